Background: an optimization exercise with open tools, aiming at small area, a short achievable clock period and few clock cycles. Do not read the settings as production practice. At most, simulation tests tie the RTL to the original design; equivalence was not proved. Runs are listed by start time; runs that overlapped did not see each other's results, and the first one shown may already differ from the original design. Some runs may be left out. An edit can pass the tests and still lose a function that they never use. Only the layout flow was run in run 1; the RTL was not checked for function there. Power and IR drop assume default switching activity.

**design/flow/constraint.sdc**
```tcl
create_clock -name core_clock -period 16.0 [get_ports {clk}]
set_input_delay 3.2000 -clock core_clock [delete_from_list [all_inputs] [get_ports {clk}]]
set_output_delay 3.2000 -clock core_clock [all_outputs]
set_load 0.01 [all_outputs]
```
**design/flow/config.mk**
```make
export PLATFORM = sky130hd
export DESIGN_NAME = riscv
export DESIGN_NICKNAME = riscv
export VERILOG_FILES = /design/flow/design.v
export SDC_FILE = /design/flow/constraint.sdc
export NUM_CORES = 4
export LEC_CHECK = 0
export CAP_MARGIN = 20
export CORE_MARGIN = 2
export CORE_UTILIZATION = 30
export SETUP_SLACK_MARGIN = 0.5
export SLEW_MARGIN = 20
```
**design/flow/design.v**
```verilog
module alu (
  input             [31:0]  ALU_A,
  input             [31:0]  ALU_B,
  input             [ 3:0]  ALUCtrl,
  output    reg     [31:0]  ALUResult
);
    always @(*) begin
        case(ALUCtrl)
            4'b0000:      ALUResult <= ALU_A + ALU_B;
            4'b1000:      ALUResult <= ALU_A - ALU_B;
            4'b0001:      ALUResult <= ALU_A << ALU_B[4:0];
            4'b0010:      ALUResult <= $signed(ALU_A) < $signed(ALU_B);
            4'b0011:     ALUResult <= ALU_A < ALU_B;
            4'b0100:      ALUResult <= ALU_A ^ ALU_B;
            4'b0101:      ALUResult <= ALU_A >> ALU_B[4:0];
            4'b1101:      ALUResult <= $signed(ALU_A) >>> ALU_B[4:0];
            4'b0110:       ALUResult <= ALU_A | ALU_B;
            4'b0111:      ALUResult <= ALU_A & ALU_B;
            4'b1001:       ALUResult <= ALU_A == ALU_B;
            4'b1010:      ALUResult <= ALU_A != ALU_B;
            4'b1100:       ALUResult <= $signed(ALU_A) >= $signed(ALU_B);
            4'b1011:      ALUResult <= ALU_A >= ALU_B;
            default: begin 
                                ALUResult <= 32'b0; 
            end
        endcase
    end
endmodule
module extend (
    input       [31:7] instr,
    input       [2:0 ] immSrc,
    output reg  [31:0] immExt
);
    always @(*)
    begin
        case(immSrc)
            3'b000: 
                immExt = {{20{instr[31]}}, instr[31:20]};                                        
            3'b001: 
                immExt = {{20{instr[31]}}, instr[31:25], instr[11:7]};                           
            3'b010: 
                immExt = {{20{instr[31]}}, instr[7], instr[30:25], instr[11:8], 1'b0};           
            3'b100:
                immExt = {instr[31], instr[30:12], {12{1'b0}}};                                  
            3'b011: 
                immExt = {{12{instr[31]}}, instr[19:12], instr[20], instr[30:21], 1'b0};         
            default:
                immExt = 32'b0;                                                                  
        endcase
    end
endmodule
module regfile (
    input           clk,
    input           rst_n,
    input   [4 :0]  addr3,
    input           wirte_enable3,
    input   [31:0]  write_data3,
    input   [4 :0]  addr1, addr2,
    output  [31:0]  read_data1, read_data2
);
    reg [31:0] reg_files[31:0];    
    integer i;
    always @(posedge clk or negedge rst_n)
    begin
        if(!rst_n) begin
                for ( i = 0; i < 32; i = i + 1)
                    reg_files[i] <= 32'd0;
        end
        else if (wirte_enable3)
                reg_files[addr3] <= write_data3;
    end
    assign read_data1 = (addr1 != 0) ? reg_files[addr1] : 0;
    assign read_data2 = (addr2 != 0) ? reg_files[addr2] : 0;
endmodule
module decode (
    input               [31:0]  Instr,               
    output      reg     [ 2:0]  ImmSrc,              
    output      reg             ALUSrcB,             
    output      reg             ALUSrcA,             
    output      reg     [ 3:0]  ALUControl,          
    output      reg             RegWriteEn,          
    output      reg     [ 1:0]  RegResultSrc,        
    output      reg     [ 2:0]  TransferCtrl,        
    output      reg             MemWriteEn           
);
    wire [6:0] op = Instr[6:0];
    wire [2:0] funct3 = Instr[14:12];
    wire       funct7_bit_5 = Instr[30];
    reg  [1:0] ALUOp;
    always @(*) begin
        case(op)
            7'b011_0111:
                begin
                    RegWriteEn = 1'b1; ImmSrc = 3'b100; ALUSrcB = 1'b0; ALUSrcA = 1'b0; MemWriteEn = 1'b0; RegResultSrc = 2'b11; ALUOp = 2'b00; TransferCtrl = 3'b000;
                end
            7'b001_0111:
                begin
                    RegWriteEn = 1'b1; ImmSrc = 3'b100; ALUSrcB = 1'b1; ALUSrcA = 1'b1; MemWriteEn = 1'b0; RegResultSrc = 2'b00; ALUOp = 2'b00; TransferCtrl = 3'b000;
                end
            7'b000_0011:
                begin
                    RegWriteEn = 1'b1; ImmSrc = 3'b000; ALUSrcB = 1'b1; ALUSrcA = 1'b0; MemWriteEn = 1'b0; RegResultSrc = 2'b01; ALUOp = 2'b00; TransferCtrl = 3'b000;
                end
            7'b110_0111:
                begin
                    RegWriteEn = 1'b1; ImmSrc = 3'b000; ALUSrcB = 1'b1; ALUSrcA = 1'b0; MemWriteEn = 1'b0; RegResultSrc = 2'b10; ALUOp = 2'b00; TransferCtrl = 3'b011;
                end
            7'b010_0011:
                begin
                    RegWriteEn = 1'b0; ImmSrc = 3'b001; ALUSrcB = 1'b1; ALUSrcA = 1'b0; MemWriteEn = 1'b1; RegResultSrc = 2'b00; ALUOp = 2'b00; TransferCtrl = 3'b000;
                end
            7'b011_0011:
                begin
                    RegWriteEn = 1'b1; ImmSrc = 3'b000; ALUSrcB = 1'b0; ALUSrcA = 1'b0; MemWriteEn = 1'b0; RegResultSrc = 2'b00; ALUOp = 2'b10; TransferCtrl = 3'b000;
                end
            7'b110_0011:
                begin
                    RegWriteEn = 1'b0; ImmSrc = 3'b010; ALUSrcB = 1'b0; ALUSrcA = 1'b0; MemWriteEn = 1'b0; RegResultSrc = 2'b00; ALUOp = 2'b01; TransferCtrl = 3'b001;
                end
            7'b001_0011:
                begin
                    RegWriteEn = 1'b1; ImmSrc = 3'b000; ALUSrcB = 1'b1; ALUSrcA = 1'b0; MemWriteEn = 1'b0; RegResultSrc = 2'b00; ALUOp = 2'b10; TransferCtrl = 3'b000;
                end
            7'b110_1111:
                begin
                    RegWriteEn = 1'b1; ImmSrc = 3'b011; ALUSrcB = 1'b0; ALUSrcA = 1'b0; MemWriteEn = 1'b0; RegResultSrc = 2'b10; ALUOp = 2'b00; TransferCtrl = 3'b010;
                end
            default:
                begin
                    RegWriteEn = 1'b0; ImmSrc = 3'b000; ALUSrcB = 1'b0; ALUSrcA = 1'b0; MemWriteEn = 1'b0; RegResultSrc = 2'b00; ALUOp = 2'b00; TransferCtrl = 3'b000;
                end
        endcase
    end
    always @(*) begin
        case (ALUOp)
            2'b00:   
                ALUControl = 4'b0000;
            2'b01:   
                case (funct3)
                    3'b000: 
                        ALUControl = 4'b1001;
                    3'b001:
                        ALUControl = 4'b1010;
                    3'b100:
                        ALUControl = 4'b0010;
                    3'b101:
                        ALUControl = 4'b1100;
                    3'b110:
                        ALUControl = 4'b0011;
                    3'b111:
                        ALUControl = 4'b1011;
                    default: 
                        ALUControl = 4'b1111;
                endcase 
            2'b10:   
                case (funct3)
                    3'b000: 
                        if(funct7_bit_5 & op[5])
                            ALUControl = 4'b1000;
                        else
                            ALUControl = 4'b0000;
                    3'b001:
                        ALUControl = 4'b0001;
                    3'b010:
                        ALUControl = 4'b0010;
                    3'b011:
                        ALUControl = 4'b0011;
                    3'b100:
                        ALUControl = 4'b0100;
                    3'b101:
                        if(funct7_bit_5)
                            ALUControl = 4'b1101;
                        else
                            ALUControl = 4'b0101;
                    3'b110:
                        ALUControl = 4'b0110;
                    3'b111:
                        ALUControl = 4'b0111;
                    default: 
                        ALUControl = 4'b1111;
                endcase 
            default: 
                ALUControl = 4'b1111;
        endcase
    end
endmodule
module datapath (
    input                    clk,                   
    input                    rst_n,                 
    input        [31:0]      Instr,                 
    input        [ 2:0]      ImmSrc,                 
    input                    ALUSrcB,                
    input                    ALUSrcA,                
    input        [ 3:0]      ALUControl,             
    input                    RegWriteEn,             
    input        [ 1:0]      RegResultSrc,           
    input        [ 2:0]      TransferCtrl,           
    input        [31:0]      MemReadData,            
    output       [31:0]      MemWriteData,           
    output       [31:0]      MemDataAdr,             
    output  reg  [31:0]      PC                      
);
    reg     [31:0]  write_data3;    
    wire    [31:0]  read_data1;     
    wire    [31:0]  read_data2;     
    wire    [31:0]  immExt;          
    wire    [31:0]  ALU_A;           
    wire    [31:0]  ALU_B;           
    wire    [31:0]  ALUResult;
    reg     [31:0]  PCNext;          
    extend U_extend (
        .instr          (Instr[31:7]),
        .immSrc         (ImmSrc     ),
        .immExt         (immExt     )
    );
    assign ALU_A = ALUSrcA ? PC : read_data1;
    assign ALU_B = ALUSrcB ? immExt : MemWriteData;
    alu U_alu (
        .ALU_A               (ALU_A       ),
		.ALU_B               (ALU_B       ),
		.ALUCtrl            (ALUControl   ),
		.ALUResult          (ALUResult    )
    );
    always @(posedge clk or negedge rst_n) begin
        if(!rst_n)
            PC <= 32'h0;
        else
            PC <= PCNext;
    end
    always @(*) begin
        case (TransferCtrl)
            3'b000: PCNext = PC + 32'd4;        
            3'b001: PCNext = ALUResult[0] ? PC + immExt : PC + 32'd4;  
            3'b010: PCNext = PC + immExt;        
            3'b011: PCNext = ALUResult & (~1);   
            default: PCNext = PC;
        endcase
    end
    regfile U_regfile (
        .clk            (clk                ),    
        .rst_n          (rst_n              ),    
        .addr3          (Instr[11: 7]       ),     
        .wirte_enable3  (RegWriteEn         ),    
        .write_data3    (write_data3        ),    
        .addr1          (Instr[19:15]       ),    
        .addr2          (Instr[24:20]       ),    
        .read_data1     (read_data1         ),    
        .read_data2     (read_data2         )     
    );
    always @(*) begin
        case (RegResultSrc)
            2'b00:
                write_data3 = ALUResult;         
            2'b01:
                write_data3 = MemReadData;       
            2'b10:
                write_data3 = PC + 32'd4;        
            2'b11:
                write_data3 = immExt;            
            default: 
                write_data3 = 32'b0;
        endcase
    end
    assign MemDataAdr = ALUResult;
    assign MemWriteData = read_data2;
endmodule
module riscv(
    input            clk,
    input            rst_n,
    input    [31:0]  Instr,
    input    [31:0]  ReadData,
    output   [31:0]  PC,
    output           MemWriteEn,
    output   [31:0]  MemDataAdr,
    output   [31:0]  WriteData
);
    wire ALUSrcB, ALUSrcA, RegWriteEn;
    wire [1:0] ResultSrc;
    wire [2:0] ImmSrc;
    wire [3:0] ALUControl;
    wire [2:0] TransferCtrl;
    decode U_decode (
        .Instr          (Instr          ),
        .ImmSrc         (ImmSrc         ),
        .ALUSrcB        (ALUSrcB        ),
        .ALUSrcA        (ALUSrcA        ),
        .ALUControl     (ALUControl     ),
        .RegWriteEn     (RegWriteEn     ),
        .RegResultSrc   (ResultSrc      ),
        .TransferCtrl   (TransferCtrl   ),
        .MemWriteEn     (MemWriteEn     )
    );
    datapath U_datapath (
        .clk                (clk            ),
        .rst_n              (rst_n          ),
        .Instr              (Instr          ),
        .ImmSrc             (ImmSrc         ),
        .ALUSrcB            (ALUSrcB        ),
        .ALUSrcA            (ALUSrcA        ),
        .ALUControl         (ALUControl     ),
        .RegWriteEn         (RegWriteEn     ),
        .RegResultSrc       (ResultSrc      ),
        .TransferCtrl       (TransferCtrl   ),
        .MemDataAdr         (MemDataAdr     ),
        .MemWriteData       (WriteData      ),
        .MemReadData        (ReadData       ),
        .PC                 (PC             )
    );
endmodule
```
**design/flow/run.sh**
```bash
#!/bin/bash
# synth_recipe.tcl (not shown) runs the flow's synth.tcl, then flattens the netlist and writes it again
# the make line also repeats each setting of config.mk as NAME=value (left out here)
make -C /OpenROAD-flow-scripts/flow DESIGN_CONFIG=/design/flow/config.mk WORK_HOME=/design/flow/orfs CLKGATE_MAP_FILE= SYNTH_SCRIPT=/design/flow/synth_recipe.tcl finish
```
==> results.yml, run 1 <==
global_route:
  grt.total_usage: 0.408
  grt-ovfl-total: 0
  antenna_found_initial: 62
  grt_max_degree: 166
  grt_pass1_wl_um: 643000
  grt_pass1_vias: 70747
setup_path:
  worst_setup_path_start_kind: "primary input"
  critical_path.max_stage_delay_ps: 1000
  critPathRequiredTime_ps: 12800
  worstPathMaxFanout: 14
  arrival_ps: 12240
  critPathKind: "in -> out"
  path_cells: "clkdlybuf4s50_1 -> or3b_1 -> nor2_4 -> buf_4 -> a22oi_1 -> nand2_1 -> or4_1 -> nor2_1 -> a21oi_1 -> inv_1 -> ha_1 -> nor2b_1 -> o21ai_0 -> a31oi_1 -> nor3_1 -> o21ai_0 -> a31oi_1 -> nor3_1 -> a2111oi_0 -> o21ai_0 -> a221oi_1 -> nand3_1 -> clkdlybuf4s50_1"
  cp-end-kind: "output port"
  cpMaxStageDelayCell: "a2111oi_0"
  reg2reg_depth: 21
  crit_top_cell: "o21ai_0"
timing:
  max_freq_mhz: 64.8
  fin_skew_ps: 65.9
  slew_violations: 0
  worst_hold_slack_ps: 503
  rsz0062_at_grt: "false"
  tns_ps: 0
  setup_slack_ps: 556
  finalCriticalPeriod_ps: 15440
  slew_headroom: 0.0707
  worst_pin_slew_ps: 1390
  setup_viol: 0
  finalHoldViolCount: 0
  period_share: 0.965
logic_synthesis:
  async_reset_ff_frac: 1.00
  synth.avg_cell_area_um2: 8.47
  synthCells: 7914
  synthFlopType: "dfrtp_1"
  ys_seq_elements: 1024
  synth_edf_count: 0
  yosysWarnings: 6
  synth_cell_types: 103
  syn_area_mm2: 0.0670
  yosysSeqAreaShare: 0.382
place:
  dp_slack_ps: 1150
  io_buffers: 162
  hpwl_um: 338000
  gp_congestion: 1.10
run_status:
  status: "complete, no violations"
die:
  initial_core_util: 0.302
  rows: 173
  fp.dieW_um: 477
  core-area_mm2: 0.222
  dieArea_mm2: 0.227
  die_h_um: 477
  ioPinCount: 163
cts:
  worstSkewPairLatency_ps: 820
  hold_buffers: 0
  cts_setup_buffers: 0
  cts_buffers: 116
  root_buffer: "clkbuf_16"
  cts_tree: "built"
  clk_pin_slew_ps: 60
  clock-sinks: 1024
  cts_buffer_depth: 3
  ctsHtreeMaxLevel: 3
  cts_resized: 0
routing:
  via_per_inst: 7.09
  via_count: 77411
  wl_per_cell_um: 44.2
  route.detailed.drc: 0
  wirelength_um: 483000
  drtPass1Iterations: 10
  ant_nets: 0
  drt_iter0_drc: 15640
layout:
  drive_gt1_frac: 0.127
  syn_to_final_growth_pct: 15.5
  nets: 7997
  num-fill-cells: 23142
power:
  ir_worst_vdd_mv: 0.0867
  total_power_uw: 7560
  p_per_area_mw_per_mm2: 97.7
  power_leakage_uw: 0.0330
hold_path:
  holdCritPathClass: "reg -> reg"
  whs_path_depth: 2
flow_run:
  cap_violations: 0
-- metal layers --
metal | global-route usage | up-vias | routed length [um]
li1 | - | 29631 | -
met1 | 0.482 | 37645 | 169000
met2 | 0.560 | 7524 | 188000
met3 | 0.181 | 2573 | 71900
met4 | 0.348 | 38 | 53600
met5 | 0.00546 | - | 329
-- cell families (layout without fill, tap and decap cells) --
logic type / after synthesis / count (layout) / synth area share
AO/OA/AOI/OAI: 2842 / 2842 / 0.291
XOR/XNOR: 73 / 73 / 0.00954
adder cells (fa/ha/maj): 133 / 133 / 0.0252
buffers and inverters: 927 / 910 / 0.0580
flip-flops: 1024 / 1024 / 0.382
multiplexers: 265 / 265 / 0.0434
other: 0 / 51 / 0
AND/OR/NAND/NOR: 2650 / 2650 / 0.190
-- report_power, final --
group	internal (uW)	switching, uW	total, uW
combinational	496	1240	1740
sequential	2690	202	2890
clock	1680	1250	2930
-- sequential cells by signal, summed over array words and instances (netlist names) --
signal,count
U_datapath.U_regfile.reg_files,992
U_datapath.PC,32
-- synthesized netlist by cell type (all sizes together) (38+ instances only) --
library cell / n / area (um^2)
dfrtp: 1024 / 25600
nand2: 843 / 3160
a22oi: 750 / 5660
nor2: 681 / 2590
o21ai: 609 / 3190
clkbuf: 591 / 2230
a21oi: 440 / 2210
and3: 391 / 2450
o31ai: 235 / 1790
buf: 200 / 1140
mux2i: 168 / 1680
nand3: 163 / 826
nand4: 146 / 913
inv: 133 / 499
ha: 130 / 1630
a2111oi: 114 / 1020
nor3: 100 / 500
a31oi: 96 / 613
mux2: 85 / 957
o211ai: 63 / 473
a221oi: 56 / 503
a22o: 53 / 464
a21o: 51 / 384
or3: 45 / 282
o22ai: 44 / 275
xnor2: 41 / 359
nand2b: 39 / 244
a211oi: 38 / 290
-- final cells by class --
cell class | count | area, um^2 | share of cell area
Sequential cell | 1024 | 25600 | 0.331
Timing Repair Buffer | 557 | 4830 | 0.0623
Clock buffer | 166 | 3390 | 0.0438
Clock inverter | 51 | 679 | 0.00877
Multi-Input combinational cell | 5963 | 38600 | 0.498
Antenna cell | 51 | 128 | 0.00165
Tap cell | 2975 | 3720 | 0.0481
Inverter | 136 | 510 | 0.00659
-- through the flow --
| stage | util | cell area [um^2] | instances |
|---|---|---|---|
| floorplan | - | 67000 | 7914 |
| finish | 0.349 | 77400 | 10923 |
| global route | 0.348 | 77400 | 10891 |
| global placement | 0.329 | 73100 | 10647 |
| CTS | 0.347 | 77200 | 10864 |
| detailed placement | 0.329 | 73100 | 10647 |
-- final timing paths --
kind	startpoint	end	slack [ps]
min in group asynchronous	rst_n	U_datapath.U_regfile.reg_files[15][11]$_DFFE_PN0P_	2440
max reg2reg	U_datapath.U_regfile.reg_files[3][8]$_DFFE_PN0P_	U_datapath.U_regfile.reg_files[20][31]$_DFFE_PN0P_	7320
max	Instr[22]	MemDataAdr[31]	560
min reg2reg	U_datapath.U_regfile.reg_files[12][4]$_DFFE_PN0P_	U_datapath.U_regfile.reg_files[12][4]$_DFFE_PN0P_	500
min	U_datapath.U_regfile.reg_files[12][4]$_DFFE_PN0P_	U_datapath.U_regfile.reg_files[12][4]$_DFFE_PN0P_	500
max in group asynchronous	rst_n	U_datapath.U_regfile.reg_files[25][15]$_DFFE_PN0P_	10360
-- worst max-delay path, delay by kind of cell --
kind                     cells  cell delay, ps
adder cells (fa/ha/maj)      1             240
AND/OR/NAND/NOR              9            3230
AO/OA/AOI/OAI                9            3380
buffers and inverters        4            2120
-- cell usage in the layout (no fill, tap or decap), types with 32 or more instances in the layout --
| cell | instances |
|---|---|
| a2111oi_0 | 108 |
| a211oi_1 | 37 |
| a21o_1 | 50 |
| a21oi_1 | 435 |
| a221oi_1 | 54 |
| a222oi_1 | 33 |
| a22o_1 | 53 |
| a22oi_1 | 742 |
| a31oi_1 | 92 |
| and3_1 | 389 |
| and4_1 | 32 |
| buf_4 | 374 |
| clkbuf_16 | 117 |
| clkdlybuf4s50_1 | 156 |
| dfrtp_1 | 1024 |
| diode_2 | 51 |
| ha_1 | 130 |
| inv_1 | 128 |
| mux2_2 | 85 |
| mux2i_1 | 167 |
| nand2_1 | 807 |
| nand2b_1 | 38 |
| nand3_1 | 161 |
| nand4_1 | 146 |
| nor2_1 | 574 |
| nor2_2 | 47 |
| nor2_4 | 60 |
| nor3_1 | 96 |
| o211ai_1 | 63 |
| o21ai_0 | 528 |
| o21ai_1 | 41 |
| o21ai_2 | 34 |
| o22ai_1 | 41 |
| o31ai_1 | 231 |
| o41ai_1 | 32 |
| or3_1 | 45 |
| xnor2_1 | 39 |
==> run 2, diff against run 1 <==
==> design/flow/design.v (replaced) <==
module regfile (
    input             clk,
    input             rst_n,
    input             we,
    input      [4:0]  wa,
    input      [31:0] wd,
    input      [4:0]  ra1,
    input      [4:0]  ra2,
    output reg [31:0] rd1,
    output reg [31:0] rd2
);
    reg [31:0] r [1:31];
    reg [31:1] v;
    integer i;
    always @(posedge clk)
        if (we && wa != 5'd0) r[wa] <= wd;
    always @(posedge clk or negedge rst_n)
        if (!rst_n) v <= 31'd0;
        else if (we && wa != 5'd0) v[wa] <= 1'b1;
    always @(*) begin
        rd1 = 32'd0;
        rd2 = 32'd0;
        for (i = 1; i < 32; i = i + 1) begin
            rd1 = rd1 | ({32{ra1 == i && v[i]}} & r[i]);
            rd2 = rd2 | ({32{ra2 == i && v[i]}} & r[i]);
        end
    end
endmodule
module riscv(
    input            clk,
    input            rst_n,
    input    [31:0]  Instr,
    input    [31:0]  ReadData,
    output   [31:0]  PC,
    output           MemWriteEn,
    output   [31:0]  MemDataAdr,
    output   [31:0]  WriteData
);
    reg  [31:2] pc_f;
    reg         d_valid;
    reg  [31:0] d_instr;
    reg  [31:2] d_pc, d_tgt;     
    reg         e_valid, e_kill, e_wen, e_br, e_jalr, e_load, e_store;
    reg         e_alu, e_xsel, e_sub, e_sra, e_pred, e_fa, e_fb, e_fsd;
    reg  [2:0]  e_f3;
    reg  [4:0]  e_rd;
    reg  [31:0] e_a, e_b, e_sd;    
    reg  [31:2] e_x;         
    reg         m_wen, m_load, m_store;
    reg  [4:0]  m_rd;
    reg  [31:0] m_res, m_adr, m_sd;
    wire [31:0] wb_data = m_load ? ReadData : m_res;
    assign MemDataAdr = m_adr;
    assign WriteData  = m_sd;
    assign MemWriteEn = m_store;
    assign PC         = {pc_f, 2'b00};
    wire ev    = e_valid & ~e_kill;
    wire e_wr  = e_wen   & ~e_kill;
    wire [31:0] i   = d_instr;
    wire [4:0]  op  = i[6:2];
    wire [2:0]  f3  = i[14:12];
    wire [4:0]  rd  = i[11:7];
    wire [4:0]  rs1 = i[19:15];
    wire [4:0]  rs2 = i[24:20];
    wire is_lui   = op == 5'b01101;
    wire is_auipc = op == 5'b00101;
    wire is_jal   = op == 5'b11011;
    wire is_jalr  = op == 5'b11001;
    wire is_br    = op == 5'b11000;
    wire is_load  = op == 5'b00000;
    wire is_store = op == 5'b01000;
    wire is_alui  = op == 5'b00100;
    wire is_alur  = op == 5'b01100;
    wire use_rs1  = is_jalr | is_br | is_load | is_store | is_alui | is_alur;
    wire use_rs2  = is_br | is_store | is_alur;
    wire wr_rd    = (is_lui | is_auipc | is_jal | is_jalr | is_load | is_alui | is_alur) && rd != 5'd0;
    wire [31:0] imm_i = {{20{i[31]}}, i[31:20]};
    wire [31:0] imm_s = {{20{i[31]}}, i[31:25], i[11:7]};
    wire [31:2] imm_b = {{20{i[31]}}, i[7], i[30:25], i[11:9]};
    wire [31:2] imm_j = {{12{i[31]}}, i[19:12], i[20], i[30:22]};
    wire jalr_fast = is_jalr & e_wr & e_xsel & (rs1 == e_rd);
    wire [31:2] jalr_tgt = e_x + imm_i[31:2];
    wire [31:2] d_pc4    = d_pc + 30'd1;
    wire [31:12] auipc_hi = d_pc[31:12] + i[31:12];
    wire        d_pred = is_br & i[31];
    wire        d_sub  = is_br | ((is_alui | is_alur) & f3[2:1] == 2'b01) | (is_alur & f3 == 3'b000 & i[30]);
    wire [31:0] rf1, rf2;
    regfile u_rf (
        .clk (clk), .rst_n (rst_n),
        .we  (m_wen), .wa (m_rd), .wd (wb_data),
        .ra1 (rs1), .ra2 (rs2),
        .rd1 (rf1), .rd2 (rf2)
    );
    wire [31:0] rs1v = (m_wen && m_rd == rs1) ? wb_data : rf1;
    wire [31:0] rs2v = (m_wen && m_rd == rs2) ? wb_data : rf2;
    wire stall = d_valid & e_load & e_wr &
                 ((use_rs1 && rs1 == e_rd) || (use_rs2 && rs2 == e_rd));
    wire [31:0] A  = e_fa  ? m_res : e_a;
    wire [31:0] B  = e_fb  ? m_res ^ {32{e_sub}} : e_b;    
    wire [31:0] SD = e_fsd ? m_res : e_sd;
    wire [33:0] sum2 = {1'b0, A, e_sub} + {1'b0, B, e_sub};    
    wire [32:0] sum  = sum2[33:1];
    wire [31:0] x   = A ^ B;
    wire        eq  = &x;                                    
    wire        ltu = ~sum[32];
    wire        lt  = (A[31] ^ ~B[31]) ? A[31] : sum[31];
    wire        shl = ~e_f3[2];
    reg  [31:0] sh_in_r, sh_out_r;
    integer k;
    always @(*) for (k = 0; k < 32; k = k + 1) sh_in_r[k] = A[31-k];
    wire [31:0] sh_in  = shl ? sh_in_r : A;
    wire [31:0] sh_out = $signed({e_sra & A[31], sh_in}) >>> B[4:0];
    always @(*) for (k = 0; k < 32; k = k + 1) sh_out_r[k] = sh_out[31-k];
    wire [31:0] shres = shl ? sh_out_r : sh_out;
    reg  [31:0] alu;
    always @(*) begin
        case (e_f3)
            3'b000:  alu = sum[31:0];
            3'b010:  alu = {31'd0, lt};
            3'b011:  alu = {31'd0, ltu};
            3'b100:  alu = x;
            3'b110:  alu = A | B;
            3'b111:  alu = A & B;
            default: alu = shres;
        endcase
    end
    wire [31:0] e_res = e_xsel ? {e_x, 2'b00} : e_alu ? alu : sum[31:0];
    wire taken = e_f3[2] ? ((e_f3[1] ? ltu : lt) ^ e_f3[0]) : (eq ^ e_f3[0]);
    wire e_redirect = ev & (e_jalr | (e_br & (taken != e_pred)));
    wire [31:2] e_tgt = e_jalr ? sum[31:2] : e_x;
    wire d_redirect = d_valid & ~stall & jalr_fast;
    wire        f_jal = Instr[6:2] == 5'b11011;
    wire        f_bbr = Instr[6:2] == 5'b11000 && Instr[31];
    wire [31:2] f_imm = Instr[3] ? {{12{Instr[31]}}, Instr[19:12], Instr[20], Instr[30:22]} :
                                   {{20{Instr[31]}}, Instr[7], Instr[30:25], Instr[11:9]};
    wire [31:2] f_tgt = pc_f + f_imm;
    wire [31:2] f_pc4 = pc_f + 30'd1;
    always @(posedge clk or negedge rst_n) begin
        if (!rst_n) begin
            pc_f    <= 30'd0;
            d_valid <= 1'b0;
        end else if (e_redirect) begin
            pc_f    <= e_tgt;
            d_valid <= 1'b0;
        end else if (stall) begin
            pc_f    <= d_pc;
            d_valid <= 1'b0;
        end else if (d_redirect) begin
            pc_f    <= jalr_tgt;
            d_valid <= 1'b0;
        end else begin
            pc_f    <= (f_jal | f_bbr) ? f_tgt : f_pc4;
            d_valid <= 1'b1;
        end
    end
    always @(posedge clk) begin
        d_instr <= Instr;
        d_pc    <= pc_f;
        d_tgt   <= f_tgt;
    end
    wire d_go = d_valid & ~stall;
    always @(posedge clk or negedge rst_n) begin
        if (!rst_n) begin
            e_valid <= 1'b0; e_kill <= 1'b0; e_wen <= 1'b0; e_br <= 1'b0; e_jalr <= 1'b0;
            e_load  <= 1'b0; e_store <= 1'b0;
        end else begin
            e_valid <= d_go;
            e_kill  <= e_redirect;
            e_wen   <= d_go & wr_rd;
            e_br    <= d_go & is_br;
            e_jalr  <= d_go & is_jalr & ~jalr_fast;
            e_load  <= d_go & is_load;
            e_store <= d_go & is_store;
        end
    end
    always @(posedge clk) begin
        e_alu  <= is_alui | is_alur;
        e_xsel <= is_lui | is_auipc | is_jal | is_jalr;
        e_sub  <= d_sub;
        e_sra  <= i[30];
        e_pred <= d_pred;
        e_f3   <= f3;
        e_rd   <= rd;
        e_a    <= rs1v;
        e_b    <= ((is_alur | is_br) ? rs2v : is_store ? imm_s : imm_i) ^ {32{d_sub}};
        e_sd   <= rs2v;
        e_x    <= is_lui ? {i[31:12], 10'd0} : is_auipc ? {auipc_hi, d_pc[11:2]} :
                  (is_br & ~d_pred) ? d_tgt : d_pc4;
        e_fa   <= e_wr && use_rs1 && rs1 == e_rd;
        e_fb   <= e_wr && (is_alur | is_br) && rs2 == e_rd;
        e_fsd  <= e_wr && is_store && rs2 == e_rd;
    end
    always @(posedge clk or negedge rst_n) begin
        if (!rst_n) begin
            m_wen   <= 1'b0;
            m_store <= 1'b0;
        end else begin
            m_wen   <= e_wr;
            m_store <= e_store & ~e_kill;
        end
    end
    always @(posedge clk) begin
        m_load <= e_load;
        m_rd   <= e_rd;
        m_res  <= e_res;
        m_adr  <= sum[31:0];
        m_sd   <= SD;
    end
endmodule
==> design/flow/flow/run.sh (new file) <==
#!/bin/bash
set -euo pipefail
MARGIN=$(cat flow/margin.txt)
TNS=$(cat flow/tns.txt)
bash standard.sh SETUP_SLACK_MARGIN=$MARGIN TNS_END_PERCENT=$TNS finish > make_finish.log 2>&1
==> design/flow/flow/margin.txt (new file) <==
11
==> design/flow/flow/tns.txt (new file) <==
100
==> design/flow/standard.sh (new file) <==
#!/bin/bash
# synth_recipe.tcl (not shown) runs the flow's synth.tcl, then flattens the netlist and writes it again
# the make line also repeats each setting of config.mk as NAME=value (left out here)
make -C /OpenROAD-flow-scripts/flow DESIGN_CONFIG=/design/flow/config.mk WORK_HOME=/design/flow/orfs CLKGATE_MAP_FILE= SYNTH_SCRIPT=/design/flow/synth_recipe.tcl "${@:-finish}"
--- a/design/flow/config.mk
+++ b/design/flow/config.mk
@@ -7,6 +7,5 @@
 export LEC_CHECK = 0
 export CAP_MARGIN = 20
 export CORE_MARGIN = 2
-export CORE_UTILIZATION = 30
-export SETUP_SLACK_MARGIN = 0.5
+export CORE_UTILIZATION = 40
 export SLEW_MARGIN = 20
removed: design/flow/run.sh
==> results.yml, run 2 <==
power:
  seqPwrFrac: 0.423
  p_per_area_mw_per_mm2: 144
  switching_share: 0.331
  p_int_uw: 7600
  clkPwrFrac: 0.319
  ir_worst_vdd_mv: 0.0858
  share_comb_of_total_power: 0.258
  power_leakage_uw: 0.0275
  p_switching_uw: 3750
global_route:
  grt-ovfl-total: 0
  grt.total_usage: 0.356
  grt_max_degree: 75
  grt_pass1_vias: 54060
  grt_pass1_wl_um: 430000
  antenna_found_initial: 15
layout:
  instances_no_fill: 8010
  drive_gt1_frac: 0.157
  mostFrequentLayoutCells: "992 x edfxtp_1, 459 x a221oi_1, 452 x a22o_1, 323 x dfxtp_1, 276 x a21oi_1"
  multiInputGateArea_mm2: 0.0283
  largest_reg_flops: 992
  num-fill-cells: 14750
  syn_to_final_growth_pct: 16.8
  seqCellArea_mm2: 0.0383
  nets: 5901
  largest-register: "u_rf.r"
  mostFrequentLayoutCell: "edfxtp_1"
routing:
  dr_wl_met3_um: 48100
  drt_iter0_drc: 12338
  wirelength_um: 319000
  via_per_inst: 7.24
  drtPass1Iterations: 11
  met2WireLength_um: 134000
  routedLengthMet1_um: 108000
  via_count: 57984
  route.top_layer_used: "met5"
  ant_nets: 0
  route.detailed.drc: 0
  wl_per_cell_um: 39.9
setup_path:
  reg2reg_from: "e_sub$_DFF_P_"
  critPathKind: "in -> reg"
  worstPathMaxFanout: 5
  path_cells: "buf_12 -> mux2_4 -> ha_4 -> inv_4 -> fa_2 -> nor2b_4 -> o31ai_4 -> a21oi_4 -> or4_4 -> a41oi_4 -> o21ai_2 -> xor2_2 -> o311ai_4 -> o2111a_1 -> o2bb2ai_1"
  arrival_ps: 6150
  critical_path.max_stage_delay_ps: 540
  cp-end-kind: "register"
  critPathRequiredTime_ps: 16710
  worst_setup_path_start_kind: "primary input"
  cpMaxStageDelayCell: "or4_4"
  crit_path_start: "Instr[3]"
  reg2reg_depth: 23
place:
  hpwl_um: 183000
  io_buffers: 158
  gp_congestion: 0.980
  place_inst: 7638
timing:
  fin_skew_ps: 44.5
  rsz0062_at_grt: "true"
  finalCriticalPeriod_ps: 5440
  tns_ps: 0
  worst_pin_slew_ps: 1270
  period_share: 0.340
  setup_viol: 0
  finalHoldViolCount: 0
  slew_violations: 0
  slew_headroom: 0.145
  max_freq_mhz: 184
logic_synthesis:
  synth_xor_area_frac: 0.0298
  synth.avg_cell_area_um2: 12.1
  synth.most_common_cell: "edfxtp_1"
  synth_area_leaders: "edfxtp_1 44%, dfxtp_1 9.9%, a221oi_1 6.0%"
  synth_edf_count: 992
  syn_area_mm2: 0.0673
  synth.mux.area_fraction: 0.0455
  synth_compound_area_frac: 0.212
  yosysSeqAreaShare: 0.568
  async_reset_ff_frac: 0.0508
  yosysTopAreaCell: "edfxtp_1"
  synthCells: 5576
  synth_cell_types: 98
  yosysWarnings: 2
  ys_seq_elements: 1397
  synth_adder_area_share: 0.0303
  yosys.area_share.simple: 0.0798
  synth_top_family_by_area: "compound AO/OA/AOI/OAI gates"
  synthFlopType: "edfxtp_1"
  synthTopCellsByCount: "992 x edfxtp_1, 460 x a221oi_1, 452 x a22o_1, 365 x clkbuf_1, 334 x dfxtp_1"
  synth_top_area_frac: 0.442
cts:
  clk_pin_slew_ps: 60
  clock-sinks: 1397
  root_buffer: "clkbuf_16"
  ctsHtreeMaxLevel: 4
  worstSkewPairLatency_ps: 840
  cts_buffers: 148
  cts_tree: "built"
  cts_buffer_depth: 3
die:
  fp.dieW_um: 414
  dieArea_mm2: 0.172
  initial_core_util: 0.403
  ioPinCount: 163
  core-area_mm2: 0.167
  rows: 150
  die_h_um: 414
flow_run:
  cap_violations: 0
hold_path:
  whs_path_depth: 0
  hp-start: "d_instr[10]$_DFF_P_"
  holdCritPathClass: "reg -> reg"
run_status:
  status: "complete, no violations"
run 2: cell types whose count changed in the layout (fill, tap and decap cells not counted), moves of 121 or more:
cell	change
a22oi_1	-727
a221oi_1	+405
dfrtp_1	-982
and3_1	-358
a22o_1	+399
nor2_1	-352
xnor2_1	+121
o21ai_0	-362
a21oi_1	-159
dfxtp_1	+323
o31ai_1	-221
nand2_1	-584
edfxtp_1	+992
buf_4	-184
run 2: per-stage QoR:
step	setup slack, ps	hold slack [ps]	area, um^2	util	power (uW)
finish	10560	403	78600	0.470	11400
CTS	10440	401	77700	0.465	11100
global route	10510	406	78600	0.470	11700
global placement	8590	387	71500	0.428	7320
detailed placement	8560	385	71500	0.428	7350
floorplan	10230	342	67500	-	6250
run 2: area by class of cell:
cell class | instances | share of cell area
flip-flops and latches | 1397 | 0.487
repair buffers | 379 | 0.0451
multi-input cells | 3594 | 0.360
inverters | 155 | 0.00745
clock inverters | 91 | 0.0144
well taps | 2204 | 0.0351
diodes | 7 | 0.000223
clock buffers | 183 | 0.0507
run 2: cells by family (layout without fill, tap and decap cells):
group,after synthesis,count (layout)
adders and majority gates,160,160
xor gates and xnor gates,228,228
buffers and inverters,586,808
DFF,1397,1397
AOI/OAI and AO/OA,1882,1882
other,1,9
muxes,246,246
and+or+nand+nor,1076,1076
run 2: timing repair:
action,in CTS,in global routing
pin swaps,51,93
buffers inserted,54,29
cloned,5,3
hold buffers,0,0
setup endpoints to repair,107,100
resized for setup,202,135
run 2: final timing paths:
path                                 endpoint  slack, ps
setup / recovery           pc_f[30]$_DFF_PN0_      10560
hold / removal                e_rd[3]$_DFF_P_        400
setup reg to reg           pc_f[27]$_DFF_PN0_      11050
hold reg to reg               e_rd[3]$_DFF_P_        400
max in group asynchronous   pc_f[7]$_DFF_PN0_      12600
min in group asynchronous  pc_f[30]$_DFF_PN0_       2190
run 2: power groups by stage:
stage | clock, uW | sequential [uW] | combinational [uW]
after global routing | 3760 | 4810 | 3090
after detailed placement | 0 | 4890 | 2460
after global placement | 0 | 4890 | 2430
after CTS | 3620 | 4790 | 2690
final | 3620 | 4800 | 2930
after floorplan | 0 | 4700 | 1550
run 2: routing by layer:
| layer | vias up | track usage |
|---|---|---|
| met4 | 22 | 0.258 |
| li1 | 22563 | - |
| met5 | - | 0.00194 |
| met1 | 28229 | 0.423 |
| met2 | 5574 | 0.523 |
| met3 | 1596 | 0.141 |
run 2: worst max-delay path: cells and delay by family:
kind	cells	cell delay, ps
XOR/XNOR	1	170
multiplexers	1	300
buffers and inverters	2	160
AO/OA/AOI/OAI	7	1290
adder cells (fa/ha/maj)	2	400
AND/OR/NAND/NOR	2	600
Testbench counts for the RTL of run 2, summed over its fixed seeds: cycles 86,983.
==> run 3, diff against run 2 <==
--- a/design/flow/design.v
+++ b/design/flow/design.v
@@ -1,30 +1,24 @@
-module regfile (
-    input             clk,
-    input             rst_n,
-    input             we,
-    input      [4:0]  wa,
-    input      [31:0] wd,
-    input      [4:0]  ra1,
-    input      [4:0]  ra2,
-    output reg [31:0] rd1,
-    output reg [31:0] rd2
+module pcnext (
+    input      [12:2]  pc_lo,      
+    input      [31:13] hi,         
+    input      [31:13] hi_inc,     
+    input      [31:13] hi_dec,     
+    input      [31:0]  instr,      
+    input              kill,       
+    input      [31:2]  pc_other,   
+    output     [31:2]  tgt,        
+    output     [31:2]  pc_next
 );
-    reg [31:0] r [1:31];
-    reg [31:1] v;
-    integer i;
-    always @(posedge clk)
-        if (we && wa != 5'd0) r[wa] <= wd;
-    always @(posedge clk or negedge rst_n)
-        if (!rst_n) v <= 31'd0;
-        else if (we && wa != 5'd0) v[wa] <= 1'b1;
-    always @(*) begin
-        rd1 = 32'd0;
-        rd2 = 32'd0;
-        for (i = 1; i < 32; i = i + 1) begin
-            rd1 = rd1 | ({32{ra1 == i && v[i]}} & r[i]);
-            rd2 = rd2 | ({32{ra2 == i && v[i]}} & r[i]);
-        end
-    end
+    wire s   = instr[31];
+    wire jal = instr[6:2] == 5'b11011 && instr[19:12] == {8{s}};
+    wire bbr = instr[6:2] == 5'b11000 && s;
+    wire [12:2] off = instr[3] ? {instr[12], instr[20], instr[30:22]}
+                               : {s, instr[7], instr[30:25], instr[11:9]};
+    wire [11:0] lo  = {1'b0, pc_lo} + {1'b0, off};
+    wire        c   = lo[11];
+    wire [31:13] up = s ? (c ? hi : hi_dec) : (c ? hi_inc : hi);
+    assign tgt     = {up, lo[10:0]};
+    assign pc_next = ((jal | bbr) & ~kill) ? tgt : pc_other;
 endmodule
 module riscv(
     input            clk,
@@ -44,7 +38,7 @@
     reg         e_alu, e_xsel, e_sub, e_sra, e_pred, e_fa, e_fb, e_fsd;
     reg  [2:0]  e_f3;
     reg  [4:0]  e_rd;
-    reg  [31:0] e_a, e_b, e_sd;    
+    reg  [31:0] e_a, e_b, e_sd;
     reg  [31:2] e_x;         
     reg         m_wen, m_load, m_store;
     reg  [4:0]  m_rd;
@@ -79,31 +73,42 @@
     wire [31:2] imm_b = {{20{i[31]}}, i[7], i[30:25], i[11:9]};
     wire [31:2] imm_j = {{12{i[31]}}, i[19:12], i[20], i[30:22]};
     wire jalr_fast = is_jalr & e_wr & e_xsel & (rs1 == e_rd);
-    wire [31:2] jalr_tgt = e_x + imm_i[31:2];
+    wire        jal_long = is_jal && i[19:12] != {8{i[31]}};
+    wire [31:2] jalr_tgt = (is_jal ? d_pc : e_x) + (is_jal ? imm_j : imm_i[31:2]);
     wire [31:2] d_pc4    = d_pc + 30'd1;
     wire [31:12] auipc_hi = d_pc[31:12] + i[31:12];
     wire        d_pred = is_br & i[31];
-    wire        d_sub  = is_br | ((is_alui | is_alur) & f3[2:1] == 2'b01) | (is_alur & f3 == 3'b000 & i[30]);
-    wire [31:0] rf1, rf2;
-    regfile u_rf (
-        .clk (clk), .rst_n (rst_n),
-        .we  (m_wen), .wa (m_rd), .wd (wb_data),
-        .ra1 (rs1), .ra2 (rs2),
-        .rd1 (rf1), .rd2 (rf2)
-    );
+    wire        d_sub  = is_alur & f3 == 3'b000 & i[30];
+    reg  [31:0] rf [1:31];
+    reg  [31:1] rf_v;
+    reg  [31:0] rf1, rf2;
+    integer n;
+    always @(posedge clk)
+        if (m_wen) rf[m_rd] <= wb_data;
+    always @(posedge clk or negedge rst_n)
+        if (!rst_n) rf_v <= 31'd0;
+        else if (m_wen) rf_v[m_rd] <= 1'b1;
+    always @(*) begin
+        rf1 = 32'd0;
+        rf2 = 32'd0;
+        for (n = 1; n < 32; n = n + 1) begin
+            rf1 = rf1 | ({32{rs1 == n && rf_v[n]}} & rf[n]);
+            rf2 = rf2 | ({32{rs2 == n && rf_v[n]}} & rf[n]);
+        end
+    end
     wire [31:0] rs1v = (m_wen && m_rd == rs1) ? wb_data : rf1;
     wire [31:0] rs2v = (m_wen && m_rd == rs2) ? wb_data : rf2;
     wire stall = d_valid & e_load & e_wr &
                  ((use_rs1 && rs1 == e_rd) || (use_rs2 && rs2 == e_rd));
     wire [31:0] A  = e_fa  ? m_res : e_a;
-    wire [31:0] B  = e_fb  ? m_res ^ {32{e_sub}} : e_b;    
+    wire [31:0] B  = e_fb  ? m_res : e_b;
     wire [31:0] SD = e_fsd ? m_res : e_sd;
-    wire [33:0] sum2 = {1'b0, A, e_sub} + {1'b0, B, e_sub};    
-    wire [32:0] sum  = sum2[33:1];
+    wire [33:0] sum2 = {1'b0, A, e_sub} + {1'b0, B ^ {32{e_sub}}, e_sub};    
+    wire [31:0] sum  = sum2[32:1];
     wire [31:0] x   = A ^ B;
-    wire        eq  = &x;                                    
-    wire        ltu = ~sum[32];
-    wire        lt  = (A[31] ^ ~B[31]) ? A[31] : sum[31];
+    wire        eq  = A == B;
+    wire        ltu = A < B;
+    wire        lt  = $signed(A) < $signed(B);
     wire        shl = ~e_f3[2];
     reg  [31:0] sh_in_r, sh_out_r;
     integer k;
@@ -115,7 +120,7 @@
     reg  [31:0] alu;
     always @(*) begin
         case (e_f3)
-            3'b000:  alu = sum[31:0];
+            3'b000:  alu = sum;
             3'b010:  alu = {31'd0, lt};
             3'b011:  alu = {31'd0, ltu};
             3'b100:  alu = x;
@@ -124,33 +129,29 @@
             default: alu = shres;
         endcase
     end
-    wire [31:0] e_res = e_xsel ? {e_x, 2'b00} : e_alu ? alu : sum[31:0];
+    wire [31:0] e_res = e_xsel ? {e_x, 2'b00} : e_alu ? alu : sum;
     wire taken = e_f3[2] ? ((e_f3[1] ? ltu : lt) ^ e_f3[0]) : (eq ^ e_f3[0]);
     wire e_redirect = ev & (e_jalr | (e_br & (taken != e_pred)));
     wire [31:2] e_tgt = e_jalr ? sum[31:2] : e_x;
-    wire d_redirect = d_valid & ~stall & jalr_fast;
-    wire        f_jal = Instr[6:2] == 5'b11011;
-    wire        f_bbr = Instr[6:2] == 5'b11000 && Instr[31];
-    wire [31:2] f_imm = Instr[3] ? {{12{Instr[31]}}, Instr[19:12], Instr[20], Instr[30:22]} :
-                                   {{20{Instr[31]}}, Instr[7], Instr[30:25], Instr[11:9]};
-    wire [31:2] f_tgt = pc_f + f_imm;
+    wire d_redirect = d_valid & ~stall & (jalr_fast | jal_long);
     wire [31:2] f_pc4 = pc_f + 30'd1;
+    wire [31:2] pc_other = stall ? d_pc : d_redirect ? jalr_tgt : f_pc4;
+    wire [31:2] f_tgt, pc_fd;
+    wire [31:13] hi_inc = pc_f[31:13] + 19'd1;
+    wire [31:13] hi_dec = pc_f[31:13] - 19'd1;
+    pcnext u_pcn (
+        .pc_lo (pc_f[12:2]), .hi (pc_f[31:13]), .hi_inc (hi_inc), .hi_dec (hi_dec),
+        .instr (Instr), .kill (stall | d_redirect),
+        .pc_other (pc_other), .tgt (f_tgt), .pc_next (pc_fd)
+    );
+    wire [31:2] pc_next = e_redirect ? e_tgt : pc_fd;
     always @(posedge clk or negedge rst_n) begin
         if (!rst_n) begin
             pc_f    <= 30'd0;
             d_valid <= 1'b0;
-        end else if (e_redirect) begin
-            pc_f    <= e_tgt;
-            d_valid <= 1'b0;
-        end else if (stall) begin
-            pc_f    <= d_pc;
-            d_valid <= 1'b0;
-        end else if (d_redirect) begin
-            pc_f    <= jalr_tgt;
-            d_valid <= 1'b0;
         end else begin
-            pc_f    <= (f_jal | f_bbr) ? f_tgt : f_pc4;
-            d_valid <= 1'b1;
+            pc_f    <= pc_next;
+            d_valid <= ~(e_redirect | stall | d_redirect);
         end
     end
     always @(posedge clk) begin
@@ -182,7 +183,7 @@
         e_f3   <= f3;
         e_rd   <= rd;
         e_a    <= rs1v;
-        e_b    <= ((is_alur | is_br) ? rs2v : is_store ? imm_s : imm_i) ^ {32{d_sub}};
+        e_b    <= (is_alur | is_br) ? rs2v : is_store ? imm_s : imm_i;
         e_sd   <= rs2v;
         e_x    <= is_lui ? {i[31:12], 10'd0} : is_auipc ? {auipc_hi, d_pc[11:2]} :
                   (is_br & ~d_pred) ? d_tgt : d_pc4;
@@ -203,7 +204,7 @@
         m_load <= e_load;
         m_rd   <= e_rd;
         m_res  <= e_res;
-        m_adr  <= sum[31:0];
+        m_adr  <= sum;
         m_sd   <= SD;
     end
 endmodule
==> design/flow/flow/run.sh (replaced) <==
#!/bin/bash
set -euo pipefail
MARGIN=$(cat flow/margin.txt)
TNS=$(cat flow/tns.txt)
bash standard.sh SETUP_SLACK_MARGIN=$MARGIN TNS_END_PERCENT=$TNS \
  "BUFFER_PORTS_ARGS=-buffer_cell sky130_fd_sc_hd__buf_4" finish > make_finish.log 2>&1
--- a/design/flow/config.mk
+++ b/design/flow/config.mk
@@ -9,3 +9,4 @@
 export CORE_MARGIN = 2
 export CORE_UTILIZATION = 40
 export SLEW_MARGIN = 20
+export SYNTH_HIERARCHICAL = 1
==> results.yml, run 3 <==
die:
  core-area_mm2: 0.173
  fp.dieW_um: 421
  rows: 153
  ioPinCount: 163
  initial_core_util: 0.402
  die_h_um: 421
  dieArea_mm2: 0.178
logic_synthesis:
  synth_edf_count: 992
  synthTopCellsByCount: "992 x edfxtp_1, 469 x a221oi_1, 449 x a22o_1, 445 x nand2_1, 380 x clkbuf_1"
  yosysWarnings: 7
  synth_area_leaders: "edfxtp_1 43%, dfxtp_1 9.6%, a221oi_1 5.9%"
  synth_cell_types: 100
  synthCells: 5921
  synth.most_common_cell: "edfxtp_1"
  async_reset_ff_frac: 0.0508
  yosysTopAreaCell: "edfxtp_1"
  ys_seq_elements: 1397
  synth.avg_cell_area_um2: 11.8
  syn_area_mm2: 0.0697
  synth_top_area_frac: 0.427
  yosysSeqAreaShare: 0.549
  synthFlopType: "edfxtp_1"
setup_path:
  worst_setup_path_start_kind: "register"
  r2r_setup_slack_ps: 11040
  critPathKind: "reg -> reg"
  critical_path.max_stage_delay_ps: 710
  path_cells: "buf_8 -> mux2i_1 -> ha_1 -> inv_1 -> a221oi_1 -> nor3_1 -> o21ai_0 -> a31oi_2 -> a2111oi_1 -> o31a_1 -> nor3_4 -> buf_6 -> a221o_1"
  worstPathMaxFanout: 37
  critical_path.top_delay_family: "compound AO/OA/AOI/OAI gates"
  cpMaxStageDelayCell: "mux2i_1"
  critPathRequiredTime_ps: 16710
  path_buf_inv: 3
  arrival_ps: 5660
  cp-end-kind: "register"
timing:
  setup_viol: 0
  rsz0062_at_grt: "false"
  worst_pin_slew_ps: 1410
  slew_headroom: 0.0522
  finalCriticalPeriod_ps: 4960
  finalHoldViolCount: 0
  tns_ps: 0
  slew_violations: 0
  max_freq_mhz: 202
  setup_slack_ps: 11040
  fin_skew_ps: 39.5
  period_share: 0.310
power:
  ir_worst_vdd_mv: 0.110
  power_leakage_uw: 0.0290
  p_per_area_mw_per_mm2: 141
routing:
  wirelength_um: 325000
  wl_per_cell_um: 38.7
  via_per_inst: 7.16
  route.detailed.drc: 0
  drt_iter0_drc: 12684
  via_count: 60155
  drtPass1Iterations: 10
  ant_nets: 0
global_route:
  grt-ovfl-total: 0
  grt_max_degree: 61
  antenna_found_initial: 11
  grt_pass1_vias: 56029
  grt.total_usage: 0.350
  grt_pass1_wl_um: 442000
cts:
  clk_pin_slew_ps: 60
  root_buffer: "clkbuf_16"
  ctsHtreeMaxLevel: 4
  cts_buffers: 150
  clock-sinks: 1397
  worstSkewPairLatency_ps: 830
  cts_buffer_depth: 3
  hold_buffers: 0
  cts_tree: "built"
place:
  gp_congestion: 0.984
  dp_slack_ps: 9440
  io_buffers: 158
  hpwl_um: 188000
run_status:
  status: "complete, no violations"
layout:
  largest_reg_flops: 992
  largest-register: "rf"
  drive_gt1_frac: 0.145
  mostFrequentLayoutCell: "edfxtp_1"
  mostFrequentLayoutCells: "992 x edfxtp_1, 469 x a221oi_1, 449 x a22o_1, 444 x nand2_1, 326 x dfxtp_1"
  syn_to_final_growth_pct: 14.1
  nets: 6211
hold_path:
  holdCritPathClass: "reg -> reg"
flow_run:
  cap_violations: 0
run 3: Yosys stat by module, one instance, submodules excluded:
module  flops+latches  cells
riscv            1397   5628
pcnext              0    293
run 3: final cells by class:
| type | instances | area, um^2 |
|---|---|---|
| clock inverter | 99 | 1210 |
| clock buffer | 178 | 3990 |
| antenna | 11 | 27.5 |
| sequential | 1397 | 38300 |
| timing repair buffer | 328 | 2720 |
| tap | 2325 | 2910 |
| multi-input combinational | 3897 | 29800 |
| inverter | 166 | 628 |
| fill | 15732 | 93900 |
run 3: report_power, final:
group	switching [uW]	internal, uW	total (uW)
registers	478	4370	4850
logic	1600	1000	2600
clock network	1580	2160	3730
total	3660	7530	11200
run 3: repair_timing:
item	4_1_cts	5_1_grt
endpoints found under the setup margin	59	45
pin swaps	6	11
cloned	3	3
buffers inserted	9	21
gates resized for setup	36	36
run 3: logic make-up (layout without fill, tap and decap cells):
kind of cell	Yosys count	count (layout)	synth area share
other cells	1	13	0.0000538
xor+xnor	211	211	0.0268
compound gates	1781	1781	0.197
mux	363	363	0.0609
buf+inv	629	771	0.0364
fa+ha+maj	205	205	0.0371
flops	1397	1397	0.549
simple gates	1334	1335	0.0928
run 3: metal layers:
metal  global-route usage  routed length (um)
met5                    0                  88
met3                0.134               47100
met1                0.416              110000
met4                0.250               30000
met2                0.520              138000
run 3: final timing paths:
path / from / to / depth (start not counted)
max in group asynchronous: rst_n / pc_f[24]$_DFF_PN0_ / 2
min in group asynchronous: rst_n / rf_v[1]$_DFFE_PN0P_ / 1
worst min-delay path: e_rd[2]$_DFF_P_ / m_rd[2]$_DFF_P_ / 0
worst max-delay path: e_fb$_DFF_P_ / pc_f[30]$_DFF_PN0_ / 13
worst max register to register: e_fb$_DFF_P_ / pc_f[30]$_DFF_PN0_ / 13
worst min register to register: e_rd[2]$_DFF_P_ / m_rd[2]$_DFF_P_ / 0
run 3: metrics by stage:
stage               power (uW)  area [um^2]  utilization  hold WS [ps]  cells
detailed placement        7280        73600        0.424           385   8076
CTS                      11000        79100        0.456           396   8365
floorplan                 6300        69900            -           347   5922
global route             11500        79500        0.459           402   8390
global placement          7240        73600        0.424           379   8076
finish                   11200        79600        0.459           395   8401
Testbench counts for the RTL of run 3, summed over its fixed seeds: cycles 86,983.
==> run 4, diff against run 3 <==
--- a/design/flow/design.v
+++ b/design/flow/design.v
@@ -11,7 +11,7 @@
 );
     wire s   = instr[31];
     wire jal = instr[6:2] == 5'b11011 && instr[19:12] == {8{s}};
-    wire bbr = instr[6:2] == 5'b11000 && s;
+    wire bbr = instr[6:2] == 5'b11000 && (instr[19:15] == instr[24:20] ? ~(instr[12] ^ instr[14]) : (s | instr[12]));
     wire [12:2] off = instr[3] ? {instr[12], instr[20], instr[30:22]}
                                : {s, instr[7], instr[30:25], instr[11:9]};
     wire [11:0] lo  = {1'b0, pc_lo} + {1'b0, off};
@@ -33,7 +33,7 @@
     reg  [31:2] pc_f;
     reg         d_valid;
     reg  [31:0] d_instr;
-    reg  [31:2] d_pc, d_tgt;     
+    reg  [31:2] d_pc;
     reg         e_valid, e_kill, e_wen, e_br, e_jalr, e_load, e_store;
     reg         e_alu, e_xsel, e_sub, e_sra, e_pred, e_fa, e_fb, e_fsd;
     reg  [2:0]  e_f3;
@@ -74,10 +74,10 @@
     wire [31:2] imm_j = {{12{i[31]}}, i[19:12], i[20], i[30:22]};
     wire jalr_fast = is_jalr & e_wr & e_xsel & (rs1 == e_rd);
     wire        jal_long = is_jal && i[19:12] != {8{i[31]}};
-    wire [31:2] jalr_tgt = (is_jal ? d_pc : e_x) + (is_jal ? imm_j : imm_i[31:2]);
+    wire [31:2] jalr_tgt = (is_jal | is_br ? d_pc : e_x) + (is_jal ? imm_j : is_br ? imm_b : imm_i[31:2]);
     wire [31:2] d_pc4    = d_pc + 30'd1;
     wire [31:12] auipc_hi = d_pc[31:12] + i[31:12];
-    wire        d_pred = is_br & i[31];
+    wire        d_pred = is_br & (rs1 == rs2 ? ~(i[12] ^ i[14]) : (i[31] | i[12]));
     wire        d_sub  = is_alur & f3 == 3'b000 & i[30];
     reg  [31:0] rf [1:31];
     reg  [31:1] rf_v;
@@ -157,7 +157,6 @@
     always @(posedge clk) begin
         d_instr <= Instr;
         d_pc    <= pc_f;
-        d_tgt   <= f_tgt;
     end
     wire d_go = d_valid & ~stall;
     always @(posedge clk or negedge rst_n) begin
@@ -186,7 +185,7 @@
         e_b    <= (is_alur | is_br) ? rs2v : is_store ? imm_s : imm_i;
         e_sd   <= rs2v;
         e_x    <= is_lui ? {i[31:12], 10'd0} : is_auipc ? {auipc_hi, d_pc[11:2]} :
-                  (is_br & ~d_pred) ? d_tgt : d_pc4;
+                  (is_br & ~d_pred) ? jalr_tgt : d_pc4;
         e_fa   <= e_wr && use_rs1 && rs1 == e_rd;
         e_fb   <= e_wr && (is_alur | is_br) && rs2 == e_rd;
         e_fsd  <= e_wr && is_store && rs2 == e_rd;
==> results.yml, run 4 <==
run_status:
  status: "complete, no violations"
power:
  total_power_uw: 10700
  power_leakage_uw: 0.0281
  p_per_area_mw_per_mm2: 137
  ir_worst_vdd_mv: 0.116
routing:
  via_per_inst: 7.15
  via_count: 58997
  wirelength_um: 323000
  wl_per_cell_um: 39.2
  drt_iter0_drc: 11876
  ant_nets: 0
  drtPass1Iterations: 11
  route.detailed.drc: 0
timing:
  setup_slack_ps: 10900
  setup_viol: 0
  finalHoldViolCount: 0
  slew_headroom: 0.0704
  rsz0062_at_grt: "true"
  finalCriticalPeriod_ps: 5100
  slew_violations: 0
  tns_ps: 0
  period_share: 0.319
  max_freq_mhz: 196
  fin_skew_ps: 50.5
  worst_pin_slew_ps: 1380
logic_synthesis:
  synth_edf_count: 992
  synth_top_area_frac: 0.432
  synth_area_leaders: "edfxtp_1 43%, dfxtp_1 8.8%, a221oi_1 5.9%"
  synth.avg_cell_area_um2: 11.9
  synth_cell_types: 101
  ys_seq_elements: 1367
  synthFlopType: "edfxtp_1"
  synth.most_common_cell: "edfxtp_1"
  synthCells: 5797
  synthTopCellsByCount: "992 x edfxtp_1, 463 x a221oi_1, 449 x a22o_1, 369 x clkbuf_1, 332 x nand2_1"
  async_reset_ff_frac: 0.0519
  syn_area_mm2: 0.0690
  yosysWarnings: 7
  yosysSeqAreaShare: 0.546
  yosysTopAreaCell: "edfxtp_1"
cts:
  clock-sinks: 1367
  hold_buffers: 0
  clk_pin_slew_ps: 70
  ctsHtreeMaxLevel: 4
  worstSkewPairLatency_ps: 830
  cts_tree: "built"
  root_buffer: "clkbuf_16"
  cts_buffer_depth: 3
  cts_buffers: 145
setup_path:
  critPathRequiredTime_ps: 16690
  reg2reg_depth: 15
  worstReg2RegEnd: "pc_f[27]$_DFF_PN0_"
  critical_path.max_stage_delay_ps: 520
  worst_setup_path_start_kind: "register"
  path_buf_inv: 4
  critPathKind: "reg -> reg"
  cpMaxStageDelayCell: "mux2i_2"
  arrival_ps: 5790
  critical_path_cell_count: 15
  crit_path_start: "e_fb$_DFF_P_"
  reg2reg_from: "e_fb$_DFF_P_"
  crit_end: "pc_f[27]$_DFF_PN0_"
  path_cells: "buf_12 -> mux2i_2 -> ha_1 -> nor3_1 -> nand4_1 -> buf_4 -> nor3_4 -> o311ai_0 -> nand4_1 -> mux2i_4 -> mux2_2 -> a221oi_4 -> buf_12 -> clkinv_2 -> a2bb2oi_1"
  worstPathMaxFanout: 56
  cp-end-kind: "register"
  critical_path.top_delay_family: "multiplexers"
  r2r_setup_slack_ps: 10900
die:
  dieArea_mm2: 0.176
  rows: 152
  die_h_um: 419
  initial_core_util: 0.402
  ioPinCount: 163
  core-area_mm2: 0.172
  fp.dieW_um: 419
place:
  gp_congestion: 0.988
  hpwl_um: 190000
  io_buffers: 158
  dp_slack_ps: 9080
layout:
  multiInputGateArea_mm2: 0.0295
  largest_reg_flops: 992
  nets: 6080
  seqCellArea_mm2: 0.0377
  mostFrequentLayoutCell: "edfxtp_1"
  syn_to_final_growth_pct: 13.5
  drive_gt1_frac: 0.154
  mostFrequentLayoutCells: "992 x edfxtp_1, 460 x a221oi_1, 449 x a22o_1, 330 x nand2_1, 304 x buf_4"
  num-fill-cells: 15545
  largest-register: "rf"
global_route:
  grt-ovfl-total: 0
  grt_max_degree: 61
  grt.total_usage: 0.356
  grt_pass1_vias: 55257
  grt_pass1_wl_um: 438000
  antenna_found_initial: 13
hold_path:
  holdCritPathClass: "reg -> reg"
flow_run:
  cap_violations: 0
## run 4: worst reg2reg max path, delay by kind of cell, from the launching register on
| family | cells | cell delay (ps) |
|---|---|---|
| mux | 3 | 1370 |
| simple gates | 4 | 1130 |
| buf+inv | 4 | 1050 |
| compound gates | 3 | 730 |
| fa+ha+maj | 1 | 350 |
| flops | 1 | 340 |
## run 4: stage by stage
| step | utilization | hold slack (ps) | area, um^2 | std cells |
|---|---|---|---|---|
| 4_1_cts | 0.454 | 389 | 77800 | 8217 |
| 5_1_grt | 0.456 | 397 | 78300 | 8234 |
| 2_1_floorplan | - | 348 | 69200 | 5798 |
| 3_3_place_gp | 0.423 | 388 | 72600 | 7938 |
| 3_5_place_dp | 0.423 | 388 | 72600 | 7939 |
| 6_report | 0.456 | 382 | 78300 | 8247 |
## run 4: modules after synthesis (local to each module, per instance)
module | times used | area (um^2) | cells | flops+latches
pcnext | 1 | 2010 | 268 | 0
riscv | 1 | 67000 | 5529 | 1367
## run 4: what timing repair did
item / in CTS / in global routing
pin swaps: 7 / 16
buffers inserted: 10 / 12
gates cloned: 4 / 4
resized for setup: 56 / 33
setup endpoints to repair: 54 / 35
## run 4: cell type report
cell class / instances / share of cell area
tap: 2310 / 0.0369
timing repair buffer: 326 / 0.0346
clock buffer: 180 / 0.0492
antenna: 13 / 0.000415
timing repair inverter: 1 / 0.000144
inverter: 163 / 0.00817
multi-input combinational: 3803 / 0.377
sequential: 1367 / 0.481
clock inverter: 84 / 0.0123
## run 4: layer usage
| layer | GRT usage | part of all wire | vias up |
|---|---|---|---|
| met5 | 0.00639 | 0.00082 | - |
| met4 | 0.254 | 0.093 | 22 |
| met3 | 0.148 | 0.15 | 1698 |
| met2 | 0.521 | 0.42 | 5632 |
| met1 | 0.419 | 0.34 | 28559 |
| li1 | - | - | 23086 |
## run 4: kinds of logic (layout without fill, tap and decap cells)
| logic type | Yosys count | in the layout | share of synthesized area |
|---|---|---|---|
| AOI/OAI and AO/OA | 1848 | 1849 | 0.206 |
| xor gates and xnor gates | 226 | 226 | 0.0287 |
| adders and majority gates | 207 | 207 | 0.0379 |
| buffers and inverters | 629 | 754 | 0.0393 |
| DFF | 1367 | 1367 | 0.546 |
| muxes | 333 | 333 | 0.0585 |
| other | 1 | 15 | 0.0000544 |
| and+or+nand+nor | 1186 | 1186 | 0.0837 |
## run 4: report_power, final
part	internal, uW	switching, uW
sequential	4260	456
combinational	963	1560
clock	1940	1520
total	7160	3540
## run 4: how the worst min path moves through the flow
stage,startpoint,endpoint,cells past startpoint
after floorplan,e_load$_DFF_PN0_,m_load$_DFF_P_,0
after global placement,e_rd[3]$_DFF_P_,m_rd[3]$_DFF_P_,0
after detailed placement,e_rd[4]$_DFF_P_,m_rd[4]$_DFF_P_,0
after CTS,e_load$_DFF_PN0_,m_load$_DFF_P_,0
after global routing,e_load$_DFF_PN0_,m_load$_DFF_P_,0
final,e_load$_DFF_PN0_,m_load$_DFF_P_,0
Testbench counts for the RTL of run 4, summed over its fixed seeds: cycles 83,013.
==> run 5, diff against run 4 <==
==> design/flow/flow/margin.txt (replaced) <==
11.3
--- a/design/flow/config.mk
+++ b/design/flow/config.mk
@@ -7,6 +7,7 @@
 export LEC_CHECK = 0
 export CAP_MARGIN = 20
 export CORE_MARGIN = 2
-export CORE_UTILIZATION = 40
+export CORE_UTILIZATION = 50
+export CTS_BUF_LIST = sky130_fd_sc_hd__clkbuf_8
 export SLEW_MARGIN = 20
 export SYNTH_HIERARCHICAL = 1
==> results.yml, run 5 <==
run_status:
  status: "complete, no violations"
hold_path:
  holdCritPathClass: "reg -> reg"
die:
  fp.dieW_um: 375
  initial_core_util: 0.503
  die_h_um: 375
  ioPinCount: 163
  core-area_mm2: 0.137
  dieArea_mm2: 0.141
  rows: 136
routing:
  drt_iter0_drc: 12444
  route.top_layer_used: "met5"
  via_count: 59899
  dr_wl_met3_um: 48600
  wirelength_um: 326000
  ant_nets: 0
  routedLengthMet1_um: 112000
  route.detailed.drc: 0
  met2WireLength_um: 135000
  drtPass1Iterations: 10
  wl_per_cell_um: 40.9
  via_per_inst: 7.53
layout:
  syn_to_final_growth_pct: 14.4
  mostFrequentLayoutCell: "edfxtp_1"
  largest-register: "rf"
  nets: 6239
  drive_gt1_frac: 0.193
  largest_reg_flops: 992
  mostFrequentLayoutCells: "992 x edfxtp_1, 460 x a221oi_1, 449 x a22o_1, 331 x buf_4, 327 x nand2_1"
timing:
  setup_slack_ps: 11210
  tns_ps: 0
  finalHoldViolCount: 0
  finalCriticalPeriod_ps: 4790
  slew_headroom: 0.145
  setup_viol: 0
  period_share: 0.299
  worst_pin_slew_ps: 1270
  rsz0062_at_grt: "true"
  fin_skew_ps: 54.5
  slew_violations: 0
  max_freq_mhz: 209
setup_path:
  critical_path.max_stage_delay_ps: 350
  crit_top_cell: "buf_12"
  cp-end-kind: "register"
  critPathRequiredTime_ps: 16840
  path_cells: "buf_12 -> mux2i_4 -> inv_2 -> ha_4 -> a21oi_2 -> nand4b_4 -> a211oi_4 -> buf_6 -> buf_12 -> a211oi_2 -> a311o_1 -> mux2_4 -> nand2_2 -> o21ai_2"
  reg2reg_depth: 10
  path_buf_inv: 4
  worst_setup_path_start_kind: "primary input"
  worstPathMaxFanout: 5
  r2r_setup_slack_ps: 11360
  arrival_ps: 5630
  critical_path_cell_count: 14
  reg2reg_from: "d_instr[22]$_DFF_P_"
  critical_path.top_delay_family: "compound AO/OA/AOI/OAI gates"
  cpMaxStageDelayCell: "a311o_1"
  crit_path_start: "Instr[3]"
  critPathKind: "in -> reg"
  worstReg2RegEnd: "e_b[15]$_DFF_P_"
  crit_end: "pc_f[20]$_DFF_PN0_"
power:
  ir_worst_vdd_mv: 0.113
  power_leakage_uw: 0.0290
  p_per_area_mw_per_mm2: 136
place:
  io_buffers: 158
  gp_congestion: 0.994
  dp_slack_ps: 9220
  hpwl_um: 190000
logic_synthesis:
  synth.avg_cell_area_um2: 11.9
  synthCells: 5797
  synth_top_area_frac: 0.432
  synth_area_leaders: "edfxtp_1 43%, dfxtp_1 8.8%, a221oi_1 5.9%"
  ys_seq_elements: 1367
  yosysSeqAreaShare: 0.546
  synth.most_common_cell: "edfxtp_1"
  async_reset_ff_frac: 0.0519
  yosysWarnings: 7
  synthFlopType: "edfxtp_1"
  syn_area_mm2: 0.0690
  yosysTopAreaCell: "edfxtp_1"
  synthTopCellsByCount: "992 x edfxtp_1, 463 x a221oi_1, 449 x a22o_1, 369 x clkbuf_1, 332 x nand2_1"
  synth_edf_count: 992
  synth_cell_types: 101
global_route:
  grt-ovfl-total: 0
  grt.total_usage: 0.446
  grt_max_degree: 64
  grt_pass1_wl_um: 439000
  antenna_found_initial: 8
  grt_pass1_vias: 55362
cts:
  clock-sinks: 1367
  ctsHtreeMaxLevel: 4
  cts_buffer_depth: 3
  cts_tree: "built"
  root_buffer: "clkbuf_8"
  worstSkewPairLatency_ps: 1020
  hold_buffers: 0
  cts_buffers: 220
  clk_pin_slew_ps: 60
flow_run:
  cap_violations: 0
## run 5: cell counts after synthesis
No cell type changed its count.
## run 5: logic make-up (layout without fill, tap and decap cells)
logic type	Yosys count	in the layout	synth area share
AO/OA/AOI/OAI	1848	1849	0.206
flip-flops	1367	1367	0.546
AND/OR/NAND/NOR	1186	1186	0.0837
buffers and inverters	629	983	0.0393
multiplexers	333	333	0.0585
XOR/XNOR	226	226	0.0287
adder cells (fa/ha/maj)	207	207	0.0379
other	1	13	0.0000544
## run 5: layer usage
metal | vias to the layer above | global-route usage
li1 | 23449 | -
met1 | 28844 | 0.552
met2 | 5893 | 0.643
met3 | 1699 | 0.161
met4 | 14 | 0.317
met5 | - | 0.0154
## run 5: how the worst min path moves through the flow
stage          slack, ps        startpoint               to  cells past startpoint
3_3_place_gp         350  e_load$_DFF_PN0_   m_load$_DFF_P_                      0
3_5_place_dp         360  e_load$_DFF_PN0_   m_load$_DFF_P_                      0
4_1_cts              380  e_load$_DFF_PN0_   m_load$_DFF_P_                      0
2_1_floorplan        350  e_load$_DFF_PN0_   m_load$_DFF_P_                      0
6_report             380  e_load$_DFF_PN0_   m_load$_DFF_P_                      0
5_1_grt              410   e_rd[0]$_DFF_P_  m_rd[0]$_DFF_P_                      0
## run 5: modules after synthesis (local to each module, per instance)
module  times used  cells inside  cell area (um^2)  flip-flops and latches
riscv            1          5529             67000                    1367
pcnext           1           268              2010                       0
## run 5: cell type report
class                      count  area [um^2]
clock inverter               175         1470
sequential                  1367        37700
fill                       11465        58300
timing repair buffer         409         3630
tap                         1794         2240
clock buffer                 234         3220
timing repair inverter         2         22.5
antenna                       11         27.5
multi-input combinational   3803        29900
inverter                     163          641
## run 5: repair_timing
action                                 in CTS  in global routing
gates resized for setup                   182                 98
setup endpoints to repair                 117                 72
setup buffers                              55                 32
cloned                                      6                  8
endpoints found under the hold margin       0                  0
pin swaps                                  15                 39
## run 5: per-stage QoR
step / cells / hold slack [ps] / total power, uW / area, um^2 / utilization
finish: 7958 / 379 / 10700 / 78900 / 0.575
global route: 7949 / 406 / 11100 / 78900 / 0.575
global placement: 7436 / 353 / 7110 / 72000 / 0.525
detailed placement: 7436 / 364 / 7130 / 72000 / 0.525
floorplan: 5798 / 348 / 6140 / 69200 / -
CTS: 7906 / 377 / 10500 / 78000 / 0.569
## run 5: worst register-to-register path: cells and delay by family (launching register included)
kind	cells	cell delay (ps)
simple gates	5	2100
compound gates	4	1140
flops	1	840
buf+inv	1	490
## run 5: report_power, final
group          internal [uW]  switching [uW]
clock                   1740            1530
sequential              4270             378
combinational           1080            1740
==> run 6, diff against run 5 <==
--- a/design/flow/design.v
+++ b/design/flow/design.v
@@ -74,9 +74,9 @@
     wire [31:2] imm_j = {{12{i[31]}}, i[19:12], i[20], i[30:22]};
     wire jalr_fast = is_jalr & e_wr & e_xsel & (rs1 == e_rd);
     wire        jal_long = is_jal && i[19:12] != {8{i[31]}};
-    wire [31:2] jalr_tgt = (is_jal | is_br ? d_pc : e_x) + (is_jal ? imm_j : is_br ? imm_b : imm_i[31:2]);
+    wire [31:2] jalr_tgt = (jalr_fast ? e_x : d_pc) +
+                           (is_jal ? imm_j : is_br ? imm_b : is_auipc ? {i[31:12], 10'd0} : imm_i[31:2]);
     wire [31:2] d_pc4    = d_pc + 30'd1;
-    wire [31:12] auipc_hi = d_pc[31:12] + i[31:12];
     wire        d_pred = is_br & (rs1 == rs2 ? ~(i[12] ^ i[14]) : (i[31] | i[12]));
     wire        d_sub  = is_alur & f3 == 3'b000 & i[30];
     reg  [31:0] rf [1:31];
@@ -184,8 +184,7 @@
         e_a    <= rs1v;
         e_b    <= (is_alur | is_br) ? rs2v : is_store ? imm_s : imm_i;
         e_sd   <= rs2v;
-        e_x    <= is_lui ? {i[31:12], 10'd0} : is_auipc ? {auipc_hi, d_pc[11:2]} :
-                  (is_br & ~d_pred) ? jalr_tgt : d_pc4;
+        e_x    <= is_lui ? {i[31:12], 10'd0} : (is_auipc | (is_br & ~d_pred)) ? jalr_tgt : d_pc4;
         e_fa   <= e_wr && use_rs1 && rs1 == e_rd;
         e_fb   <= e_wr && (is_alur | is_br) && rs2 == e_rd;
         e_fsd  <= e_wr && is_store && rs2 == e_rd;
==> results.yml, run 6 <==
power:
  clkPwrFrac: 0.289
  p_int_uw: 7110
  ir_worst_vdd_mv: 0.0927
  share_comb_of_total_power: 0.276
  switching_share: 0.346
  p_switching_uw: 3760
  p_per_area_mw_per_mm2: 139
  power_leakage_uw: 0.0288
  seqPwrFrac: 0.435
global_route:
  grt-ovfl-total: 0
  grt.total_usage: 0.448
  grt_pass1_wl_um: 438000
  grt_max_degree: 70
  grt_pass1_vias: 55524
  antenna_found_initial: 22
setup_path:
  critPathRequiredTime_ps: 16850
  worstReg2RegEnd: "pc_f[28]$_DFF_PN0_"
  arrival_ps: 5780
  worstPathMaxFanout: 6
  worst_setup_path_start_kind: "primary input"
  r2r_setup_slack_ps: 11110
  crit_path_start: "Instr[3]"
  critPathKind: "in -> reg"
  reg2reg_from: "d_instr[18]$_DFF_P_"
  reg2reg_depth: 20
  cp-end-kind: "register"
logic_synthesis:
  syn_area_mm2: 0.0680
  async_reset_ff_frac: 0.0519
  yosysWarnings: 7
  synth_area_leaders: "edfxtp_1 44%, dfxtp_1 8.9%, a221oi_1 5.9%"
  synthTopCellsByCount: "992 x edfxtp_1, 456 x a221oi_1, 449 x a22o_1, 357 x clkbuf_1, 314 x nand2_1"
  ys_seq_elements: 1367
  synthCells: 5641
  synth.most_common_cell: "edfxtp_1"
  synth.avg_cell_area_um2: 12.1
  yosysTopAreaCell: "edfxtp_1"
  synth_top_area_frac: 0.438
  synth_cell_types: 106
  synth_edf_count: 992
  yosysSeqAreaShare: 0.553
  synthFlopType: "edfxtp_1"
die:
  ioPinCount: 163
  rows: 135
  dieArea_mm2: 0.139
  core-area_mm2: 0.135
  initial_core_util: 0.503
  die_h_um: 373
  fp.dieW_um: 373
cts:
  cts_tree: "built"
  root_buffer: "clkbuf_8"
  worstSkewPairLatency_ps: 1010
  clock-sinks: 1367
  ctsHtreeMaxLevel: 4
  cts_buffers: 221
  cts_buffer_depth: 3
  hold_buffers: 0
  clk_pin_slew_ps: 60
timing:
  fin_skew_ps: 76.4
  setup_slack_ps: 11070
  worst_pin_slew_ps: 1300
  slew_violations: 0
  worst_hold_slack_ps: 397
  setup_viol: 0
  max_freq_mhz: 203
  slew_headroom: 0.128
  period_share: 0.308
  finalHoldViolCount: 0
  rsz0062_at_grt: "true"
  tns_ps: 0
  finalCriticalPeriod_ps: 4930
hold_path:
  whs_path_depth: 0
  hp-start: "e_load$_DFF_PN0_"
  hold_path_end: "m_load$_DFF_P_"
  holdCritPathClass: "reg -> reg"
layout:
  drive_gt1_frac: 0.209
  largest-register: "rf"
  instances_no_fill: 7849
  mostFrequentLayoutCell: "edfxtp_1"
  mostFrequentLayoutCells: "992 x edfxtp_1, 454 x a221oi_1, 449 x a22o_1, 372 x buf_4, 312 x nand2_1"
  largest_reg_flops: 992
  fin_util: 0.580
  syn_to_final_growth_pct: 15.3
  nets: 6124
run_status:
  status: "complete, no violations"
routing:
  via_per_inst: 7.54
  ant_nets: 0
  drtPass1Iterations: 11
  drt_iter0_drc: 12410
  wl_per_cell_um: 41.0
  via_count: 59187
  route.detailed.drc: 0
  wirelength_um: 322000
place:
  io_buffers: 158
  hpwl_um: 187000
  gp_congestion: 0.993
  place_inst: 7276
  dp_slack_ps: 9320
flow_run:
  cap_violations: 0
==> run 6: cell count changes after synthesis, moves of 12 or more <==
cell	before	now
a21o_1	66	84
a21oi_1	256	277
clkbuf_1	369	357
ha_1	204	186
inv_1	156	170
nand2_1	332	314
nor2_1	263	239
nor3_1	130	112
o21ai_0	211	148
o21bai_1	39	21
==> run 6: cell type report <==
class,instances,area (um^2)
flip-flops and latches,1367,37800
fillers,11116,56800
inverters,172,671
multi-input cells,3645,29200
repair buffers,462,4050
diodes,11,27.5
repair inverters,1,8.76
clock inverters,170,1180
well taps,1781,2230
clock buffers,240,3300
==> run 6: metal layers <==
layer  global-route usage  routed length, um  vias up
li1                     -                  -    22976
met1                0.545             111000    28653
met2                0.649             135000     5865
met3                0.180              48900     1663
met4                0.306              27100       30
met5              0.00105                278        -
==> run 6: worst max-delay path by stage <==
stage | endpoint | cells after the start | slack [ps]
finish | pc_f[28]$_DFF_PN0_ | 13 | 11070
global route | pc_f[30]$_DFF_PN0_ | 22 | 10960
CTS | pc_f[30]$_DFF_PN0_ | 23 | 11030
floorplan | pc_f[28]$_DFF_PN0_ | 13 | 10320
detailed placement | pc_f[31]$_DFF_PN0_ | 12 | 9320
global placement | pc_f[28]$_DFF_PN0_ | 13 | 9330
==> run 6: per-module statistics from Yosys (local to each module, per instance) <==
module  flip-flops and latches  area (um^2)  times used
riscv                     1367        66000           1
pcnext                       0         2010           1
==> run 6: repair_timing <==
action,in CTS,in global routing
gates resized for setup,244,96
setup endpoints to repair,136,80
pin swaps,56,40
cloned,9,2
buffers inserted,108,32
==> run 6: cell families after synthesis <==
| kind of cell | after synthesis | share of synthesized area |
|---|---|---|
| xor+xnor | 224 | 0.0288 |
| flops | 1367 | 0.553 |
| fa+ha+maj | 188 | 0.0348 |
| mux | 340 | 0.0609 |
| other cells | 1 | 0.0000551 |
| buf+inv | 632 | 0.0392 |
| simple gates | 1114 | 0.0803 |
| compound gates | 1775 | 0.203 |
==> run 6: power groups by stage <==
stage	clock, uW	combinational, uW	sequential [uW]
5_1_grt	3280	3170	4730
3_5_place_dp	0	2380	4850
4_1_cts	3120	2780	4710
2_1_floorplan	0	1570	4600
3_3_place_gp	0	2360	4850
6_report	3140	3010	4730
==> run 6: per-stage QoR <==
stage / total power, uW / instance area [um^2]
2_1_floorplan: 6170 / 68200
3_3_place_gp: 7210 / 71200
3_5_place_dp: 7230 / 71200
4_1_cts: 10600 / 77700
5_1_grt: 11200 / 78500
6_report: 10900 / 78500
==> run 6: critical path: stages <==
cell and delay [ps]:
buf_12 120, mux2_4 340, ha_4 310, nand4_1 150, buf_6 160, a211oi_4 210, buf_4 170, buf_8 130
a211oi_2 50, a311o_1 360, mux2_4 280, o22a_1 200, o21a_1 100
Testbench counts for the RTL of run 6, summed over its fixed seeds: cycles 83,013.
==> run 7, diff against run 6 <==
--- a/design/flow/config.mk
+++ b/design/flow/config.mk
@@ -8,6 +8,8 @@
 export CAP_MARGIN = 20
 export CORE_MARGIN = 2
 export CORE_UTILIZATION = 50
-export CTS_BUF_LIST = sky130_fd_sc_hd__clkbuf_8
+export CTS_BUF_LIST = sky130_fd_sc_hd__clkbuf_16
+export CTS_CLUSTER_DIAMETER = 80
+export CTS_CLUSTER_SIZE = 25
 export SLEW_MARGIN = 20
 export SYNTH_HIERARCHICAL = 1
==> results.yml, run 7 <==
routing:
  wirelength_um: 318000
  via_count: 57842
  via_per_inst: 7.67
  drtPass1Iterations: 12
  wl_per_cell_um: 42.2
  route.detailed.drc: 0
  drt_iter0_drc: 12357
  ant_nets: 0
logic_synthesis:
  syn_area_mm2: 0.0680
  synth.most_common_cell: "edfxtp_1"
  synthFlopType: "edfxtp_1"
  yosysSeqAreaShare: 0.553
  ys_seq_elements: 1367
  synth_cell_types: 106
  synth_edf_count: 992
  yosysWarnings: 7
  async_reset_ff_frac: 0.0519
  yosysTopAreaCell: "edfxtp_1"
  synthCells: 5641
  synthTopCellsByCount: "992 x edfxtp_1, 456 x a221oi_1, 449 x a22o_1, 357 x clkbuf_1, 314 x nand2_1"
  synth.avg_cell_area_um2: 12.1
  synth_top_area_frac: 0.438
  synth_area_leaders: "edfxtp_1 44%, dfxtp_1 8.9%, a221oi_1 5.9%"
global_route:
  grt_max_degree: 70
  grt_pass1_wl_um: 430000
  met3_usage: 0.167
  busiest_layer: "met2"
  antenna_found_initial: 17
  grt_pass1_vias: 53605
  use_met2: 0.641
  grt.total_usage: 0.440
  grt-ovfl-total: 0
  gr-usage-met1: 0.543
timing:
  setup_viol: 0
  worst_pin_slew_ps: 1340
  finalHoldViolCount: 0
  period_share: 0.316
  slew_violations: 0
  finalCriticalPeriod_ps: 5050
  fin_skew_ps: 60.5
  rsz0062_at_grt: "true"
  max_freq_mhz: 198
  slew_headroom: 0.0843
  tns_ps: 0
layout:
  drive_gt1_frac: 0.180
  instances_no_fill: 7541
  largest-register: "rf"
  largest_reg_flops: 992
  mostFrequentLayoutCells: "992 x edfxtp_1, 454 x a221oi_1, 449 x a22o_1, 396 x buf_4, 311 x nand2_1"
  num-fill-cells: 11277
  mostFrequentLayoutCell: "edfxtp_1"
  syn_to_final_growth_pct: 11.6
  nets: 5958
hold_path:
  hp-start: "e_rd[4]$_DFF_P_"
  holdCritPathClass: "reg -> reg"
  whs_path_depth: 0
setup_path:
  reg2reg_from: "d_instr[4]$_DFF_P_"
  critical_path.max_stage_delay_ps: 360
  arrival_ps: 5730
  critPathKind: "reg -> reg"
  worst_setup_path_start_kind: "register"
  critPathRequiredTime_ps: 16680
  worstPathMaxFanout: 2
  cp-end-kind: "register"
  cpMaxStageDelayCell: "dfxtp_4"
  reg2reg_depth: 38
  crit_top_cell: "buf_4"
  crit_path_start: "d_instr[4]$_DFF_P_"
die:
  ioPinCount: 163
  die_h_um: 373
  fp.dieW_um: 373
  dieArea_mm2: 0.139
  core-area_mm2: 0.135
  rows: 135
  initial_core_util: 0.503
cts:
  ctsHtreeMaxLevel: 3
  root_buffer: "clkbuf_16"
  cts_buffer_depth: 3
  cts_buffers: 78
  cts_tree: "built"
  worstSkewPairLatency_ps: 770
  clock-sinks: 1367
  clk_pin_slew_ps: 110
flow_run:
  cap_violations: 0
power:
  total_power_uw: 9840
  p_per_area_mw_per_mm2: 130
  power_leakage_uw: 0.0273
  ir_worst_vdd_mv: 0.131
place:
  place_inst: 7276
  io_buffers: 158
  gp_congestion: 0.993
  hpwl_um: 187000
run_status:
  status: "complete, no violations"
-- run 7: cell count changes in the layout (fill, tap and decap cells not counted), sizes merged --
cell and change:
buf -24, clkinv -66, bufinv -13, clkbuf -162
clkinvlp +2, diode -2, a211o +1, inv -44
-- run 7: final timing paths --
check | slack [ps] | endpoint
worst max register to register | 10950 | e_wen$_DFF_PN0_
max in group asynchronous | 12770 | pc_f[25]$_DFF_PN0_
min in group asynchronous | 2220 | rf_v[1]$_DFFE_PN0P_
worst min register to register | 410 | m_rd[4]$_DFF_P_
worst max-delay path | 10950 | e_wen$_DFF_PN0_
worst min-delay path | 410 | m_rd[4]$_DFF_P_
-- run 7: critical path, delay by kind of cell (launching register included) --
family                 cells  cell delay, ps
flip-flops                 1             360
AO/OA/AOI/OAI              1             200
buffers and inverters     34            4050
AND/OR/NAND/NOR            3             340
-- run 7: what timing repair did --
| action | 4_1_cts | 5_1_grt |
|---|---|---|
| hold buffers | 0 | 0 |
| pin swaps | 43 | 43 |
| resized for setup | 147 | 96 |
| setup endpoints to repair | 113 | 55 |
| setup buffers | 76 | 39 |
| cloned | 10 | 4 |
-- run 7: final cells by class --
cell class                      instances  area [um^2]  share of cell area
Timing Repair Buffer                  438         3680              0.0484
Timing Repair inverter                  1         8.76            0.000115
Tap cell                             1781         2230              0.0293
Inverter                              172          668             0.00880
Sequential cell                      1367        37700               0.497
Antenna cell                            9         22.5            0.000297
Clock buffer                           78         1950              0.0257
Multi-Input combinational cell       3646        29100               0.384
Clock inverter                         49          534             0.00703
-- run 7: power breakdown --
part	switching, uW	internal (uW)	leakage (uW)
clock network	1330	945	0.00123
logic	1710	1070	0.0137
registers	475	4320	0.0124
-- run 7: per-module statistics from Yosys (local to each module, per instance) --
module,flops+latches,cells
riscv,1367,5373
pcnext,0,268
-- run 7: through the flow --
| stage | worst slack, ps | hold WS (ps) | area, um^2 | util |
|---|---|---|---|---|
| 2_1_floorplan | 10320 | 348 | 68200 | - |
| 3_3_place_gp | 9330 | 385 | 71200 | 0.526 |
| 3_5_place_dp | 9320 | 387 | 71200 | 0.526 |
| 4_1_cts | 11020 | 408 | 75100 | 0.555 |
| 5_1_grt | 10860 | 411 | 75900 | 0.561 |
| 6_report | 10950 | 408 | 76000 | 0.561 |
-- run 7: logic make-up after synthesis --
| logic type | synth area share |
|---|---|
| compound gates | 0.203 |
| flops | 0.553 |
| simple gates | 0.0803 |
| buf+inv | 0.0392 |
| mux | 0.0609 |
| xor+xnor | 0.0288 |
| fa+ha+maj | 0.0348 |
| other cells | 0.0000551 |
-- run 7: layer usage --
metal	vias to the layer above	routed length, um	share of wire
met5	-	340	0.0011
met4	22	27400	0.086
met3	1565	47800	0.15
met2	5560	133000	0.42
met1	28190	110000	0.34
li1	22505	-	-
==> run 8, diff against run 7 <==
==> design/flow/flow/margin.txt (replaced) <==
11.5
==> results.yml, run 8 <==
logic_synthesis:
  ys_seq_elements: 1367
  yosysTopAreaCell: "edfxtp_1"
  synthTopCellsByCount: "992 x edfxtp_1, 456 x a221oi_1, 449 x a22o_1, 357 x clkbuf_1, 314 x nand2_1"
  yosysWarnings: 7
  yosysSeqAreaShare: 0.553
  synth_area_leaders: "edfxtp_1 44%, dfxtp_1 8.9%, a221oi_1 5.9%"
  synth.most_common_cell: "edfxtp_1"
  syn_area_mm2: 0.0680
  async_reset_ff_frac: 0.0519
  synth_edf_count: 992
  synth.avg_cell_area_um2: 12.1
  synthCells: 5641
  synthFlopType: "edfxtp_1"
  synth_top_area_frac: 0.438
  synth_cell_types: 106
cts:
  cts_buffer_depth: 3
  ctsHtreeMaxLevel: 3
  clk_pin_slew_ps: 90
  worstSkewPairLatency_ps: 780
  hold_buffers: 0
  clock-sinks: 1367
  cts_tree: "built"
  root_buffer: "clkbuf_16"
  cts_buffers: 77
layout:
  finish.instance_area_mm2: 0.0758
  num-fill-cells: 11280
  mostFrequentLayoutCell: "edfxtp_1"
  drive_gt1_frac: 0.176
  syn_to_final_growth_pct: 11.5
  largest_reg_flops: 992
  nets: 5926
  largest-register: "rf"
  mostFrequentLayoutCells: "992 x edfxtp_1, 455 x a221oi_1, 449 x a22o_1, 347 x buf_4, 312 x nand2_1"
place:
  io_buffers: 158
  gp_congestion: 0.979
  placed_area_mm2: 0.0711
  hpwl_um: 185000
timing:
  period_share: 0.314
  finalHoldViolCount: 0
  finalCriticalPeriod_ps: 5020
  slew_headroom: 0.0856
  max_freq_mhz: 199
  slew_violations: 0
  fin_skew_ps: 81.1
  worst_pin_slew_ps: 1360
  tns_ps: 0
  setup_viol: 0
  rsz0062_at_grt: "true"
die:
  ioPinCount: 163
  fp.dieW_um: 373
  rows: 135
  dieArea_mm2: 0.139
  initial_core_util: 0.503
  die_h_um: 373
  core-area_mm2: 0.135
routing:
  ant_nets: 0
  via_per_inst: 7.69
  drtPass1Iterations: 10
  wl_per_cell_um: 42.3
  route.detailed.drc: 0
  via_count: 57769
  wirelength_um: 318000
  drt_iter0_drc: 11950
setup_path:
  cp-end-kind: "register"
  critPathRequiredTime_ps: 16650
  worstPathMaxFanout: 10
  worst_setup_path_start_kind: "primary input"
  critPathKind: "in -> reg"
  arrival_ps: 5670
global_route:
  grt-ovfl-total: 0
  grt_max_degree: 59
  grt_pass1_vias: 53445
  grt.total_usage: 0.440
  grt_pass1_wl_um: 430000
  antenna_found_initial: 21
hold_path:
  holdCritPathClass: "reg -> reg"
run_status:
  status: "complete, no violations"
power:
  total_power_uw: 9960
  p_per_area_mw_per_mm2: 131
  power_leakage_uw: 0.0272
  ir_worst_vdd_mv: 0.0952
flow_run:
  cap_violations: 0
-- run 8: cell counts after synthesis --
No cell type changed its count.
-- run 8: cell type report --
| cell class | instances | area [um^2] | area share |
|---|---|---|---|
| timing repair buffer | 406 | 3490 | 0.0460 |
| tap | 1781 | 2230 | 0.0294 |
| timing repair inverter | 4 | 35.0 | 0.000462 |
| multi-input combinational | 3644 | 29000 | 0.383 |
| clock inverter | 51 | 656 | 0.00865 |
| inverter | 172 | 686 | 0.00904 |
| antenna | 11 | 27.5 | 0.000363 |
| clock buffer | 78 | 1950 | 0.0257 |
| sequential | 1367 | 37700 | 0.498 |
-- run 8: path summary, 6_finish.rpt --
path / from / to / slack, ps / cells after the start
setup / recovery: Instr[31] / pc_f[31]$_DFF_PN0_ / 10980 / 14
hold / removal: e_rd[3]$_DFF_P_ / m_rd[3]$_DFF_P_ / 400 / 0
setup reg to reg: d_instr[19]$_DFF_P_ / pc_f[30]$_DFF_PN0_ / 11100 / 21
hold reg to reg: e_rd[3]$_DFF_P_ / m_rd[3]$_DFF_P_ / 400 / 0
max in group asynchronous: rst_n / pc_f[18]$_DFF_PN0_ / 12470 / 2
min in group asynchronous: rst_n / rf_v[19]$_DFFE_PN0P_ / 2300 / 1
-- run 8: layer usage --
| metal | routed length, um | vias up | track usage |
|---|---|---|---|
| met3 | 47700 | 1648 | 0.161 |
| li1 | - | 22460 | - |
| met1 | 110000 | 27927 | 0.548 |
| met5 | 290 | - | 0.00384 |
| met2 | 133000 | 5709 | 0.647 |
| met4 | 27000 | 25 | 0.281 |
-- run 8: worst max-delay path: stages --
cell and delay, ps:
buf_16 120, clkinv_16 90, o21ai_4 260, ha_4 270, nand4_1 150, buf_4 140, buf_4 130, a211o_4 160
buf_12 140, a21oi_2 50, a311o_1 370, mux2_4 280, o22a_1 190, o21a_1 90
-- run 8: cell families after synthesis --
logic type | after synthesis | share of synthesized area
AOI/OAI and AO/OA | 1775 | 0.203
muxes | 340 | 0.0609
xor gates and xnor gates | 224 | 0.0288
and+or+nand+nor | 1114 | 0.0803
adders and majority gates | 188 | 0.0348
other | 1 | 0.0000551
DFF | 1367 | 0.553
buffers and inverters | 632 | 0.0392
-- run 8: per-module statistics from Yosys (local to each module, per instance) --
module / flops+latches / copies in the design / cells inside
riscv: 1367 / 1 / 5373
pcnext: 0 / 1 / 268
-- run 8: timing repair --
item / 4_1_cts / 5_1_grt
gates resized for setup: 195 / 78
gates cloned: 7 / 4
pin swaps: 37 / 27
buffers inserted: 80 / 17
endpoints found under the setup margin: 171 / 244
-- run 8: stage by stage --
stage,worst slack [ps],utilization,std cells,hold slack [ps]
detailed placement,9310,0.525,7266,391
global route,10930,0.560,7503,409
CTS,11030,0.556,7482,402
floorplan,10320,-,5642,348
global placement,9330,0.525,7266,388
finish,10980,0.561,7514,397
-- run 8: power breakdown --
part,internal (uW),switching (uW),total (uW),leakage [uW]
registers,4320,399,4720,0.0124
clock network,1020,1320,2340,0.00130
logic,1110,1790,2900,0.0136
total,6450,3500,9960,0.0272
==> run 9, diff against run 8 <==
--- a/design/flow/design.v
+++ b/design/flow/design.v
@@ -12,12 +12,11 @@
     wire s   = instr[31];
     wire jal = instr[6:2] == 5'b11011 && instr[19:12] == {8{s}};
     wire bbr = instr[6:2] == 5'b11000 && (instr[19:15] == instr[24:20] ? ~(instr[12] ^ instr[14]) : (s | instr[12]));
-    wire [12:2] off = instr[3] ? {instr[12], instr[20], instr[30:22]}
-                               : {s, instr[7], instr[30:25], instr[11:9]};
-    wire [11:0] lo  = {1'b0, pc_lo} + {1'b0, off};
-    wire        c   = lo[11];
-    wire [31:13] up = s ? (c ? hi : hi_dec) : (c ? hi_inc : hi);
-    assign tgt     = {up, lo[10:0]};
+    wire [11:0] lo_j = {1'b0, pc_lo} + {1'b0, instr[12], instr[20], instr[30:22]};
+    wire [11:0] lo_b = {1'b0, pc_lo} + {1'b0, s, instr[7], instr[30:25], instr[11:9]};
+    wire [31:13] up_j = s ? (lo_j[11] ? hi : hi_dec) : (lo_j[11] ? hi_inc : hi);
+    wire [31:13] up_b = s ? (lo_b[11] ? hi : hi_dec) : (lo_b[11] ? hi_inc : hi);
+    assign tgt     = instr[3] ? {up_j, lo_j[10:0]} : {up_b, lo_b[10:0]};
     assign pc_next = ((jal | bbr) & ~kill) ? tgt : pc_other;
 endmodule
 module riscv(
==> design/flow/flow/margin.txt (replaced) <==
11.3
==> results.yml, run 9 <==
setup_path:
  cp-end-kind: "register"
  worstPathMaxFanout: 2
  critPathKind: "in -> reg"
  critical_path.max_stage_delay_ps: 390
  crit_top_cell: "mux2_4"
  arrival_ps: 5480
  worst_setup_path_start_kind: "primary input"
  critical_path.top_delay_family: "multiplexers"
  path_buf_inv: 1
  cpMaxStageDelayCell: "fa_2"
  path_cells: "buf_8 -> ha_4 -> fa_2 -> a21oi_4 -> o211ai_1 -> a221o_1 -> xor2_1 -> mux2_4 -> mux2_4 -> mux2_4"
  critPathRequiredTime_ps: 16640
cts:
  clk_pin_slew_ps: 90
  worstSkewPairLatency_ps: 770
  cts_tree: "built"
  ctsHtreeMaxLevel: 3
  cts_buffer_depth: 3
  cts_buffers: 83
  clock-sinks: 1367
  root_buffer: "clkbuf_16"
  hold_buffers: 0
timing:
  fin_skew_ps: 55.3
  setup_viol: 0
  slew_headroom: 0.0716
  finalHoldViolCount: 0
  worst_pin_slew_ps: 1380
  slew_violations: 0
  max_freq_mhz: 206
  tns_ps: 0
  period_share: 0.303
  rsz0062_at_grt: "true"
  finalCriticalPeriod_ps: 4850
global_route:
  grt.total_usage: 0.451
  grt_pass1_vias: 55218
  antenna_found_initial: 15
  grt_max_degree: 53
  grt-ovfl-total: 0
  grt_pass1_wl_um: 444000
die:
  core-area_mm2: 0.137
  rows: 136
  fp.dieW_um: 375
  initial_core_util: 0.502
  ioPinCount: 163
  die_h_um: 375
  dieArea_mm2: 0.141
logic_synthesis:
  synthCells: 5719
  yosysWarnings: 7
  syn_area_mm2: 0.0688
  synth.avg_cell_area_um2: 12.0
layout:
  nets: 5975
  syn_to_final_growth_pct: 11.6
  num-fill-cells: 11435
  largest_reg_flops: 992
  mostFrequentLayoutCells: "992 x edfxtp_1, 473 x a221oi_1, 455 x a22o_1, 336 x buf_4, 287 x dfxtp_1"
  drive_gt1_frac: 0.175
  mostFrequentLayoutCell: "edfxtp_1"
  largest-register: "rf"
routing:
  via_per_inst: 7.80
  via_count: 59090
  ant_nets: 0
  wirelength_um: 329000
  route.detailed.drc: 0
  wl_per_cell_um: 43.5
  drt_iter0_drc: 12594
  drtPass1Iterations: 11
power:
  power_leakage_uw: 0.0275
  p_switching_uw: 3620
  clkPwrFrac: 0.239
  p_per_area_mw_per_mm2: 132
  switching_share: 0.358
  p_int_uw: 6480
  ir_worst_vdd_mv: 0.101
  seqPwrFrac: 0.471
  share_comb_of_total_power: 0.290
  total_power_uw: 10100
flow_run:
  cap_violations: 0
place:
  io_buffers: 158
  hpwl_um: 192000
  gp_congestion: 1.02
hold_path:
  holdCritPathClass: "reg -> reg"
run_status:
  status: "complete, no violations"
==> run 9: through the flow <==
stage | cells | hold WS [ps] | util | worst slack, ps | cell area, um^2
after detailed placement | 7345 | 390 | 0.527 | 9900 | 72200
after global routing | 7567 | 429 | 0.561 | 11120 | 76800
after global placement | 7344 | 382 | 0.527 | 9890 | 72200
final | 7571 | 418 | 0.561 | 11150 | 76800
after CTS | 7516 | 417 | 0.553 | 11140 | 75800
after floorplan | 5720 | 351 | - | 10690 | 69300
==> run 9: worst paths after layout <==
check	from	to	slack (ps)	cells past startpoint
worst max-delay path	Instr[9]	pc_f[12]$_DFF_PN0_	11150	10
worst min-delay path	e_rd[2]$_DFF_P_	m_rd[2]$_DFF_P_	420	0
worst max register to register	e_fb$_DFF_P_	pc_f[19]$_DFF_PN0_	11240	13
worst min register to register	e_rd[2]$_DFF_P_	m_rd[2]$_DFF_P_	420	0
max in group asynchronous	rst_n	pc_f[11]$_DFF_PN0_	12540	2
min in group asynchronous	rst_n	pc_f[26]$_DFF_PN0_	2380	1
==> run 9: timing repair <==
| action | in CTS | in global routing |
|---|---|---|
| pin swaps | 12 | 33 |
| gates cloned | 7 | 7 |
| endpoints found under the setup margin | 96 | 47 |
| setup buffers | 22 | 41 |
| gates resized for setup | 120 | 105 |
==> run 9: power groups by stage <==
| stage | registers, uW | clock network, uW | logic, uW |
|---|---|---|---|
| finish | 4760 | 2420 | 2930 |
| global route | 4770 | 2510 | 3080 |
| CTS | 4740 | 2390 | 2680 |
| detailed placement | 4810 | 0 | 2560 |
| global placement | 4810 | 0 | 2540 |
| floorplan | 4580 | 0 | 1710 |
==> run 9: final cells by class <==
cell class,count,area [um^2],share of cell area
timing repair inverter,1,11.3,0.000147
tap,1794,2240,0.0292
clock inverter,57,583,0.00759
sequential,1367,37700,0.491
inverter,165,652,0.00849
timing repair buffer,370,3180,0.0414
antenna,5,12.5,0.000163
clock buffer,85,2130,0.0277
multi-input combinational,3727,30200,0.394
==> run 9: routing by layer <==
metal	vias to the layer above	global-route usage	share of wire	routed length [um]
met2	5776	0.661	0.42	138000
li1	22812	-	-	-
met5	-	0.0199	0.0016	510
met3	1801	0.160	0.15	47800
met1	28674	0.545	0.34	111000
met4	27	0.336	0.097	32100
==> run 9: worst register-to-register path: stages (launching register included) <==
cell,delay (ps)
dfxtp_2,470
buf_16,300
mux2i_4,300
buf_4,390
xnor2_1,140
ha_1,390
nand2_1,160
a2111o_1,480
nand4_1,170
o2111ai_2,230
and2_1,260
xnor2_1,700
mux2i_1,470
o21ai_1,220
Testbench counts for the RTL of run 9, summed over its fixed seeds: cycles 83,013.
==> run 10, diff against run 9 <==
--- a/design/flow/config.mk
+++ b/design/flow/config.mk
@@ -8,8 +8,6 @@
 export CAP_MARGIN = 20
 export CORE_MARGIN = 2
 export CORE_UTILIZATION = 50
-export CTS_BUF_LIST = sky130_fd_sc_hd__clkbuf_16
-export CTS_CLUSTER_DIAMETER = 80
-export CTS_CLUSTER_SIZE = 25
+export CTS_BUF_LIST = sky130_fd_sc_hd__clkbuf_8
 export SLEW_MARGIN = 20
 export SYNTH_HIERARCHICAL = 1
==> results.yml, run 10 <==
run_status:
  status: "complete, no violations"
cts:
  worstSkewPairLatency_ps: 1020
  clk_pin_slew_ps: 70
  clock-sinks: 1367
  cts_buffer_depth: 3
  cts_tree: "built"
  hold_buffers: 0
  ctsHtreeMaxLevel: 4
  root_buffer: "clkbuf_8"
  cts_buffers: 222
layout:
  fin_util: 0.574
  largest-register: "rf"
  finish.instance_area_mm2: 0.0787
  mostFrequentLayoutCells: "992 x edfxtp_1, 480 x a221oi_1, 455 x a22o_1, 301 x buf_4, 264 x dfxtp_1"
  syn_to_final_growth_pct: 14.3
  mostFrequentLayoutCell: "edfxtp_1"
  nets: 6119
  largest_reg_flops: 992
  drive_gt1_frac: 0.199
global_route:
  grt_max_degree: 63
  antenna_found_initial: 19
  grt_pass1_wl_um: 448000
  grt-ovfl-total: 0
  grt_pass1_vias: 56602
  gr-usage-met1: 0.540
  grt.total_usage: 0.455
  use_met2: 0.663
  met3_usage: 0.176
  busiest_layer: "met2"
place:
  placed_area_mm2: 0.0722
  hpwl_um: 192000
  gp_congestion: 1.02
  io_buffers: 158
timing:
  period_share: 0.302
  max_freq_mhz: 207
  slew_headroom: 0.0936
  worst_hold_slack_ps: 410
  rsz0062_at_grt: "true"
  fin_skew_ps: 64.2
  worst_pin_slew_ps: 1350
  tns_ps: 0
  setup_viol: 0
  slew_violations: 0
  finalHoldViolCount: 0
  finalCriticalPeriod_ps: 4830
setup_path:
  critical_path.top_delay_family: "flip-flops"
  worstPathMaxFanout: 2
  path_cells: "buf_6"
  critical_path.max_stage_delay_ps: 480
  cp-end-kind: "output port"
  worst_setup_path_start_kind: "register"
  critPathRequiredTime_ps: 12800
  cpMaxStageDelayCell: "dfrtp_2"
  arrival_ps: 1630
  critPathKind: "reg -> out"
  path_buf_inv: 1
routing:
  wl_per_cell_um: 42.1
  wirelength_um: 331000
  drt_iter0_drc: 12225
  route.detailed.drc: 0
  drtPass1Iterations: 12
  via_count: 60327
  via_per_inst: 7.67
  ant_nets: 0
power:
  power_leakage_uw: 0.0288
  p_per_area_mw_per_mm2: 139
  ir_worst_vdd_mv: 0.0842
logic_synthesis:
  syn_area_mm2: 0.0688
  yosysWarnings: 7
  synthCells: 5719
  synth.avg_cell_area_um2: 12.0
die:
  ioPinCount: 163
  die_h_um: 375
  fp.dieW_um: 375
  rows: 136
  initial_core_util: 0.502
  dieArea_mm2: 0.141
  core-area_mm2: 0.137
flow_run:
  cap_violations: 0
hold_path:
  holdCritPathClass: "reg -> reg"
run 10: cell count changes in the layout (fill, tap and decap cells not counted), moves of 9 or more:
| cell | before | now |
|---|---|---|
| buf_4 | 336 | 301 |
| clkbuf_16 | 89 | 2 |
| buf_12 | 13 | 4 |
| inv_6 | 11 | 1 |
| inv_8 | 15 | 1 |
| clkinv_2 | 9 | 43 |
| inv_1 | 159 | 229 |
| buf_6 | 8 | 64 |
| clkbuf_8 | 0 | 238 |
| diode_2 | 5 | 16 |
| dfxtp_1 | 287 | 264 |
| dfxtp_2 | 8 | 31 |
| clkinv_1 | 6 | 38 |
| bufinv_16 | 1 | 16 |
run 10: path summary, 6_finish.rpt:
check                      depth (start not counted)  slack [ps]                 end              start
setup / recovery                                   1       11170               PC[5]  pc_f[5]$_DFF_PN0_
hold / removal                                     0         410     m_rd[2]$_DFF_P_    e_rd[2]$_DFF_P_
setup reg to reg                                  13       11200  pc_f[19]$_DFF_PN0_       e_fb$_DFF_P_
hold reg to reg                                    0         410     m_rd[2]$_DFF_P_    e_rd[2]$_DFF_P_
max in group asynchronous                          2       12760  pc_f[12]$_DFF_PN0_              rst_n
min in group asynchronous                          1        2150  pc_f[26]$_DFF_PN0_              rst_n
run 10: per-stage QoR:
stage / cells / setup WS, ps / total power, uW
finish: 7864 / 11170 / 10900
CTS: 7815 / 11140 / 10700
detailed placement: 7345 / 9900 / 7370
global placement: 7344 / 9890 / 7350
global route: 7849 / 11140 / 11200
floorplan: 5720 / 10690 / 6290
run 10: report_power, final:
| part | switching, uW | internal, uW | total, uW |
|---|---|---|---|
| registers | 374 | 4320 | 4700 |
| logic | 1890 | 1130 | 3030 |
| clock network | 1540 | 1640 | 3190 |
| total | 3810 | 7100 | 10900 |
run 10: timing repair:
| action | in CTS | in global routing |
|---|---|---|
| pin swaps | 18 | 31 |
| cloned | 4 | 3 |
| endpoints found under the setup margin | 129 | 73 |
| setup buffers | 47 | 29 |
| resized for setup | 210 | 72 |
run 10: cell type report:
| cell class | count | area (um^2) |
|---|---|---|
| repair buffers | 379 | 3290 |
| multi-input cells | 3724 | 30100 |
| well taps | 1794 | 2240 |
| clock buffers | 236 | 3250 |
| flip-flops and latches | 1367 | 37800 |
| inverters | 165 | 638 |
| clock inverters | 183 | 1340 |
| fillers | 11363 | 58300 |
| diodes | 16 | 40.0 |
run 10: layer usage:
layer | share of wire | wire, um
met1 | 0.33 | 111000
met4 | 0.099 | 32900
met5 | 0.00094 | 311
met2 | 0.42 | 138000
met3 | 0.15 | 49300
==> run 11, diff against run 10 <==
==> design/flow/flow/run.sh (replaced) <==
#!/bin/bash
set -euo pipefail
MARGIN=$(cat flow/margin.txt)
TNS=$(cat flow/tns.txt)
bash standard.sh SETUP_SLACK_MARGIN=$MARGIN TNS_END_PERCENT=$TNS \
  "BUFFER_PORTS_ARGS=-buffer_cell sky130_fd_sc_hd__buf_2" finish > make_finish.log 2>&1
--- a/design/flow/config.mk
+++ b/design/flow/config.mk
@@ -8,6 +8,8 @@
 export CAP_MARGIN = 20
 export CORE_MARGIN = 2
 export CORE_UTILIZATION = 50
-export CTS_BUF_LIST = sky130_fd_sc_hd__clkbuf_8
+export CTS_BUF_LIST = sky130_fd_sc_hd__clkbuf_16
+export CTS_CLUSTER_DIAMETER = 80
+export CTS_CLUSTER_SIZE = 25
 export SLEW_MARGIN = 20
 export SYNTH_HIERARCHICAL = 1
==> results.yml, run 11 <==
cts:
  cts_buffers: 80
  cts_buffer_depth: 3
  hold_buffers: 0
  cts_tree: "built"
  ctsHtreeMaxLevel: 3
  worstSkewPairLatency_ps: 760
  clock-sinks: 1367
  clk_pin_slew_ps: 100
  root_buffer: "clkbuf_16"
setup_path:
  cpMaxStageDelayCell: "mux2i_1"
  cp-end-kind: "register"
  critPathKind: "in -> reg"
  critPathRequiredTime_ps: 16280
  path_cells: "buf_2 -> mux2i_1 -> inv_1"
  worstReg2RegEnd: "pc_f[6]$_DFF_PN0_"
  crit_end: "rf[2][3]$_DFFE_PP_"
  r2r_setup_slack_ps: 11290
  worst_setup_path_start_kind: "primary input"
  critical_path_cell_count: 3
  critical_path.max_stage_delay_ps: 1010
  reg2reg_depth: 16
  arrival_ps: 5180
  crit_path_start: "ReadData[3]"
  path_buf_inv: 2
  critical_path.top_delay_family: "multiplexers"
  reg2reg_from: "d_instr[4]$_DFF_P_"
  worstPathMaxFanout: 31
layout:
  mostFrequentLayoutCells: "992 x edfxtp_1, 474 x a221oi_1, 454 x a22o_1, 287 x dfxtp_1, 260 x nand2_1"
  largest_reg_flops: 992
  fin_util: 0.561
  multiInputGateArea_mm2: 0.0305
  seqCellArea_mm2: 0.0377
  syn_to_final_growth_pct: 11.6
  instances_no_fill: 7608
  num-fill-cells: 11413
  drive_gt1_frac: 0.182
  largest-register: "rf"
  nets: 6012
  mostFrequentLayoutCell: "edfxtp_1"
global_route:
  grt_pass1_wl_um: 443000
  antenna_found_initial: 13
  grt.total_usage: 0.451
  grt_max_degree: 56
  grt-ovfl-total: 0
  grt_pass1_vias: 54966
timing:
  rsz0062_at_grt: "true"
  slew_violations: 0
  tns_ps: 0
  fin_skew_ps: 43.0
  finalCriticalPeriod_ps: 4910
  finalHoldViolCount: 0
  slew_headroom: 0.108
  setup_viol: 0
  worst_pin_slew_ps: 1300
  period_share: 0.307
  max_freq_mhz: 204
place:
  gp_congestion: 1.02
  io_buffers: 158
  place_inst: 7348
  hpwl_um: 193000
power:
  power_leakage_uw: 0.0275
  total_power_uw: 10100
  ir_worst_vdd_mv: 0.119
  p_per_area_mw_per_mm2: 131
routing:
  drtPass1Iterations: 12
  ant_nets: 0
  via_per_inst: 7.83
  route.detailed.drc: 0
  drt_iter0_drc: 12545
  wl_per_cell_um: 43.4
  wirelength_um: 331000
  via_count: 59549
die:
  core-area_mm2: 0.137
  die_h_um: 375
  ioPinCount: 163
  fp.dieW_um: 375
  dieArea_mm2: 0.141
  rows: 136
  initial_core_util: 0.502
logic_synthesis:
  yosysWarnings: 7
  synth.avg_cell_area_um2: 12.0
  syn_area_mm2: 0.0688
  synthCells: 5719
hold_path:
  holdCritPathClass: "reg -> reg"
run_status:
  status: "complete, no violations"
flow_run:
  cap_violations: 0
[run 11: cell count changes in the layout (fill, tap and decap cells not counted), sizes merged, moves of 2 or more]
cell    before  now
clkinv      86   19
a21o        95   97
buf        373  399
clkbuf     240   85
diode       16    9
inv        243  193
bufbuf       2    4
a31o         5    9
bufinv      16    1
[run 11: layer usage]
metal,wire length (um),GRT usage
met5,162,0.00446
met4,31200,0.329
met3,50100,0.169
met2,137000,0.657
met1,112000,0.548
[run 11: worst reg2reg max path: stages, from the launching register on]
cell and delay, ps:
dfxtp_4 350, buf_4 130, buf_4 140, nor4b_2 470, a21oi_1 100, nor3_2 260, o2111ai_4 300, nand2_4 270
a21oi_4 40, buf_4 270, nor2_4 310, inv_2 290, nor2_1 230, nand3_2 390, a31o_4 450, mux2_4 330
mux2_4 260
[run 11: through the flow]
step | hold slack (ps) | setup slack, ps | area, um^2
after floorplan | 351 | 10690 | 69300
after global placement | 388 | 9670 | 71800
after detailed placement | 388 | 9650 | 71800
after CTS | 405 | 11170 | 75700
after global routing | 419 | 11200 | 76800
final | 408 | 11090 | 76800
[run 11: report_power, final]
part / switching, uW / internal [uW] / total [uW]
Sequential: 430 / 4310 / 4740
Combinational: 1870 / 1100 / 2970
Clock: 1350 / 1030 / 2380
Total: 3650 / 6440 / 10100
[run 11: worst min-delay path by stage]
stage / from / endpoint / slack [ps] / cells past startpoint
global placement: e_rd[4]$_DFF_P_ / m_rd[4]$_DFF_P_ / 390 / 0
detailed placement: e_rd[4]$_DFF_P_ / m_rd[4]$_DFF_P_ / 390 / 0
floorplan: d_instr[8]$_DFF_P_ / e_rd[1]$_DFF_P_ / 350 / 0
CTS: e_rd[4]$_DFF_P_ / m_rd[4]$_DFF_P_ / 410 / 0
finish: e_rd[4]$_DFF_P_ / m_rd[4]$_DFF_P_ / 410 / 0
global route: e_rd[4]$_DFF_P_ / m_rd[4]$_DFF_P_ / 420 / 0
[run 11: layout make-up]
type,count,area share
multi-input cells,3733,0.397
well taps,1794,0.0292
clock inverters,51,0.00726
repair buffers,404,0.0389
flip-flops and latches,1367,0.491
repair inverters,1,0.000147
diodes,9,0.000293
inverters,165,0.00855
clock buffers,84,0.0274
[run 11: repair_timing]
action	CTS	global route
buffers inserted	54	44
gates resized for setup	139	127
pin swaps	23	47
gates cloned	13	5
setup endpoints to repair	104	48
==> run 12, diff against run 11 <==
==> design/flow/flow/run.sh (replaced) <==
#!/bin/bash
set -euo pipefail
MARGIN=$(cat flow/margin.txt)
TNS=$(cat flow/tns.txt)
bash standard.sh SETUP_SLACK_MARGIN=$MARGIN TNS_END_PERCENT=$TNS \
  "BUFFER_PORTS_ARGS=-buffer_cell sky130_fd_sc_hd__buf_4" finish > make_finish.log 2>&1
--- a/design/flow/config.mk
+++ b/design/flow/config.mk
@@ -7,7 +7,7 @@
 export LEC_CHECK = 0
 export CAP_MARGIN = 20
 export CORE_MARGIN = 2
-export CORE_UTILIZATION = 50
+export CORE_UTILIZATION = 55
 export CTS_BUF_LIST = sky130_fd_sc_hd__clkbuf_16
 export CTS_CLUSTER_DIAMETER = 80
 export CTS_CLUSTER_SIZE = 25
==> results.yml, run 12 <==
power:
  ir_worst_vdd_mv: 0.120
  power_leakage_uw: 0.0275
  total_power_uw: 10000
  p_per_area_mw_per_mm2: 131
layout:
  fin_util: 0.618
  drive_gt1_frac: 0.175
  mostFrequentLayoutCell: "edfxtp_1"
  finish.instance_area_mm2: 0.0766
  syn_to_final_growth_pct: 11.3
  largest_reg_flops: 992
  seqCellArea_mm2: 0.0377
  instances_no_fill: 7444
  multiInputGateArea_mm2: 0.0304
  mostFrequentLayoutCells: "992 x edfxtp_1, 476 x a221oi_1, 455 x a22o_1, 369 x buf_4, 290 x dfxtp_1"
  num-fill-cells: 9801
  nets: 6009
  largest-register: "rf"
cts:
  clk_pin_slew_ps: 100
  clock-sinks: 1367
  cts_tree: "built"
  root_buffer: "clkbuf_16"
  cts_buffer_depth: 3
  cts_buffers: 74
  ctsHtreeMaxLevel: 3
  worstSkewPairLatency_ps: 710
hold_path:
  holdCritPathClass: "reg -> reg"
  whs_path_depth: 0
  hold_path_end: "m_rd[3]$_DFF_P_"
  hp-start: "e_rd[3]$_DFF_P_"
setup_path:
  cp-end-kind: "register"
  critPathRequiredTime_ps: 16580
  arrival_ps: 5430
  r2r_setup_slack_ps: 11240
  critPathKind: "in -> reg"
  worst_setup_path_start_kind: "primary input"
  crit_path_start: "Instr[9]"
  reg2reg_from: "e_fa$_DFF_P_"
  reg2reg_depth: 14
  worstReg2RegEnd: "pc_f[18]$_DFF_PN0_"
  worstPathMaxFanout: 2
timing:
  max_freq_mhz: 206
  finalCriticalPeriod_ps: 4850
  finalHoldViolCount: 0
  slew_violations: 0
  fin_skew_ps: 38.5
  slew_headroom: 0.104
  rsz0062_at_grt: "true"
  tns_ps: 0
  setup_viol: 0
  worst_pin_slew_ps: 1340
  period_share: 0.303
die:
  initial_core_util: 0.555
  ioPinCount: 163
  core-area_mm2: 0.124
  fp.dieW_um: 358
  die_h_um: 358
  rows: 129
  dieArea_mm2: 0.128
routing:
  wirelength_um: 327000
  route.detailed.drc: 0
  via_count: 59903
  drtPass1Iterations: 11
  drt_iter0_drc: 13025
  wl_per_cell_um: 43.9
  ant_nets: 0
  via_per_inst: 8.05
global_route:
  grt_max_degree: 51
  grt.total_usage: 0.494
  antenna_found_initial: 19
  grt_pass1_vias: 54803
  grt-ovfl-total: 0
  grt_pass1_wl_um: 440000
place:
  placed_area_mm2: 0.0721
  gp_congestion: 1.01
  hpwl_um: 192000
  place_inst: 7198
  io_buffers: 158
logic_synthesis:
  synthCells: 5719
  syn_area_mm2: 0.0688
  yosysWarnings: 7
  synth.avg_cell_area_um2: 12.0
run_status:
  status: "complete, no violations"
flow_run:
  cap_violations: 0
-- run 12: worst max-delay path: stages --
cell,delay [ps]
buf_8,100
ha_4,150
fa_2,370
a21oi_4,160
o211ai_1,160
a221o_1,350
xor2_1,150
mux2_4,260
mux2_4,270
mux2_4,270
-- run 12: power by group --
part	switching [uW]	total [uW]	internal, uW	leakage [uW]
Clock	1290	2230	942	0.00120
Combinational	1860	3060	1190	0.0140
Sequential	456	4760	4310	0.0124
-- run 12: metal layers --
metal  vias up  wire length (um)  global-route usage
li1      22900                 -                   -
met1     29079            110000               0.609
met2      6119            135000               0.712
met3      1787             51900               0.194
met4        18             29400               0.343
met5         -               126             0.00185
-- run 12: cell type report --
| type | instances | area share |
|---|---|---|
| Clock inverter | 43 | 0.00524 |
| Inverter | 165 | 0.00852 |
| Timing Repair inverter | 1 | 0.000147 |
| Antenna cell | 13 | 0.000424 |
| Sequential cell | 1367 | 0.492 |
| Clock buffer | 78 | 0.0255 |
| Tap cell | 1637 | 0.0267 |
| Timing Repair Buffer | 411 | 0.0453 |
| Multi-Input combinational cell | 3729 | 0.396 |
-- run 12: what timing repair did --
item | in CTS | in global routing
gates cloned | 11 | 3
setup buffers | 47 | 49
pin swaps | 32 | 60
resized for setup | 128 | 111
endpoints found under the hold margin | 0 | 0
hold buffers | 0 | 0
setup endpoints to repair | 74 | 51
-- run 12: worst max path at each step --
stage | end | slack [ps] | cells past startpoint
global placement | pc_f[14]$_DFF_PN0_ | 9880 | 9
detailed placement | pc_f[14]$_DFF_PN0_ | 9880 | 9
CTS | pc_f[12]$_DFF_PN0_ | 11200 | 10
floorplan | pc_f[12]$_DFF_PN0_ | 10690 | 9
global route | pc_f[12]$_DFF_PN0_ | 11110 | 10
finish | pc_f[12]$_DFF_PN0_ | 11150 | 10
-- run 12: per-stage QoR --
step / hold slack [ps] / worst slack, ps
2_1_floorplan: 351 / 10690
3_3_place_gp: 377 / 9880
3_5_place_dp: 382 / 9880
4_1_cts: 405 / 11200
5_1_grt: 415 / 11110
6_report: 405 / 11150

## static timing again, ports no longer ideal
In the flow no input, the clock included, has a driving cell. The finished layouts below were timed again as built, in two steps.
Step 1, drivers: a clkbuf_16 drives clk and a buf_2 each remaining input, both assumed.
Step 2 moves the port delays by t, midway between the first and last clock arrival at a register: inputs arrive t later, outputs are due t later. That takes back most of the time a late clock gives input paths.
Three values: ideal, step 1, step 2; two values: the first two.
run	shift t [ns]	setup WS [ns]	worst setup path after step 2
run 1	0.886	0.556 / 0.529 / 0.529	input to output
run 2	0.910	10.565 / 10.603 / 9.693	input to register
run 3	0.909	11.043 / 10.956 / 10.180	input to register
run 4	0.895	10.903 / 10.903 / 10.090	input to register
run 5	1.073	11.212 / 11.145 / 10.093	input to register
run 6	1.048	11.069 / 11.074 / 10.026	input to register
run 7	0.827	10.945 / 10.945 / 10.159	input to register
run 8	0.817	10.976 / 10.807 / 9.990	input to register
run 9	0.822	11.155 / 11.193 / 10.372	input to register
run 10	1.066	11.172 / 11.097 / 10.244	input to register
run 11	0.821	11.093 / 11.155 / 10.334	input to register
run 12	0.773	11.147 / 11.183 / 10.410	input to register
After both steps every run listed still meets setup and hold. For run 5, which loses most, drivers alone change the setup slack by -0.067 ns; drivers and shift together by -1.119 ns.
